Context: an optimization exercise on an open-source flow, tuned for small area and a short achievable clock period. The choices shown serve that exercise and are no tape-out recipe.
Only simulation tests tie the RTL to the original design; equivalence was not proved.
Order is by start time. A run may have started before the one above it ended, and the first run may already hold edits.
Some runs may be left out. An edit can pass the tests and still lose a function that they never use.
No activity file was given, so power comes from the tool's default toggle rates.

<file path="config.mk">
export PLATFORM = sky130hd
export DESIGN_NAME = LEGv8_Processor
export DESIGN_NICKNAME = LEGv8_Processor
export VERILOG_FILES = /design/flow/design.v
export SDC_FILE = /design/flow/constraint.sdc
export NUM_CORES = 4
export LEC_CHECK = 0
export CAP_MARGIN = 30
export CORE_MARGIN = 2
export CORE_UTILIZATION = 40
export SLEW_MARGIN = 40
</file>
<file path="constraint.sdc">
create_clock -name core_clock -period 7.3 [get_ports {clk}]
set_input_delay 1.4600 -clock core_clock [delete_from_list [all_inputs] [get_ports {clk}]]
set_output_delay 1.4600 -clock core_clock [all_outputs]
set_load 0.01 [all_outputs]
</file>
<file path="design.v">
`timescale 1ns / 1ps
module LEGv8_ALC(
    input [10:0] op_code,
    input [1:0]  ALUOp,
    output reg [3:0] ALU_ctrl
    );
    always @(*)
        begin
            case(ALUOp)
            2'b00:
                ALU_ctrl <= 4'b0010;
            2'b01:
                ALU_ctrl <= 4'b0111;
            2'b10:
                if (op_code == 11'b10001011000)
                    ALU_ctrl <= 4'b0010;
                else if (op_code == 11'b11001011000)
                    ALU_ctrl <= 4'b0110;
                else if (op_code == 11'b10001010000)
                    ALU_ctrl <= 4'b0000;
                else if (op_code == 11'b10101010000)
                    ALU_ctrl <= 4'b0001;
                else
                    ALU_ctrl <= 4'b0010;
            default:
                ALU_ctrl <= 4'b0010;
            endcase
        end
endmodule
`timescale 1ns / 1ps
module LEGv8_ALU(
    input [3:0]  ALU_ctrl,
    input [63:0] src_1,
    input [63:0] src_2,
    output reg        zero,
    output reg [63:0] ALU_result
    );
    always @(*)
        case(ALU_ctrl)
            4'b0000: ALU_result <= src_1 & src_2;
            4'b0001:  ALU_result <= src_1 | src_2;
            4'b0010: ALU_result <= src_1 + src_2;
            4'b0110: ALU_result <= src_1 - src_2;
            4'b0111: ALU_result <= src_2;
            4'b1100: ALU_result <= !(src_1 | src_2);
            default: ALU_result <= 64'b0;
        endcase
    always @(ALU_result)
        if (ALU_result == 0)
            zero <= 1'b1;
        else
            zero <= 1'b0;
endmodule
`timescale 1ns / 1ps
module LEGv8_Ctrl(
    input        rst,
    input [10:0] Inst,
    output reg        UBranch,
    output reg        Branch,
    output reg        MemRead,
    output reg        MemtoReg,
    output reg [1:0]  ALUop,
    output reg        MemWrite,
    output reg        ALUSrc,
    output reg        RegWrite
    );
    always @(Inst or rst)
        begin
            if(Inst == 11'd1986)                 
                begin
                    UBranch     <= 1'b0;
                    Branch      <= 1'b0;
                    MemRead     <= 1'b1;
                    MemtoReg    <= 1'b1;
                    ALUop       <= 2'b00;
                    MemWrite    <= 1'b0;
                    ALUSrc      <= 1'b1;
                    RegWrite    <= 1'b1;
                end
            else if (Inst == 11'd1984)           
                begin
                    UBranch     <= 1'b0;
                    Branch      <= 1'b0;
                    MemRead     <= 1'b0;
                    MemtoReg    <= 1'b0;
                    ALUop       <= 2'b00;
                    MemWrite    <= 1'b1;
                    ALUSrc      <= 1'b1;
                    RegWrite    <= 1'b0;
                end
            else if (Inst[10:3] == 8'd180)       
                begin
                    UBranch     <= 1'b0;
                    Branch      <= 1'b1;
                    MemRead     <= 1'b0;
                    MemtoReg    <= 1'b0;
                    ALUop       <= 2'b01;
                    MemWrite    <= 1'b0;
                    ALUSrc      <= 1'b0;
                    RegWrite    <= 1'b0;
                end
            else if (Inst[10:5] == 6'd5)         
                begin
                    UBranch     <= 1'b1;
                    Branch      <= 1'b0;
                    MemRead     <= 1'b0;
                    MemtoReg    <= 1'b0;
                    ALUop       <= 2'b00;
                    MemWrite    <= 1'b0;
                    ALUSrc      <= 1'b0;
                    RegWrite    <= 1'b0;
                end
            else
                begin                            
                    UBranch     <= 1'b0;
                    Branch      <= 1'b0;
                    MemRead     <= 1'b0;
                    MemtoReg    <= 1'b0;
                    ALUop       <= 2'b10;
                    MemWrite    <= 1'b0;
                    ALUSrc      <= 1'b0;
                    RegWrite    <= 1'b1;
                end
        end
endmodule
`timescale 1ns / 1ps
module LEGv8_SE(
    input        rst,
    input [31:0] inst,
    output reg [63:0] extd
    );
    reg [63:0] temp;
    always @(inst or rst)
        case(inst[31:28])
        4'b1111:
            begin
                temp = inst[20:12];
                if (inst[20] == 1)
                    extd <= (64'hFFFFFFFFFFFFFE00) | temp;
                else
                    extd <= (64'h00000000000001FF) & temp;
            end
        4'b1011:
            begin
                temp = inst[23:5];
                if (inst[23] == 1)
                    extd <= (64'hFFFFFFFFFFFC0000) | temp;
                else
                    extd <= (64'h000000000003FFFF) & temp;
            end
        4'b0001:
            begin
                temp = inst[25:0];
                if (inst[25] == 1)
                    extd <= (64'hFFFFFFFFFC000000) | temp;
                else
                    extd <= (64'h0000000003FFFFFF) & temp;
            end
        default:
            begin
                temp = 64'b0;
                extd <= 64'b0;
            end
        endcase
endmodule
`timescale 1ns / 1ps
module LEGv8_RegFile(
    input        clk,
    input        rst,
    input        RegWrite,
    input [4:0]  RR1,
    input [4:0]  RR2,
    input [4:0]  WR,
    input [63:0] WD,
    output reg [63:0] RD1,
    output reg [63:0] RD2
    );
    reg [63:0] RegFile [31:0];
    always @(*)
        begin
            RD1 <= RegFile[RR1];
            RD2 <= RegFile[RR2];
        end
    always @(posedge clk)
        begin
            if(rst)
                RegFile[31] <= 64'h0000000000000000;
            else if(RegWrite == 1'b1)
                begin
                    RegFile[WR] <= WD;
                end
        end
endmodule
`timescale 1ns / 1ps
module LEGv8_MEM(
    input rst,
    input UBranch,
    input Branch,
    input is_zero,
    output reg PCSrc
    );
    reg CBZ;
    always @(Branch or is_zero)
        begin
            CBZ <= Branch & is_zero;
        end
    always @(UBranch or CBZ)
        begin
            PCSrc <= UBranch | CBZ;
        end
endmodule
`timescale 1ns / 1ps
module LEGv8_IF(
    input        clk,
    input        rst,
    input        PCSrc,
    input [63:0] Br_Tar,
    output reg [63:0] PC
    );
    always @(posedge clk)
        if (rst)
            PC <= 64'b0;
        else
        case (PCSrc)
        1'b0:
            begin
                PC <= PC + 4;
            end
        1'b1:
            begin
                PC <= Br_Tar;
            end
        endcase
endmodule
`timescale 1ns / 1ps
module LEGv8_ID(
    input        clk,
    input        rst,
    input [31:0] inst,
    input [4:0]  WR,
    input [63:0] WD,
    input        RegWrite,
    output wire [63:0] RD1,
    output wire [63:0] RD2,
    output wire [63:0] SE,
    output wire        UBranch,
    output wire        Branch,
    output wire        MemRead,
    output wire        MemtoReg,
    output wire [1:0]  ALUop,
    output wire        MemWrite,
    output wire        ALUSrc,
    output wire        RegWrite_c
    );
    reg Reg2Loc;
    reg [10:0] opcode;
    reg [4:0]  RR1;
    reg [4:0]  RR2;
    LEGv8_RegFile RF_mod(clk, rst, RegWrite, RR1, RR2, WR, WD, RD1, RD2);
    LEGv8_SE      SE_mod(rst, inst, SE);
    LEGv8_Ctrl    CT_mod(rst, opcode, UBranch, Branch, MemRead, MemtoReg,
                         ALUop, MemWrite, ALUSrc, RegWrite_c);
    always @(inst or rst)
        begin
            Reg2Loc = inst[28];
            opcode  <= inst[31:21];
            RR1     <= inst[9:5];
            case(Reg2Loc)
            1'b0:
                begin
                    RR2 <= inst[20:16];
                end
            1'b1:
                begin
                    RR2 <= inst[4:0];
                end
            endcase
        end
endmodule
`timescale 1ns / 1ps
module LEGv8_EX(
    input [63:0] RD1,
    input [63:0] RD2,
    input [63:0] PC,
    input [63:0] SE,
    input [10:0] op_code,
    input [1:0]  ALUop,
    input        ALUSrc,
    output reg  [63:0] Br_Tar,
    output wire        is_zero,
    output wire [63:0] ALU_result
    );
    reg  [63:0] src_2;
    reg  [63:0] shift;
    wire [3:0]  ALU_ctrl;
    LEGv8_ALC ALC_mod(op_code, ALUop, ALU_ctrl);
    LEGv8_ALU ALU_mod(ALU_ctrl, RD1, src_2, is_zero, ALU_result);
    always @(*)
        begin
            case(ALUSrc)
                1'b0: src_2 <= RD2;
                1'b1: src_2 <= SE;
            endcase
        end
    always @(SE)
        begin
            shift <= SE << 2;
        end
    always @(*)
        begin
            Br_Tar <= PC + shift;
        end
endmodule
`timescale 1ns / 1ps
module LEGv8_Processor(
    input        clk,
    input        rst,
    input [31:0] inst,
    input [63:0] RD_DM,
    output wire [63:0] PC,
    output reg [63:0] address_DM,
    output reg [63:0] WD_DM,
    output reg        MemRead_DM,
    output reg        MemWrite_DM
    );
    reg [63:0] IF_PC;
    reg [31:0] IF_inst;
    reg        IF_valid;
    reg [63:0] ID_RD1;
    reg [63:0] ID_RD2;
    reg [63:0] ID_PC;
    reg [63:0] ID_SE;
    reg        ID_UBranch;
    reg        ID_Branch;
    reg        ID_MemRead;
    reg        ID_MemtoReg;
    reg [1:0]  ID_ALUop;
    reg        ID_MemWrite;
    reg        ID_ALUSrc;
    reg        ID_RegWrite;
    reg [10:0] ID_op_code;
    reg [4:0]  ID_WR;
    reg [63:0] EX_Br_Tar;
    reg        EX_is_zero;
    reg [63:0] EX_ALU_result;
    reg        EX_UBranch;
    reg        EX_Branch;
    reg        EX_MemRead;
    reg        EX_MemtoReg;
    reg        EX_MemWrite;
    reg        EX_RegWrite;
    reg [63:0] EX_WD;
    reg [4:0]  EX_WR;
    reg [63:0] WB_RD_DM;
    reg [63:0] WB_ALU_result;
    reg [4:0]  WB_WR;
    reg        WB_MemtoReg;
    reg        WB_RegWrite;
    wire        PCSrc;
    wire [63:0] RD1;
    wire [63:0] RD2;
    wire [63:0] SE;
    wire        UBranch;
    wire        Branch;
    wire        MemRead;
    wire        MemtoReg;
    wire [1:0]  ALUop;
    wire        MemWrite;
    wire        ALUSrc;
    wire        RegWrite;
    wire [63:0] Br_Tar;
    wire        is_zero;
    wire [63:0] ALU_result;
    reg [63:0] WriteData;
    LEGv8_IF  M0(clk, rst, PCSrc, EX_Br_Tar, PC);
    LEGv8_ID  M1(clk, rst, IF_inst, WB_WR, WriteData,
                 WB_RegWrite, RD1, RD2, SE, UBranch, Branch,
                 MemRead, MemtoReg, ALUop, MemWrite,
                 ALUSrc, RegWrite);
    LEGv8_EX  M2(ID_RD1, ID_RD2, ID_PC, ID_SE, ID_op_code,
                 ID_ALUop, ID_ALUSrc, Br_Tar, is_zero,
                 ALU_result);
    LEGv8_MEM M3(rst, EX_UBranch, EX_Branch, EX_is_zero, PCSrc);
    always @(posedge clk)
        begin
            IF_PC <= PC;
            IF_inst <= inst;
            ID_RD1 <= RD1;
            ID_RD2 <= RD2;
            ID_PC <= IF_PC;
            ID_SE <= SE;
            ID_MemtoReg <= MemtoReg;
            ID_ALUop <= ALUop;
            ID_ALUSrc <= ALUSrc;
            ID_op_code <= IF_inst[31:21];
            ID_WR <= IF_inst[4:0];
            EX_Br_Tar <= Br_Tar;
            EX_is_zero <= is_zero;
            EX_ALU_result <= ALU_result;
            EX_WD <= ID_RD2;
            EX_WR <= ID_WR;
            EX_MemtoReg <= ID_MemtoReg;
            WB_RD_DM <= RD_DM;
            WB_ALU_result <= EX_ALU_result;
            WB_WR <= EX_WR;
            WB_MemtoReg <= EX_MemtoReg;
        end
    always @(posedge clk)
        begin
            if (rst)
                begin
                    IF_valid <= 1'b0;
                    ID_UBranch <= 1'b0;
                    ID_Branch <= 1'b0;
                    ID_MemRead <= 1'b0;
                    ID_MemWrite <= 1'b0;
                    ID_RegWrite <= 1'b0;
                    EX_UBranch <= 1'b0;
                    EX_Branch <= 1'b0;
                    EX_MemRead <= 1'b0;
                    EX_MemWrite <= 1'b0;
                    EX_RegWrite <= 1'b0;
                    WB_RegWrite <= 1'b0;
                end
            else
                begin
                    IF_valid <= 1'b1;
                    ID_UBranch <= UBranch & IF_valid;
                    ID_Branch <= Branch & IF_valid;
                    ID_MemRead <= MemRead & IF_valid;
                    ID_MemWrite <= MemWrite & IF_valid;
                    ID_RegWrite <= RegWrite & IF_valid;
                    EX_UBranch <= ID_UBranch;
                    EX_Branch <= ID_Branch;
                    EX_MemRead <= ID_MemRead;
                    EX_MemWrite <= ID_MemWrite;
                    EX_RegWrite <= ID_RegWrite;
                    WB_RegWrite <= EX_RegWrite;
                end
        end
    always @(*)
        begin
            address_DM <= EX_ALU_result;
            WD_DM <= EX_WD;
            MemRead_DM <= EX_MemRead;
            MemWrite_DM <= EX_MemWrite;
        end
    always @(*)
        begin
        case(WB_MemtoReg)
            1'b0: WriteData <= WB_ALU_result;
            1'b1: WriteData <= WB_RD_DM;
        endcase
        end
endmodule
</file>
<file path="run.sh">
#!/bin/bash
# synth_recipe.tcl (not shown) runs the flow's synth.tcl, then flattens the netlist and writes it again
# the make line also repeats each setting of config.mk as NAME=value (left out here)
make -C /OpenROAD-flow-scripts/flow DESIGN_CONFIG=/design/flow/config.mk WORK_HOME=/design/flow/orfs CLKGATE_MAP_FILE= SYNTH_SCRIPT=/design/flow/synth_recipe.tcl finish
</file>
==> notes.md, run 1 <==
Die Wd - 559 µm
Clock root cell - clkbuf_16
Worst EP required - 8.16 ns
Clock slew seen by the registers of the worst setup and hold paths - 0.06 ns
Max IR drop VDD - 203 µV
Vias per cell - 6.24
Initial DRT Pass Iterations - 6
Die area - 0.313 mm²
R2r endpoint - EX_is_zero$_DFF_P_
GRT Util Overall - 25.8%
Antenna-violating nets left - 0
Most frequent cells in the layout - 2048 x edfxtp_1, 1152 x mux4_2, 804 x nand2_1
Clock Path Buffers - 4
Number of global-route vias before repair - 77392
Cts bufs inserted - 306
YS warnings - 10
Fmax - 145 MHz
Hold path startpoint - IF_PC[62]$_DFF_P_
Syn Area/Cell - 16.0 µm²
R2R setup slack - 0.39 ns
Residual DRC - 0
Post-layout net count - 8310
Post-Layout Cell Count - 12469
Filler cells - 26104
Critical Path End Type - flip-flop
WL per Instance - 33.1 µm
Initial DRC Count - 9677
Period utilization - 94.7%
Unique masters post-synth - 77
R2R cell count - 26
Hold WC Path Type - flip-flop to flip-flop
Largest Register - M1.RF_mod.RegFile
Starting Density - 40.2%
Most common cell after layout, fill and taps aside - edfxtp_1
Asr flop ratio synth - 0%
Final clock skew - 0.0694 ns
Placed inst area - 0.133 mm²
Synth Cell Area - 0.123 mm²
Crit Path Category - flip-flop to flip-flop
Layout cells sized above 1 - 24.9%
Post-synth EDFFs - 2048
Die Height - 559 µm
Worst-Margin Slew - 0.955 ns
TritonCTS clock tree - yes
Routability cong. - 0.937
Most used flip-flop cell after synthesis - edfxtp_1
Hold Crit Depth - 0
Slew headroom - 34.5%
Final Hold Viols - 0
Post-route cell area - 0.143 mm²
Via Count - 77795
Max Cap Violations - 0
Hold Path Sink - ID_PC[62]$_DFF_P_
# clock sinks - 2791
Clock latency on the worst-skew pair - 0.94 ns
Syn Inst Count - 7697
Grt ovf - 0
Period minus WS final - 6.91 ns
DP Wirelength - 252 mm
CP max stage delay - 0.68 ns
IO buf count - 291
Initial antenna violation count - 32
Seq/Total Area, Yosys - 62.0%
Pwr/cell area - 264 mW/mm²
Placed insts - 11867
Total Neg Setup Slack - 0 ns
Launching point of the worst reg2reg path - ID_ALUSrc$_SDFF_PP1_
Overall power - 0.0378 W
Final setup viols - 0
Status - complete, no violations
First-pass GRT wire length - 582 mm
Drt total wl - 412 mm
H-tree depth - 5
Site Rows - 203
Leak - 44.5 nW
Area growth, synth to finish - 16.3%
Yosys reg bits - 2791
CP Max Fanout - 53
CP arrival - 7.77 ns
CP max-delay cell - or4b_2
CP most frequent cell - nor2_1
RSZ-0062 raised after global routing - false
Number of flip-flops under the largest register name - 2048
Core box area - 0.306 mm²
Largest net degree at the start of global routing - 118
Max-slew violation count - 0
I/O pin total - 292
Worst Setup Start Kind - flip-flop
## power by group
part	leakage (nW)	switching (W)	internal (W)	total, W
Sequential	21.8	0.000580	0.0173	0.0179
Combinational	17.7	0.00245	0.00172	0.00417
Clock	5.00	0.00665	0.00911	0.0158
Total	44.5	0.00969	0.0282	0.0378
## worst max-delay path, delay by kind of cell (launching register included)
family / cells / cell delay, ns
and+or+nand+nor: 14 / 3.95
AOI/OAI and AO/OA: 6 / 1.23
buffers and inverters: 3 / 0.63
DFF: 1 / 0.39
adders and majority gates: 1 / 0.34
xor gates and xnor gates: 2 / 0.32
## cell usage after synthesis, drive strengths merged, types with 26 or more instances
cell type / count / area [µm²]
and3: 27 / 169
mux2: 66 / 743
o21a: 28 / 210
a31oi: 32 / 200
nand3: 403 / 2020
inv: 52 / 195
nand4: 52 / 325
xnor2: 101 / 885
nor2b: 38 / 238
or3: 26 / 163
xor2: 120 / 1050
nor2: 309 / 1160
o21ai: 251 / 1260
a21oi: 219 / 1100
nand2: 808 / 3030
mux4: 1152 / 25900
clkbuf: 372 / 1400
buf: 136 / 521
nor3: 49 / 245
a21o: 77 / 578
mux2i: 101 / 1010
edfxtp: 2048 / 61500
a211oi: 61 / 458
o221ai: 28 / 245
ha: 130 / 1630
dfxtp: 743 / 14900
## through the flow
stage | worst slack, ns | util, % | hold WS (ns)
floorplan | 0.601 | - | 0.310
global route | 0.00171 | 46.8 | 0.315
detailed placement | -0.109 | 43.4 | 0.312
global placement | -0.247 | 43.2 | 0.310
CTS | 0.0738 | 46.7 | 0.301
finish | 0.386 | 46.8 | 0.296
## area by class of cell
class | instances | area, µm² | share of cell area (%)
sequential | 2791 | 76400 | 53.3
multi-input combinational | 4346 | 45300 | 31.6
clock buffer | 416 | 8520 | 5.94
timing repair buffer | 583 | 5960 | 4.15
tap | 4100 | 5130 | 3.58
clock inverter | 149 | 1770 | 1.23
inverter | 52 | 195 | 0.136
antenna | 32 | 80.1 | 0.0559
## logic make-up after synthesis
| family | share of synthesized area, % |
|---|---|
| AO/OA/AOI/OAI | 4.31 |
| XOR/XNOR | 1.57 |
| adder cells (fa/ha/maj) | 1.37 |
| buffers and inverters | 1.71 |
| flip-flops | 62.0 |
| multiplexers | 22.5 |
| AND/OR/NAND/NOR | 6.61 |
## how the worst max path moves through the flow
stage                    startpoint                 end  slack (ns)  depth (start not counted)
2_1_floorplan  ID_ALUSrc$_SDFF_PP1_  EX_is_zero$_DFF_P_        0.60                         31
3_3_place_gp   ID_ALUSrc$_SDFF_PP1_  EX_is_zero$_DFF_P_       -0.25                         23
3_5_place_dp   ID_ALUSrc$_SDFF_PP1_  EX_is_zero$_DFF_P_       -0.11                         23
4_1_cts        ID_ALUSrc$_SDFF_PP1_  EX_is_zero$_DFF_P_        0.07                         26
5_1_grt        ID_ALUSrc$_SDFF_PP1_  EX_is_zero$_DFF_P_       0.002                         26
6_report       ID_ALUSrc$_SDFF_PP1_  EX_is_zero$_DFF_P_        0.39                         26
## what timing repair did
action / CTS / global route
setup buffers: 0 / 1
setup endpoints to repair: 1 / 4
pin swaps: 0 / 1
gates resized for setup: 2 / 5
cloned: 0 / 0
hold buffers: 0 / 0
## per-layer routing
layer / GRT usage, % / share of wire (%) / vias to the layer above
met4: 11.9 / 5.1 / 16
met5: 0 / 0.023 / -
li1: - / - / 31528
met2: 40.3 / 46 / 4610
met3: 5.57 / 9.8 / 814
met1: 34.7 / 39 / 40827
==> inputs of run 2 (changes only) <==
==> design.v (replaced) <==
`timescale 1ns / 1ps
module LEGv8_Processor(
    input        clk,
    input        rst,
    input [31:0] inst,
    input [63:0] RD_DM,
    output wire [63:0] PC,
    output wire [63:0] address_DM,
    output wire [63:0] WD_DM,
    output wire        MemRead_DM,
    output wire        MemWrite_DM
    );
    reg  [63:2] pc_q;
    reg         ex_take;
    reg  [63:0] ex_res;
    assign PC = {pc_q, 2'b00};
    always @(posedge clk)
        if (rst)
            pc_q <= 62'd0;
        else if (ex_take)
            pc_q <= ex_res[63:2];
        else
            pc_q <= pc_q + 62'd1;
    wire [10:0] op = inst[31:21];
    wire f_ld  = (op == 11'b11111000010);
    wire f_st  = (op == 11'b11111000000);
    wire f_cbz = (op[10:3] == 8'b10110100);
    wire f_b   = (op[10:5] == 6'b000101);
    wire f_r   = ~(f_ld | f_st | f_cbz | f_b);
    reg [25:0] if_inst;
    reg [4:0]  if_rr2;
    reg [63:2] if_pc;
    reg        if_valid;
    reg        if_ld, if_st, if_cbz, if_b, if_br, if_r, if_sub, if_logic, if_orr;
    always @(posedge clk) begin
        if_inst  <= inst[25:0];
        if_rr2   <= inst[28] ? inst[4:0] : inst[20:16];
        if_pc    <= pc_q;
        if_valid <= ~rst;
        if_ld    <= f_ld;
        if_st    <= f_st;
        if_cbz   <= f_cbz;
        if_b     <= f_b;
        if_br    <= f_cbz | f_b;
        if_r     <= f_r;
        if_sub   <= (op == 11'b11001011000);
        if_logic <= (op == 11'b10001010000) | (op == 11'b10101010000);
        if_orr   <= (op == 11'b10101010000);
    end
    wire d_mem = if_ld | if_st;
    reg [27:0] d_imm;
    always @(*)
        if (d_mem)
            d_imm = {{19{if_inst[20]}}, if_inst[20:12]};
        else if (if_cbz)
            d_imm = {{7{if_inst[23]}}, if_inst[23:5], 2'b00};
        else
            d_imm = {if_inst[25:0], 2'b00};
    reg [63:0] rf [0:31];
    reg [63:0] wb_data;
    reg [4:0]  wb_wr;
    reg        wb_rw;
    wire [63:0] rd1 = rf[if_inst[9:5]];
    wire [63:0] rd2 = rf[if_rr2];
    always @(posedge clk)
        if (rst)
            rf[31] <= 64'd0;
        else if (wb_rw)
            rf[wb_wr] <= wb_data;
    reg [63:0] id_a;
    reg [63:0] id_b;
    reg [27:0] id_imm;
    reg        id_useimm, id_sub, id_logic, id_orr;
    reg [4:0]  id_wr;
    reg        id_ld, id_st, id_cbz, id_b_br, id_rw;
    always @(posedge clk) begin
        id_a      <= if_br ? {if_pc, 2'b00} : rd1;
        id_b      <= rd2;
        id_imm    <= d_imm;
        id_useimm <= ~if_r;
        id_sub    <= if_sub;
        id_logic  <= if_logic;
        id_orr    <= if_orr;
        id_wr     <= if_inst[4:0];
        if (rst) begin
            id_ld   <= 1'b0;
            id_st   <= 1'b0;
            id_cbz  <= 1'b0;
            id_b_br <= 1'b0;
            id_rw   <= 1'b0;
        end else begin
            id_ld   <= if_valid & if_ld;
            id_st   <= if_valid & if_st;
            id_cbz  <= if_valid & if_cbz;
            id_b_br <= if_valid & if_b;
            id_rw   <= if_valid & (if_r | if_ld);
        end
    end
    wire [63:0] op2 = id_useimm ? {{36{id_imm[27]}}, id_imm} : id_b;
    wire [63:0] op2x = id_sub ? ~op2 : op2;
    wire [64:0] sum1 = {id_a, 1'b1} + {op2x, id_sub};
    wire [63:0] sum = sum1[64:1];
    wire [63:0] lgc = id_orr ? (id_a | id_b) : (id_a & id_b);
    wire [63:0] res = id_logic ? lgc : sum;
    wire        take = id_b_br | (id_cbz & ~|id_b);
    reg [63:0] ex_wd;
    reg [4:0]  ex_wr;
    reg        ex_ld, ex_st, ex_rw;
    always @(posedge clk) begin
        ex_res <= res;
        ex_wd  <= id_b;
        ex_wr  <= id_wr;
        if (rst) begin
            ex_ld   <= 1'b0;
            ex_st   <= 1'b0;
            ex_rw   <= 1'b0;
            ex_take <= 1'b0;
        end else begin
            ex_ld   <= id_ld;
            ex_st   <= id_st;
            ex_rw   <= id_rw;
            ex_take <= take;
        end
    end
    assign address_DM  = ex_res;
    assign WD_DM       = ex_wd;
    assign MemRead_DM  = ex_ld;
    assign MemWrite_DM = ex_st;
    always @(posedge clk) begin
        wb_data <= ex_ld ? RD_DM : ex_res;
        wb_wr   <= ex_wr;
        wb_rw   <= ~rst & ex_rw;
    end
endmodule
==> notes.md, run 2 <==
Crit Path Category - flip-flop to flip-flop
GRT Util Overall - 25.4% (-0.42 points)
Period utilization - 67.1% (-28 points)
Die Wd - 540 µm (-3.4%)
R2r endpoint - ex_res[60]$_DFF_P_
R2R cell count - 14 (-46%)
Syn Area/Cell - 18.9 µm² (+18%)
Max IR drop VDD - 181 µV (-11%)
Most used flip-flop cell after synthesis - edfxtp_1
Antenna-violating nets left - 0 (unchanged)
DP Wirelength - 231 mm (-8.1%)
Largest net degree at the start of global routing - 109 (-7.6%)
Hold Path Sink - wb_wr[1]$_DFF_P_
Layout cells sized above 1 - 33.0% (+8.1 points)
Syn Inst Count - 6090 (-21%)
I/O pin total - 292 (unchanged)
Area growth, synth to finish - 16.0%
Slew headroom - 36.6% (+2.1 points)
Via Count - 65829 (-15%)
Number of flip-flops under the largest register name - 2048 (unchanged)
Most common cell after layout, fill and taps aside - edfxtp_1
Clock root cell - clkbuf_16
Worst-Margin Slew - 0.941 ns (-0.0143 ns)
Most frequent cells in the layout - 2048 x edfxtp_1, 1280 x mux4_2, 524 x dfxtp_1
Pwr/cell area - 264 mW/mm² (about the same)
Most instantiated library cell after synthesis - edfxtp_1
Status - complete, no violations
Total Neg Setup Slack - 0 ns (unchanged)
Die Height - 540 µm (-3.4%)
Final clock skew - 0.0518 ns (-0.0176 ns)
Clock Path Buffers - 4 (unchanged)
WL per Instance - 35.8 µm (+8.4%)
CP Max Fanout - 37 (-30%)
Initial DRT Pass Iterations - 5 (-1)
Critical Path End Type - flip-flop
Starting Density - 40.3% (about the same)
Residual DRC - 0 (unchanged)
Setup ws final - 2.40 ns (+2.01 ns)
Hold path startpoint - ex_wr[1]$_DFF_P_
Pre-CTS WS - 2.49 ns (+2.60 ns)
Routability cong. - 0.909 (-2.9%)
Vias per cell - 6.30 (+1.0%)
Unique masters post-synth - 78 (+1.3%)
YS warnings - 1 (-9)
R2R setup slack - 2.40 ns (+2.01 ns)
Fmax - 204 MHz (+41%)
Post-CTS Hold Fix Bufs - 0 (unchanged)
First-pass GRT wire length - 521 mm (-10%)
Cts repair resizes - 0 (-2)
Seq/Total Area, Yosys - 62.9% (+0.93 points)
Die area - 0.292 mm² (-6.6%)
Post-Layout Cell Count - 10445 (-16%)
Synth Cell Area - 0.115 mm² (-6.7%)
Initial antenna violation count - 20 (-38%)
TritonCTS clock tree - yes
Clock latency on the worst-skew pair - 0.87 ns (-0.07 ns)
Hold WC Path Type - flip-flop to flip-flop
Site Rows - 196 (-3.4%)
Post-layout net count - 6608 (-20%)
Clock slew seen by the registers of the worst setup and hold paths - 0.06 ns (about the same)
RSZ-0062 raised after global routing - false
Max Cap Violations - 0 (unchanged)
Synth area leaders - edfxtp_1 53%, mux4_2 25%, dfxtp_1 9.4%
Leading area contributor after synthesis - edfxtp_1
Worst Setup Start Kind - flip-flop
Setup bufs post-CTS - 0 (unchanged)
Core box area - 0.286 mm² (-6.7%)
Asr flop ratio synth - 0% (unchanged)
Yosys top cell area share - 53.5% (+3.6 points)
Grt ovf - 0 (unchanged)
Initial DRC Count - 8234 (-15%)
Yosys reg bits - 2590 (-7.2%)
Post-synth EDFFs - 2048 (unchanged)
Largest Register - rf
H-tree depth - 5 (unchanged)
Worst EP required - 8.03 ns (-0.13 ns)
Launching point of the worst reg2reg path - id_useimm$_DFF_P_
Leak - 43.3 nW (-2.6%)
# clock sinks - 2590 (-7.2%)
Number of global-route vias before repair - 66449 (-14%)
Placed insts - 9906 (-17%)
Cts bufs inserted - 290 (-5.2%)
Hold Crit Depth - 0 (unchanged)
Commonest cells in the netlist - 2048 x edfxtp_1, 1280 x mux4_2, 542 x dfxtp_1
Final Hold Viols - 0 (unchanged)
CP arrival - 5.63 ns (-2.14 ns)
Period minus WS final - 4.90 ns (-2.01 ns)
IO buf count - 289 (-0.69%)
Max-slew violation count - 0 (unchanged)
Drt total wl - 374 mm (-9.2%)
Final setup viols - 0 (unchanged)
[run 2: cell types whose count changed in the layout (fill, tap and decap cells not counted), moves of 61 or more]
cell	delta
ha_1	-61
and2_2	+61
mux4_2	+128
o21ai_0	-95
mux2_2	+73
buf_4	-112
nor2_1	-80
nand2_1	-603
dfxtp_1	-210
nand3_1	-361
xor2_1	-65
[run 2: critical path, cell delays in order, from the launching register on]
cell      delay (ns)
dfxtp_2         0.32
buf_4           0.44
clkinv_2        0.70
a21oi_1         0.38
xnor2_1         0.09
ha_1            0.40
a21o_1          0.21
o21bai_1        0.19
a221oi_1        0.43
o221ai_1        0.22
nor2_2          0.33
o21bai_2        0.22
a21o_1          0.25
a2111o_1        0.41
o211a_1         0.13
[run 2: logic make-up (layout without fill, tap and decap cells)]
logic type / count (synthesis) / count (layout) / synth area share, %
flip-flops: 2590 / 2590 / 62.9
multiplexers: 1536 / 1536 / 27.4
AND/OR/NAND/NOR: 718 / 718 / 3.06
AO/OA/AOI/OAI: 495 / 495 / 2.53
buffers and inverters: 447 / 1028 / 1.48
XOR/XNOR: 174 / 174 / 1.32
adder cells (fa/ha/maj): 129 / 129 / 1.27
other: 1 / 13 / 0.00326
[run 2: cell type report]
| type | instances | area [µm²] |
|---|---|---|
| antenna | 11 | 27.5 |
| clock buffer | 397 | 8250 |
| clock inverter | 126 | 1270 |
| fill | 23721 | 152000 |
| inverter | 28 | 106 |
| multi-input combinational | 3054 | 41400 |
| sequential | 2590 | 72400 |
| tap | 3762 | 4710 |
| timing repair buffer | 477 | 5320 |
[run 2: stage by stage]
step,cell area (µm²),hold slack (ns),utilization (%),total power (W)
2_1_floorplan,115000,0.310,-,0.0190
3_3_place_gp,123000,0.310,43.1,0.0209
3_5_place_dp,124000,0.312,43.3,0.0208
4_1_cts,133000,0.324,46.7,0.0355
5_1_grt,133000,0.323,46.7,0.0362
6_report,133000,0.320,46.7,0.0353
[run 2: layer usage]
layer,track usage [%],vias up,routed length [µm]
li1,-,26142,-
met1,33.7,35626,145000
met2,41.0,3373,180000
met3,4.93,682,31900
met4,10.9,6,18300
met5,0,-,40
[run 2: report_power, final]
| group | switching [W] | total (W) | leakage, nW | internal, W |
|---|---|---|---|---|
| clock network | 0.00609 | 0.0147 | 4.69 | 0.00861 |
| registers | 0.000793 | 0.0170 | 23.9 | 0.0162 |
| logic | 0.00184 | 0.00353 | 14.8 | 0.00169 |
[run 2: how the worst max path moves through the flow]
stage | depth (start not counted) | startpoint | end
after floorplan | 6 | rst | rf[24][0]$_DFFE_PP_
after global placement | 7 | rst | rf[9][25]$_DFFE_PP_
after detailed placement | 6 | rst | rf[24][41]$_DFFE_PP_
after CTS | 11 | id_sub$_DFF_P_ | ex_res[57]$_DFF_P_
after global routing | 14 | id_useimm$_DFF_P_ | ex_res[60]$_DFF_P_
final | 14 | id_useimm$_DFF_P_ | ex_res[60]$_DFF_P_
==> inputs of run 3 (changes only) <==
--- a/design.v
+++ b/design.v
@@ -29,5 +29,6 @@
     wire f_r   = ~(f_ld | f_st | f_cbz | f_b);
     reg [25:0] if_inst;
-    reg [4:0]  if_rr2;
+    reg [7:0]  if_s1, if_s2;
+    reg [3:0]  if_h1, if_h2;
     reg [63:2] if_pc;
     reg        if_valid;
@@ -35,5 +36,8 @@
     always @(posedge clk) begin
         if_inst  <= inst[25:0];
-        if_rr2   <= inst[28] ? inst[4:0] : inst[20:16];
+        if_s1    <= (f_cbz | f_b) ? 8'd0 : (8'd1 << inst[7:5]);
+        if_h1    <= 4'd1 << inst[9:8];
+        if_s2    <= 8'd1 << (inst[28] ? inst[2:0] : inst[18:16]);
+        if_h2    <= 4'd1 << (inst[28] ? inst[4:3] : inst[20:19]);
         if_pc    <= pc_q;
         if_valid <= ~rst;
@@ -59,27 +63,47 @@
     reg [63:0] rf [0:31];
     reg [63:0] wb_data;
-    reg [4:0]  wb_wr;
-    reg        wb_rw;
-    wire [63:0] rd1 = rf[if_inst[9:5]];
-    wire [63:0] rd2 = rf[if_rr2];
-    always @(posedge clk)
+    reg [31:0] wb_we;             
+    reg [63:0] q1 [0:3];
+    reg [63:0] q2 [0:3];
+    integer k, h;
+    always @(*)
+        for (h = 0; h < 4; h = h + 1) begin
+            q1[h] = 64'd0;
+            q2[h] = 64'd0;
+            for (k = 0; k < 8; k = k + 1) begin
+                q1[h] = q1[h] | ({64{if_s1[k]}} & rf[8*h + k]);
+                q2[h] = q2[h] | ({64{if_s2[k]}} & rf[8*h + k]);
+            end
+        end
+    wire [63:0] rd1 = ({64{if_h1[0]}} & q1[0]) | ({64{if_h1[1]}} & q1[1]) |
+                      ({64{if_h1[2]}} & q1[2]) | ({64{if_h1[3]}} & q1[3]) |
+                      (if_br ? {if_pc, 2'b00} : 64'd0);
+    wire [63:0] rd2 = ({64{if_h2[0]}} & q2[0]) | ({64{if_h2[1]}} & q2[1]) |
+                      ({64{if_h2[2]}} & q2[2]) | ({64{if_h2[3]}} & q2[3]);
+    integer w;
+    always @(posedge clk) begin
+        for (w = 0; w < 31; w = w + 1)
+            if (wb_we[w] & ~rst)
+                rf[w] <= wb_data;
         if (rst)
             rf[31] <= 64'd0;
-        else if (wb_rw)
-            rf[wb_wr] <= wb_data;
-    reg [63:0] id_a;
-    reg [63:0] id_b;
-    reg [27:0] id_imm;
-    reg        id_useimm, id_sub, id_logic, id_orr;
+        else if (wb_we[31])
+            rf[31] <= wb_data;
+    end
+    wire [63:0] opb = if_r ? (rd2 ^ {64{if_sub}}) : {{36{d_imm[27]}}, d_imm};
+    wire [63:0] p0  = rd1 ^ opb;
+    wire [63:0] g0  = rd1 & (opb & {64{~if_logic}});
+    wire [63:0] lg  = if_orr ? (rd1 | rd2) : (rd1 & rd2);
+    reg [63:0] id_p;
+    reg [63:1] id_g;
+    reg        id_g0;
+    reg [63:0] id_wd;
     reg [4:0]  id_wr;
     reg        id_ld, id_st, id_cbz, id_b_br, id_rw;
     always @(posedge clk) begin
-        id_a      <= if_br ? {if_pc, 2'b00} : rd1;
-        id_b      <= rd2;
-        id_imm    <= d_imm;
-        id_useimm <= ~if_r;
-        id_sub    <= if_sub;
-        id_logic  <= if_logic;
-        id_orr    <= if_orr;
+        id_p  <= if_logic ? lg : {p0[63:1], rd1[0] ^ (if_r ? rd2[0] : d_imm[0])};
+        id_g  <= g0[63:1];
+        id_g0 <= if_sub ? (rd1[0] | ~rd2[0]) : g0[0];
+        id_wd     <= rd2;
         id_wr     <= if_inst[4:0];
         if (rst) begin
@@ -97,11 +121,22 @@
         end
     end
-    wire [63:0] op2 = id_useimm ? {{36{id_imm[27]}}, id_imm} : id_b;
-    wire [63:0] op2x = id_sub ? ~op2 : op2;
-    wire [64:0] sum1 = {id_a, 1'b1} + {op2x, id_sub};
-    wire [63:0] sum = sum1[64:1];
-    wire [63:0] lgc = id_orr ? (id_a | id_b) : (id_a & id_b);
-    wire [63:0] res = id_logic ? lgc : sum;
-    wire        take = id_b_br | (id_cbz & ~|id_b);
+    reg [63:0] kg [0:6];
+    reg [63:0] kp [0:6];
+    integer l, j;
+    always @(*) begin
+        kg[0] = {id_g, id_g0};
+        kp[0] = id_p;
+        for (l = 0; l < 6; l = l + 1)
+            for (j = 0; j < 64; j = j + 1)
+                if (j >= (1 << l)) begin
+                    kg[l+1][j] = kg[l][j] | (kp[l][j] & kg[l][j - (1 << l)]);
+                    kp[l+1][j] = kp[l][j] & kp[l][j - (1 << l)];
+                end else begin
+                    kg[l+1][j] = kg[l][j];
+                    kp[l+1][j] = kp[l][j];
+                end
+    end
+    wire [63:0] res  = id_p ^ {kg[6][62:0], 1'b0};
+    wire        take = id_b_br | (id_cbz & ~|id_wd);
     reg [63:0] ex_wd;
     reg [4:0]  ex_wr;
@@ -109,5 +144,5 @@
     always @(posedge clk) begin
         ex_res <= res;
-        ex_wd  <= id_b;
+        ex_wd  <= id_wd;
         ex_wr  <= id_wr;
         if (rst) begin
@@ -129,6 +164,5 @@
     always @(posedge clk) begin
         wb_data <= ex_ld ? RD_DM : ex_res;
-        wb_wr   <= ex_wr;
-        wb_rw   <= ~rst & ex_rw;
+        wb_we   <= (~rst & ex_rw) ? (32'd1 << ex_wr) : 32'd0;
     end
 endmodule
--- a/config.mk
+++ b/config.mk
@@ -9,3 +9,5 @@
 export CORE_MARGIN = 2
 export CORE_UTILIZATION = 40
+export SETUP_SLACK_MARGIN = 4.5
 export SLEW_MARGIN = 40
+export TNS_END_PERCENT = 0
==> notes.md, run 3 <==
Status - complete, no violations
Cts bufs inserted - 274 (-5.5%)
Total Neg Setup Slack - 0 ns (unchanged)
Post-layout net count - 8417 (+27%)
Placed inst area - 0.116 mm² (-6.5%)
RSZ-0062 raised after global routing - true
Post-synthesis mux area share - 1.51% (-26 points)
CP Max Fanout - 7 (-81%)
Synth Cell Area - 0.108 mm² (-6.3%)
Yosys reg bits - 2666 (+2.9%)
YS warnings - 6 (+5)
Die Height - 523 µm (-3.2%)
Internal power - 0.0283 W (+6.7%)
Share of total power in sequential cells - 52.8% (+4.5 points)
Most used flip-flop cell after synthesis - edfxtp_1
Slew headroom - 31.8% (-4.8 points)
Leading area contributor after synthesis - edfxtp_1
TritonCTS clock tree - yes
Most frequent cells in the layout - 2128 x a22oi_1, 1984 x edfxtp_1, 535 x nand4_1
Synth Area in XOR/XNOR - 1.88% (+0.56 points)
Pwr/cell area - 308 mW/mm² (+17%)
Clock latency on the worst-skew pair - 0.89 ns (+0.02 ns)
CP max stage delay - 0.92 ns (+0.22 ns)
Fmax - 308 MHz (+51%)
Clock Path Buffers - 4 (unchanged)
Worst EP required - 7.99 ns (-0.04 ns)
R2R cell count - 11 (-3)
Max IR drop VDD - 175 µV (-3.5%)
Worst Setup Start Kind - flip-flop
Hold WC Path Type - flip-flop to flip-flop
Period minus WS final - 3.25 ns (-1.65 ns)
WL per Instance - 39.0 µm (+8.7%)
Most common cell after layout, fill and taps aside - a22oi_1
Simple-Gate Fraction of Synth Area - 6.45% (+3.4 points)
Crit Path Category - flip-flop to flip-flop
Syn Inst Count - 7984 (+31%)
Max-slew violation count - 0 (unchanged)
Grt ovf - 0 (unchanged)
Routability cong. - 0.918 (+0.97%)
Filler cells - 22683 (-4.4%)
Largest net degree at the start of global routing - 100 (-8.3%)
Asr flop ratio synth - 0% (unchanged)
Synth Area in Adders - 0.617% (-0.66 points)
CP most frequent cell - inv_1
I/O pin total - 292 (unchanged)
Initial DRT Pass Iterations - 13 (+8)
Synth Area in Compound Gates - 18.9% (+16 points)
Starting Density - 40.2% (-0.051 points)
Syn Area/Cell - 13.5 µm² (-28%)
Layout cells sized above 1 - 14.7% (-18 points)
Max Cap Violations - 0 (unchanged)
Unique masters post-synth - 79 (+1.3%)
Residual DRC - 0 (unchanged)
Leak - 42.1 nW (-2.8%)
H-tree depth - 5 (unchanged)
Initial DRC Count - 19629 (+140%)
Number of flip-flops under the largest register name - 2048 (unchanged)
CP arrival - 3.94 ns (-1.69 ns)
Largest family of logic cells by synthesized area - compound AO/OA/AOI/OAI gates
Yosys top cell area share - 55.2% (+1.8 points)
Critical Path End Type - flip-flop
NetSw - 0.0114 W (+31%)
Clock power share - 35.5% (-6.2 points)
Final Hold Viols - 0 (unchanged)
Largest Register - rf
Worst-Margin Slew - 1.02 ns (+0.0826 ns)
Number of global-route vias before repair - 79073 (+19%)
Final setup viols - 0 (unchanged)
IO buf count - 289 (unchanged)
Drt total wl - 472 mm (+26%)
Area growth, synth to finish - 19.6%
Vias per cell - 7.12 (+13%)
Die Wd - 523 µm (-3.2%)
Post-route cell area - 0.129 mm² (-3.3%)
Antenna-violating nets left - 0 (unchanged)
Clock slew seen by the registers of the worst setup and hold paths - 0.06 ns (about the same)
CP cell instances - buf_12 > buf_16 > a22oi_1 > nand4_1 > a222oi_1 > inv_1 > a221oi_2 > inv_1 > maj3_1 > nand2_1 > o21ai_0
Most instantiated library cell after synthesis - a22oi_1
DP Wirelength - 252 mm (+8.7%)
Post-CTS Hold Fix Bufs - 0 (unchanged)
# clock sinks - 2666 (+2.9%)
Period utilization - 44.5% (-23 points)
Final clock skew - 0.0790 ns (+0.0272 ns)
Switching part of the total - 28.7% (+4.0 points)
Hold Crit Depth - 0 (unchanged)
Core box area - 0.268 mm² (-6.1%)
Die area - 0.274 mm² (-6.2%)
GRT Util Overall - 31.6% (+6.2 points)
Placed insts - 11404 (+15%)
Post-Layout Cell Count - 12100 (+16%)
Site Rows - 190 (-3.1%)
Via Count - 86182 (+31%)
Post-synth EDFFs - 1984 (-3.1%)
Initial antenna violation count - 30 (+50%)
CP max-delay cell - a222oi_1
Clock root cell - clkbuf_16
Seq/Total Area, Yosys - 67.9% (+5.0 points)
Commonest cells in the netlist - 2183 x a22oi_1, 1984 x edfxtp_1, 682 x dfxtp_1
First-pass GRT wire length - 616 mm (+18%)
Logic pwr share - 11.8% (+1.8 points)
Synth area leaders - edfxtp_1 55%, a22oi_1 15%, dfxtp_1 13%
==> run 3: routing by layer <==
metal  global-route usage, %  vias up  share of wire, %
met5                       0        -              0.11
met4                    14.0       38               5.4
li1                        -    33191                 -
met3                    14.2     1644                19
met1                    41.4    42298                35
met2                    44.8     9011                41
==> run 3: path summary, 6_finish.rpt <==
check | start | end | slack (ns)
hold reg to reg | id_wr[4]$_DFF_P_ | ex_wr[4]$_DFF_P_ | 0.33
setup reg to reg | if_s1[1]$_SDFF_PP0_ | id_p[31]$_DFF_P_ | 4.05
setup / recovery | if_s1[1]$_SDFF_PP0_ | id_p[31]$_DFF_P_ | 4.05
hold / removal | id_wr[4]$_DFF_P_ | ex_wr[4]$_DFF_P_ | 0.33
==> run 3: cell type report <==
| class | instances | area, µm² | area share, % |
|---|---|---|---|
| Multi-Input combinational cell | 4534 | 33000 | 25.6 |
| Tap cell | 3552 | 4440 | 3.45 |
| Clock inverter | 123 | 1150 | 0.892 |
| Sequential cell | 2666 | 73600 | 57.0 |
| Inverter | 150 | 563 | 0.436 |
| Antenna cell | 17 | 42.5 | 0.0330 |
| Clock buffer | 367 | 7660 | 5.94 |
| Timing Repair Buffer | 691 | 8560 | 6.64 |
==> run 3: cells by family after synthesis <==
family,count (synthesis)
XOR/XNOR,232
flip-flops,2666
other,1
AND/OR/NAND/NOR,1306
AO/OA/AOI/OAI,2773
adder cells (fa/ha/maj),66
multiplexers,155
buffers and inverters,785
==> run 3: power groups by stage <==
stage                     logic (W)  clock network [W]  registers (W)
after floorplan             0.00194                  0         0.0202
after global placement      0.00411                  0         0.0211
after detailed placement    0.00414                  0         0.0212
after CTS                   0.00415             0.0141         0.0208
after global routing        0.00477             0.0147         0.0211
final                       0.00467             0.0141         0.0210
==> run 3: critical path: cells and delay by family, from the launching register on <==
family                     cells  cell delay [ns]
and+or+nand+nor                2             0.20
adders and majority gates      1             0.35
AOI/OAI and AO/OA              4             1.44
buffers and inverters          4             0.63
DFF                            1             0.44
==> run 3: repair_timing <==
item,in CTS,in global routing
buffers inserted,42,91
pin swaps,29,95
endpoints found under the setup margin,809,737
gates cloned,13,40
gates resized for setup,434,236
==> run 3: through the flow <==
step,utilization [%],hold WS (ns),setup slack (ns),total power (W)
after detailed placement,43.2,0.313,3.15,0.0253
after global placement,42.9,0.318,2.03,0.0252
after global routing,48.1,0.336,4.08,0.0405
after floorplan,-,0.310,4.12,0.0221
final,48.1,0.330,4.05,0.0397
after CTS,47.0,0.331,4.20,0.0390
==> inputs of run 4 (changes only) <==
--- a/config.mk
+++ b/config.mk
@@ -9,4 +9,6 @@
 export CORE_MARGIN = 2
 export CORE_UTILIZATION = 40
+export CTS_CLUSTER_DIAMETER = 100
+export CTS_CLUSTER_SIZE = 24
 export SETUP_SLACK_MARGIN = 4.5
 export SLEW_MARGIN = 40
==> notes.md, run 4 <==
Yosys top cell area share - 55.2% (unchanged)
# clock sinks - 2666 (unchanged)
Layout cells sized above 1 - 12.7% (-2.0 points)
Crit Path Category - flip-flop to flip-flop
Most frequent cells in the layout - 2114 x a22oi_1, 1984 x edfxtp_1, 535 x nand4_1
DP Wirelength - 252 mm (unchanged)
Total Neg Setup Slack - 0 ns (unchanged)
Die Height - 523 µm (unchanged)
Largest net degree at the start of global routing - 100 (unchanged)
Commonest cells in the netlist - 2183 x a22oi_1, 1984 x edfxtp_1, 682 x dfxtp_1
Synth Cell Area - 0.108 mm² (unchanged)
CP arrival - 4.03 ns (+0.09 ns)
Final clock skew - 0.0493 ns (-0.0297 ns)
Unique masters post-synth - 79 (unchanged)
Pwr/cell area - 272 mW/mm² (-12%)
Largest Register - rf
Syn Area/Cell - 13.5 µm² (unchanged)
Final Hold Viols - 0 (unchanged)
Number of global-route vias before repair - 77992 (-1.4%)
H-tree depth - 3 (-2)
Worst-Margin Slew - 1.03 ns (+0.00893 ns)
Leak - 39.7 nW (-5.8%)
Post-layout net count - 8283 (-1.6%)
Clock root cell - clkbuf_16
Post-synthesis mux area share - 1.51% (unchanged)
Via Count - 84601 (-1.8%)
Synth Area in Adders - 0.617% (unchanged)
Asr flop ratio synth - 0% (unchanged)
GRT Util Overall - 31.3% (-0.28 points)
R2r endpoint - id_g[49]$_DFF_P_
Antenna-violating nets left - 0 (unchanged)
Site Rows - 190 (unchanged)
Initial antenna violation count - 24 (-20%)
Cts bufs inserted - 121 (-56%)
Post-synth EDFFs - 1984 (unchanged)
Fmax - 306 MHz (-0.43%)
R2R setup slack - 4.04 ns (about the same)
Drt total wl - 470 mm (-0.30%)
IO buf count - 289 (unchanged)
Seq/Total Area, Yosys - 67.9% (unchanged)
Hold Path Sink - ex_wr[1]$_DFF_P_
Clock slew seen by the registers of the worst setup and hold paths - 0.10 ns (+0.04 ns)
WL per Instance - 39.6 µm (+1.7%)
RSZ-0062 raised after global routing - true
Clock Path Buffers - 3 (-1)
Final setup viols - 0 (unchanged)
Residual DRC - 0 (unchanged)
Area growth, synth to finish - 15.2%
Synth Area in XOR/XNOR - 1.88% (unchanged)
First-pass GRT wire length - 610 mm (-0.92%)
Yosys reg bits - 2666 (unchanged)
Critical Path End Type - flip-flop
Die Wd - 523 µm (unchanged)
Slew headroom - 31.2% (-0.60 points)
Filler cells - 23171 (+2.2%)
Post-route cell area - 0.124 mm² (-3.7%)
Number of flip-flops under the largest register name - 2048 (unchanged)
Largest family of logic cells by synthesized area - compound AO/OA/AOI/OAI gates
YS warnings - 6 (unchanged)
Launching point of the worst reg2reg path - if_s2[6]$_SDFF_PN0_
Period minus WS final - 3.26 ns (+0.0141 ns)
Grt ovf - 0 (unchanged)
Most instantiated library cell after synthesis - a22oi_1
Die area - 0.274 mm² (unchanged)
Leading area contributor after synthesis - edfxtp_1
Clock latency on the worst-skew pair - 0.86 ns (-0.03 ns)
Max IR drop VDD - 241 µV (+38%)
Max-slew violation count - 0 (unchanged)
Worst EP required - 8.07 ns (+0.08 ns)
Worst Setup Start Kind - flip-flop
Syn Inst Count - 7984 (unchanged)
Synth area leaders - edfxtp_1 55%, a22oi_1 15%, dfxtp_1 13%
Max Cap Violations - 0 (unchanged)
CP Max Fanout - 94 (+87)
Post-CTS Hold Fix Bufs - 0 (unchanged)
Most common cell after layout, fill and taps aside - a22oi_1
Most used flip-flop cell after synthesis - edfxtp_1
Status - complete, no violations
Hold WC Path Type - flip-flop to flip-flop
Period utilization - 44.7% (+0.19 points)
Initial DRT Pass Iterations - 13 (unchanged)
Hold Crit Depth - 0 (unchanged)
Routability cong. - 0.918 (unchanged)
Initial DRC Count - 18507 (-5.7%)
R2R cell count - 9 (-2)
I/O pin total - 292 (unchanged)
Starting Density - 40.2% (unchanged)
Simple-Gate Fraction of Synth Area - 6.45% (unchanged)
Vias per cell - 7.13 (+0.14%)
Hold path startpoint - id_wr[1]$_DFF_P_
Synth Area in Compound Gates - 18.9% (unchanged)
Placed inst area - 0.116 mm² (unchanged)
Core box area - 0.268 mm² (unchanged)
TritonCTS clock tree - yes
run 4: where the power goes:
part | switching [W] | total, W | internal (W) | leakage, nW
Combinational | 0.00310 | 0.00468 | 0.00158 | 14.4
Sequential | 0.00230 | 0.0210 | 0.0187 | 23.6
Clock | 0.00485 | 0.00814 | 0.00329 | 1.70
Total | 0.0102 | 0.0338 | 0.0235 | 39.7
run 4: stage by stage:
step | total power [W] | hold slack, ns | instances | util (%) | setup WS, ns
final | 0.0338 | 0.336 | 11861 | 46.3 | 4.04
after CTS | 0.0330 | 0.337 | 11697 | 45.1 | 4.20
after global routing | 0.0344 | 0.352 | 11839 | 46.3 | 4.18
after detailed placement | 0.0253 | 0.313 | 11404 | 43.2 | 3.15
after global placement | 0.0252 | 0.318 | 11376 | 42.9 | 2.03
after floorplan | 0.0221 | 0.310 | 7985 | - | 4.12
run 4: critical path: stages, from the launching register on:
cell	delay [ns]
dfxtp_4	0.42
buf_16	0.20
a22oi_1	0.44
nand4_1	0.16
a22oi_1	0.20
nand2_1	0.43
xnor2_1	0.26
a21oi_1	0.24
nor3b_1	0.26
buf_4	0.22
run 4: kinds of logic after synthesis:
kind of cell	Yosys count
AOI/OAI and AO/OA	2773
xor gates and xnor gates	232
DFF	2666
other	1
buffers and inverters	785
adders and majority gates	66
and+or+nand+nor	1306
muxes	155
run 4: area by class of cell:
cell class | count | area, µm² | share of cell area [%]
Sequential cell | 2666 | 73600 | 59.3
Timing Repair Buffer | 710 | 8900 | 7.17
Clock inverter | 3 | 36.3 | 0.0292
Inverter | 150 | 563 | 0.453
Tap cell | 3552 | 4440 | 3.58
Clock buffer | 223 | 3540 | 2.85
Antenna cell | 23 | 57.6 | 0.0463
Multi-Input combinational cell | 4534 | 33100 | 26.6
run 4: worst max-delay path by stage:
stage	from	to
final	if_s2[6]$_SDFF_PN0_	id_g[49]$_DFF_P_
after global placement	pc_q[2]$_SDFF_PP0_	pc_q[54]$_SDFF_PP0_
after CTS	if_s1[7]$_SDFF_PP0_	id_p[2]$_DFF_P_
after global routing	if_s2[6]$_SDFF_PN0_	id_g[49]$_DFF_P_
after floorplan	rst	rf[10][0]$_DFFE_PP_
after detailed placement	rst	id_ld$_SDFF_PP0_
run 4: repair_timing:
action / CTS / global route
buffers inserted: 54 / 85
gates cloned: 13 / 51
setup endpoints to repair: 814 / 740
pin swaps: 30 / 83
resized for setup: 472 / 264
run 4: metal layers:
metal / part of all wire (%) / GRT usage (%)
met2: 41 / 44.6
met1: 35 / 41.2
met5: 0.033 / 0
met3: 18 / 13.3
met4: 5.2 / 14.2
==> inputs of run 5 (changes only) <==
--- a/config.mk
+++ b/config.mk
@@ -6,10 +6,10 @@
 export NUM_CORES = 4
 export LEC_CHECK = 0
-export CAP_MARGIN = 30
+export CAP_MARGIN = 20
 export CORE_MARGIN = 2
-export CORE_UTILIZATION = 40
+export CORE_UTILIZATION = 35
 export CTS_CLUSTER_DIAMETER = 100
 export CTS_CLUSTER_SIZE = 24
 export SETUP_SLACK_MARGIN = 4.5
-export SLEW_MARGIN = 40
+export SLEW_MARGIN = 20
 export TNS_END_PERCENT = 0
==> notes.md, run 5 <==
Status - complete, no violations
R2R setup slack - 3.89 ns (-0.15 ns)
Routability cong. - 0.921 (+0.35%)
Site Rows - 203 (+6.8%)
Synth area leaders - edfxtp_1 55%, a22oi_1 15%, dfxtp_1 13%
Post-synth EDFFs - 1984 (unchanged)
Hold Crit Depth - 0 (unchanged)
H-tree depth - 3 (unchanged)
Worst EP required - 7.99 ns (-0.08 ns)
Cts bufs inserted - 121 (unchanged)
Grt ovf - 0 (unchanged)
Die Height - 559 µm (+6.9%)
Number of global-route vias before repair - 79794 (+2.3%)
Clock Path Buffers - 3 (unchanged)
Period minus WS final - 3.41 ns (+0.150 ns)
IO buf count - 289 (unchanged)
Fmax - 293 MHz (-4.4%)
Vias per cell - 6.86 (-3.8%)
Clock power share - 23.9% (-0.2 points)
Antenna-violating nets left - 0 (unchanged)
Total Neg Setup Slack - 0 ns (unchanged)
GRT Util Overall - 28.2% (-3.1 points)
Most instantiated library cell after synthesis - a22oi_1
Final hold slack - 0.339 ns (+0.00247 ns)
YS warnings - 6 (unchanged)
Post-Layout Cell Count - 12350 (+4.1%)
Initial antenna violation count - 38 (+58%)
Internal power - 0.0234 W (-0.53%)
R2R cell count - 12 (+3)
Placed inst area - 0.116 mm² (about the same)
Launching point of the worst reg2reg path - if_s1[5]$_SDFF_PP0_
CP cell instances - buf_4 > buf_16 > buf_16 > a22oi_1 > nand4_1 > a222oi_1 > inv_1 > a221oi_4 > inv_2 > maj3_1 > nand2_1 > o21ai_0
DP Wirelength - 255 mm (+1.4%)
Final setup viols - 0 (unchanged)
Slew headroom - 11.4% (-20 points)
Post-CTS Hold Fix Bufs - 0 (unchanged)
Overall power - 0.0336 W (-0.67%)
Commonest cells in the netlist - 2183 x a22oi_1, 1984 x edfxtp_1, 682 x dfxtp_1
Number of flip-flops under the largest register name - 2048 (unchanged)
CP most frequent cell - buf_16
CP arrival - 4.10 ns (+0.07 ns)
Post-route cell area - 0.123 mm² (-0.70%)
CP max stage delay - 0.84 ns (+0.40 ns)
Clock slew seen by the registers of the worst setup and hold paths - 0.10 ns (about the same)
Most frequent cells in the layout - 2152 x a22oi_1, 1984 x edfxtp_1, 535 x nand4_1
Largest net degree at the start of global routing - 108 (+8.0%)
I/O pin total - 292 (unchanged)
Die area - 0.313 mm² (+14%)
Final Hold Viols - 0 (unchanged)
Hold WC Path Type - flip-flop to flip-flop
Unique masters post-synth - 79 (unchanged)
# clock sinks - 2666 (unchanged)
First-pass GRT wire length - 634 mm (+3.9%)
Worst Setup Start Kind - flip-flop
Pwr/cell area - 272 mW/mm² (about the same)
Leak - 39.2 nW (-1.3%)
Crit Path Category - flip-flop to flip-flop
Logic pwr share - 13.5% (-0.4 points)
Area growth, synth to finish - 14.4%
R2r endpoint - id_p[53]$_DFF_P_
Period utilization - 46.7% (+2.1 points)
Max-slew violation count - 0 (unchanged)
Largest Register - rf
Final clock skew - 0.0544 ns (+0.00515 ns)
Leading area contributor after synthesis - edfxtp_1
Syn Inst Count - 7984 (unchanged)
Initial DRT Pass Iterations - 10 (-3)
Layout cells sized above 1 - 10.9% (-1.8 points)
Via Count - 84764 (+0.19%)
Clock latency on the worst-skew pair - 0.85 ns (about the same)
Yosys reg bits - 2666 (unchanged)
Synth Cell Area - 0.108 mm² (unchanged)
Asr flop ratio synth - 0% (unchanged)
Yosys top cell area share - 55.2% (unchanged)
TritonCTS clock tree - yes
WL per Instance - 37.8 µm (-4.6%)
Most used flip-flop cell after synthesis - edfxtp_1
Max IR drop VDD - 243 µV (+0.95%)
Placed insts - 11930 (+4.6%)
Starting Density - 35.2% (-5.0 points)
RSZ-0062 raised after global routing - true
NetSw - 0.0101 W (-0.98%)
CP max-delay cell - a222oi_1
Worst-Margin Slew - 1.31 ns (+0.282 ns)
Filler cells - 27983 (+21%)
Die Wd - 559 µm (+6.9%)
Core box area - 0.306 mm² (+14%)
Seq/Total Area, Yosys - 67.9% (unchanged)
Most common cell after layout, fill and taps aside - a22oi_1
Post-layout net count - 8236 (-0.57%)
Initial DRC Count - 18288 (-1.2%)
Share of total power in sequential cells - 62.7% (+0.7 points)
Max Cap Violations - 0 (unchanged)
Syn Area/Cell - 13.5 µm² (unchanged)
Crit path to - id_p[53]$_DFF_P_
Critical Path End Type - flip-flop
Residual DRC - 0 (unchanged)
Crit. Startpoint - if_s1[5]$_SDFF_PP0_
Switching part of the total - 30.2% (-0.095 points)
Clock root cell - clkbuf_16
CP Max Fanout - 23 (-76%)
Drt total wl - 467 mm (-0.71%)
## run 5: timing repair
action	in CTS	in global routing
cloned	35	6
gates resized for setup	505	82
endpoints found under the setup margin	949	1063
setup buffers	105	37
endpoints found under the hold margin	0	0
pin swaps	39	38
## run 5: power by group through the flow
stage | combinational, W | clock (W) | sequential (W)
6_report | 0.00452 | 0.00800 | 0.0210
5_1_grt | 0.00463 | 0.00851 | 0.0211
4_1_cts | 0.00423 | 0.00800 | 0.0209
3_5_place_dp | 0.00409 | 0 | 0.0212
3_3_place_gp | 0.00407 | 0 | 0.0212
2_1_floorplan | 0.00194 | 0 | 0.0202
## run 5: metal layers
metal  global-route usage, %  share of wire [%]  vias up
li1                        -                  -    32701
met1                    36.2                 35    41669
met2                    41.2                 42     8644
met3                    10.7                 17     1710
met4                    14.4                6.1       40
met5                       0              0.055        -
## run 5: worst max-delay path: cells and delay by family, from the launching register on
kind / cells / cell delay (ns)
AOI/OAI and AO/OA: 4 / 1.39
buffers and inverters: 5 / 0.84
DFF: 1 / 0.39
adders and majority gates: 1 / 0.35
and+or+nand+nor: 2 / 0.18
## run 5: cells by family after synthesis
logic type                 count (synthesis)  share of synthesized area (%)
adders and majority gates                 66                          0.617
buffers and inverters                    785                           2.77
and+or+nand+nor                         1306                           6.45
other                                      1                        0.00348
AOI/OAI and AO/OA                       2773                           18.9
xor gates and xnor gates                 232                           1.88
DFF                                     2666                           67.9
muxes                                    155                           1.51
## run 5: worst min path at each step
| stage | from | endpoint | slack, ns |
|---|---|---|---|
| 2_1_floorplan | id_p[0]$_DFF_P_ | ex_res[0]$_DFF_P_ | 0.31 |
| 3_3_place_gp | id_wr[0]$_DFF_P_ | ex_wr[0]$_DFF_P_ | 0.32 |
| 3_5_place_dp | id_wr[2]$_DFF_P_ | ex_wr[2]$_DFF_P_ | 0.31 |
| 4_1_cts | id_p[0]$_DFF_P_ | ex_res[0]$_DFF_P_ | 0.34 |
| 5_1_grt | id_p[0]$_DFF_P_ | ex_res[0]$_DFF_P_ | 0.35 |
| 6_report | id_p[0]$_DFF_P_ | ex_res[0]$_DFF_P_ | 0.34 |
## run 5: layout make-up
class                      count  area (µm²)  area share [%]
multi-input combinational   4535       32800            26.6
sequential                  2666       73600            59.6
timing repair buffer         662        7790            6.31
clock inverter                 8        98.8          0.0801
clock buffer                 217        3410            2.76
antenna                       12        30.0          0.0243
tap                         4100        5130            4.16
inverter                     150         563           0.456
## run 5: through the flow
stage	worst slack, ns	util [%]
3_5_place_dp	3.24	37.8
4_1_cts	4.19	40.0
3_3_place_gp	3.28	37.8
5_1_grt	3.95	40.3
6_report	3.89	40.3
2_1_floorplan	4.12	-
==> inputs of run 6 (changes only) <==
--- a/config.mk
+++ b/config.mk
@@ -8,5 +8,5 @@
 export CAP_MARGIN = 20
 export CORE_MARGIN = 2
-export CORE_UTILIZATION = 35
+export CORE_UTILIZATION = 45
 export CTS_CLUSTER_DIAMETER = 100
 export CTS_CLUSTER_SIZE = 24
==> notes.md, run 6 <==
Simple-Gate Fraction of Synth Area - 6.45% (unchanged)
Placed inst area - 0.115 mm² (-0.77%)
Synth Cell Area - 0.108 mm² (unchanged)
Core box area - 0.238 mm² (-22%)
Total Neg Setup Slack - 0 ns (unchanged)
Die area - 0.244 mm² (-22%)
Hold path startpoint - id_p[0]$_DFF_P_
# clock sinks - 2666 (unchanged)
WL per Instance - 41.7 µm (+10%)
Fmax - 283 MHz (-3.4%)
Switching part of the total - 30.5% (+0.25 points)
Clock latency on the worst-skew pair - 0.88 ns (+0.03 ns)
CP max stage delay - 0.52 ns (-0.32 ns)
Max IR drop VDD - 231 µV (-5.1%)
Synth Area in Compound Gates - 18.9% (unchanged)
Post-route cell area - 0.123 mm² (-0.63%)
Max-slew violation count - 0 (unchanged)
Syn Area/Cell - 13.5 µm² (unchanged)
R2R setup slack - 3.77 ns (-0.12 ns)
Synth area leaders - edfxtp_1 55%, a22oi_1 15%, dfxtp_1 13%
Area growth, synth to finish - 13.7%
CP cell instances - buf_4 > buf_16 > a22oi_1 > nand4_1 > a22oi_1 > nand2_1 > xor2_1 > a21oi_1 > nor3_1
Period utilization - 48.4% (+1.6 points)
Share of total power in sequential cells - 62.4% (-0.3 points)
Commonest cells in the netlist - 2183 x a22oi_1, 1984 x edfxtp_1, 682 x dfxtp_1
Crit Path Category - flip-flop to flip-flop
First-pass GRT wire length - 640 mm (+0.95%)
Clock power share - 23.8% (about the same)
Vias per cell - 7.45 (+8.6%)
YS warnings - 6 (unchanged)
Worst EP required - 7.99 ns (about the same)
Asr flop ratio synth - 0% (unchanged)
Routability cong. - 0.942 (+2.2%)
Post-synthesis mux area share - 1.51% (unchanged)
R2R cell count - 9 (-3)
Drt total wl - 478 mm (+2.5%)
Slew headroom - 16.8% (+5.4 points)
Unique masters post-synth - 79 (unchanged)
Final Hold Viols - 0 (unchanged)
Seq/Total Area, Yosys - 67.9% (unchanged)
Syn Inst Count - 7984 (unchanged)
Cts bufs inserted - 121 (unchanged)
Largest family of logic cells by synthesized area - compound AO/OA/AOI/OAI gates
Crit. Startpoint - if_s2[2]$_SDFF_PP0_
Overall power - 0.0337 W (+0.55%)
Period minus WS final - 3.53 ns (+0.120 ns)
Layout cells sized above 1 - 11.3% (+0.34 points)
Post-synth EDFFs - 1984 (unchanged)
Die Wd - 494 µm (-12%)
CP Max Fanout - 72 (+210%)
Residual DRC - 0 (unchanged)
Logic pwr share - 13.9% (+0.4 points)
CP max-delay cell - buf_4
Launching point of the worst reg2reg path - if_s2[2]$_SDFF_PP0_
Pwr/cell area - 275 mW/mm² (+1.2%)
GRT Util Overall - 37.4% (+9.3 points)
Clock root cell - clkbuf_16
Hold WC Path Type - flip-flop to flip-flop
Die Height - 494 µm (-12%)
RSZ-0062 raised after global routing - true
Most common cell after layout, fill and taps aside - a22oi_1
Initial DRC Count - 18752 (+2.5%)
Internal power - 0.0235 W (+0.20%)
Largest net degree at the start of global routing - 153 (+42%)
Filler cells - 19721 (-30%)
Yosys top cell area share - 55.2% (unchanged)
Status - complete, no violations
Most instantiated library cell after synthesis - a22oi_1
Worst-Margin Slew - 1.23 ns (-0.0804 ns)
Hold Crit Depth - 0 (unchanged)
Yosys reg bits - 2666 (unchanged)
CP arrival - 4.22 ns (+0.12 ns)
Most used flip-flop cell after synthesis - edfxtp_1
DP Wirelength - 261 mm (+2.4%)
Most frequent cells in the layout - 2148 x a22oi_1, 1984 x edfxtp_1, 535 x nand4_1
Clock slew seen by the registers of the worst setup and hold paths - 0.10 ns (about the same)
Antenna-violating nets left - 0 (unchanged)
CP most frequent cell - a22oi_1
Largest Register - rf
H-tree depth - 3 (unchanged)
Number of global-route vias before repair - 78616 (-1.5%)
Synth Area in XOR/XNOR - 1.88% (unchanged)
Clock Path Buffers - 3 (unchanged)
Post-layout net count - 8254 (+0.22%)
Leading area contributor after synthesis - edfxtp_1
Initial DRT Pass Iterations - 19 (+9)
TritonCTS clock tree - yes
R2r endpoint - id_g[5]$_DFF_P_
Number of flip-flops under the largest register name - 2048 (unchanged)
Via Count - 85427 (+0.78%)
Critical Path End Type - flip-flop
Initial antenna violation count - 33 (-13%)
IO buf count - 289 (unchanged)
Max Cap Violations - 0 (unchanged)
Synth Area in Adders - 0.617% (unchanged)
Final setup viols - 0 (unchanged)
Final clock skew - 0.0474 ns (-0.00705 ns)
Grt ovf - 0 (unchanged)
Leak - 39.1 nW (-0.21%)
Crit path to - id_g[5]$_DFF_P_
Starting Density - 45.3% (+10 points)
I/O pin total - 292 (unchanged)
NetSw - 0.0103 W (+1.4%)
Worst Setup Start Kind - flip-flop
Site Rows - 179 (-12%)
[run 6: changes by cell type in the layout (fill, tap and decap cells not counted), moves of 12 or more]
| cell | delta |
|---|---|
| buf_12 | +29 |
| buf_6 | +12 |
| clkdlybuf4s50_1 | +62 |
| buf_4 | -12 |
| buf_16 | -14 |
| dlygate4sd2_1 | -54 |
| diode_2 | +30 |
[run 6: metrics by stage]
stage	instances	setup slack [ns]	hold WS, ns	utilization, %
floorplan	7985	4.12	0.310	-
global placement	11004	2.76	0.318	48.2
detailed placement	11007	2.88	0.318	48.2
finish	11465	3.77	0.332	51.5
CTS	11357	4.06	0.334	50.9
global route	11427	3.92	0.345	51.4
[run 6: worst min path at each step]
stage,to,slack (ns)
final,ex_res[0]$_DFF_P_,0.33
after CTS,ex_res[0]$_DFF_P_,0.33
after detailed placement,ex_res[0]$_DFF_P_,0.32
after global placement,ex_wr[4]$_DFF_P_,0.32
after global routing,ex_wr[0]$_DFF_P_,0.34
after floorplan,ex_res[0]$_DFF_P_,0.31
[run 6: logic make-up (layout without fill, tap and decap cells)]
kind of cell | Yosys count | count (layout)
DFF | 2666 | 2666
other | 1 | 44
buffers and inverters | 785 | 1055
xor gates and xnor gates | 232 | 232
adders and majority gates | 66 | 66
and+or+nand+nor | 1306 | 1307
muxes | 155 | 155
AOI/OAI and AO/OA | 2773 | 2773
[run 6: timing repair]
item                       in CTS  in global routing
gates cloned                   31                  7
resized for setup             410                132
hold buffers                    0                  0
pin swaps                      38                 48
setup buffers                  94                 57
setup endpoints to repair     732                746
[run 6: cell type report]
type	instances	area [µm²]	area share, %
diodes	42	105	0.0857
clock buffers	217	3400	2.77
clock inverters	8	96.3	0.0786
inverters	150	567	0.462
multi-input cells	4535	32700	26.7
flip-flops and latches	2666	73600	60.0
well taps	3167	3960	3.23
repair buffers	680	8140	6.64
[run 6: routing by layer]
metal	track usage, %	vias up	wire length [µm]
met5	0	-	232
met4	21.2	34	32500
met3	16.6	1818	86400
met2	52.8	9100	196000
met1	47.7	41718	163000
li1	-	32757	-
[run 6: power by group through the flow]
stage | registers (W) | clock network [W] | logic [W]
after global placement | 0.0212 | 0 | 0.00414
after CTS | 0.0209 | 0.00798 | 0.00430
after detailed placement | 0.0212 | 0 | 0.00415
final | 0.0210 | 0.00802 | 0.00468
after global routing | 0.0211 | 0.00850 | 0.00476
after floorplan | 0.0202 | 0 | 0.00194
[run 6: critical path: cells and delay by family, from the launching register on]
| family | cells | cell delay [ns] |
|---|---|---|
| AO/OA/AOI/OAI | 3 | 0.43 |
| XOR/XNOR | 1 | 0.19 |
| buffers and inverters | 2 | 0.98 |
| flip-flops | 1 | 0.49 |
| AND/OR/NAND/NOR | 3 | 1.16 |
==> inputs of run 7 (changes only) <==
--- a/config.mk
+++ b/config.mk
@@ -8,5 +8,5 @@
 export CAP_MARGIN = 20
 export CORE_MARGIN = 2
-export CORE_UTILIZATION = 45
+export CORE_UTILIZATION = 40
 export CTS_CLUSTER_DIAMETER = 100
 export CTS_CLUSTER_SIZE = 24
==> notes.md, run 7 <==
Post-CTS Hold Fix Bufs - 0 (unchanged)
Status - complete, no violations
Grt ovf - 0 (unchanged)
R2R cell count - 10 (+1)
Synth Cell Area - 0.108 mm² (unchanged)
Post-layout net count - 8294 (+0.48%)
Layout cells sized above 1 - 12.2% (+0.98 points)
Worst-Margin Slew - 1.30 ns (+0.0667 ns)
Period utilization - 47.2% (-1.2 points)
Clock Path Buffers - 3 (unchanged)
Routability cong. - 0.918 (-2.5%)
H-tree depth - 3 (unchanged)
Initial antenna violation count - 37 (+12%)
Worst Setup Start Kind - flip-flop
First-pass GRT wire length - 630 mm (-1.6%)
Asr flop ratio synth - 0% (unchanged)
CP arrival - 4.14 ns (-0.08 ns)
Final Hold Viols - 0 (unchanged)
Hold WC Path Type - flip-flop to flip-flop
Pwr/cell area - 272 mW/mm² (-1.0%)
# clock sinks - 2666 (unchanged)
Residual DRC - 0 (unchanged)
Via Count - 85030 (-0.46%)
CP cell instances - buf_16 > a22oi_2 > nand4_1 > a222oi_1 > inv_1 > a221oi_2 > inv_1 > maj3_2 > nand2_1 > o21ai_1
Most frequent cells in the layout - 2121 x a22oi_1, 1984 x edfxtp_1, 535 x nand4_1, 535 x dfxtp_1, 267 x nor2_1
Clock root cell - clkbuf_16
Final setup viols - 0 (unchanged)
Worst EP required - 7.99 ns (about the same)
Number of flip-flops under the largest register name - 2048 (unchanged)
Hold Crit Depth - 0 (unchanged)
Syn Area/Cell - 13.5 µm² (unchanged)
Die Wd - 523 µm (+6.0%)
Number of global-route vias before repair - 78821 (+0.26%)
CP Depth - 10 (+1)
Overall power - 0.0338 W (about the same)
Initial DRC Count - 18481 (-1.4%)
IO buf count - 289 (unchanged)
Slew headroom - 12.4% (-4.5 points)
Synth area leaders - edfxtp_1 55%, a22oi_1 15%, dfxtp_1 13%
CP bufs+invs - 3 (+1)
Max Cap Violations - 0 (unchanged)
Largest net degree at the start of global routing - 100 (-35%)
Total Neg Setup Slack - 0 ns (unchanged)
RSZ-0062 raised after global routing - true
Cts bufs inserted - 121 (unchanged)
Most common cell after layout, fill and taps aside - a22oi_1
Critical Path End Type - flip-flop
CP max stage delay - 1.17 ns (+0.65 ns)
Delay-heaviest family, CP - compound AO/OA/AOI/OAI gates
Yosys reg bits - 2666 (unchanged)
Core box area - 0.268 mm² (+13%)
CP Max Fanout - 13 (-82%)
Initial DRT Pass Iterations - 17 (-2)
Largest Register - rf
Commonest cells in the netlist - 2183 x a22oi_1, 1984 x edfxtp_1, 682 x dfxtp_1
Max IR drop VDD - 226 µV (-2.1%)
Max-slew violation count - 0 (unchanged)
Fmax - 290 MHz (+2.6%)
Antenna-violating nets left - 0 (unchanged)
DP Wirelength - 250 mm (-4.4%)
Syn Inst Count - 7984 (unchanged)
GRT Util Overall - 32.6% (-4.9 points)
Unique masters post-synth - 79 (unchanged)
Seq/Total Area, Yosys - 67.9% (unchanged)
Drt total wl - 467 mm (-2.4%)
TritonCTS clock tree - yes
Crit Path Category - flip-flop to flip-flop
Clock slew seen by the registers of the worst setup and hold paths - 0.11 ns (about the same)
CP max-delay cell - a222oi_1
Post-synth EDFFs - 1984 (unchanged)
Filler cells - 23225 (+18%)
WL per Instance - 39.3 µm (-5.7%)
Starting Density - 40.2% (-5.1 points)
Site Rows - 190 (+6.1%)
Leak - 39.7 nW (+1.6%)
Placed insts - 11384 (+3.4%)
Period minus WS final - 3.44 ns (-0.0885 ns)
Clock latency on the worst-skew pair - 0.86 ns (-0.02 ns)
Most used flip-flop cell after synthesis - edfxtp_1
Most instantiated library cell after synthesis - a22oi_1
YS warnings - 6 (unchanged)
CP most frequent cell - inv_1
Final clock skew - 0.0511 ns (+0.00374 ns)
Die area - 0.274 mm² (+12%)
Leading area contributor after synthesis - edfxtp_1
Area growth, synth to finish - 14.9%
Die Height - 523 µm (+6.0%)
Yosys top cell area share - 55.2% (unchanged)
Vias per cell - 7.17 (-3.8%)
I/O pin total - 292 (unchanged)
Post-Layout Cell Count - 11865 (+3.5%)
[run 7: cell counts after synthesis]
Identical to the previous run, type by type.
[run 7: through the flow]
stage	hold WS, ns	util (%)	cell area, µm²	setup slack (ns)
2_1_floorplan	0.310	-	108000	4.12
3_3_place_gp	0.318	42.9	115000	2.03
3_5_place_dp	0.313	43.0	115000	2.97
4_1_cts	0.338	46.0	123000	4.22
5_1_grt	0.351	46.2	124000	3.95
6_report	0.338	46.2	124000	3.86
[run 7: worst paths after layout]
kind	startpoint	to	slack, ns
worst min-delay path	id_wr[1]$_DFF_P_	ex_wr[1]$_DFF_P_	0.34
worst max-delay path	if_s1[6]$_SDFF_PP0_	id_p[39]$_DFF_P_	3.86
worst min register to register	id_wr[1]$_DFF_P_	ex_wr[1]$_DFF_P_	0.34
worst max register to register	if_s1[6]$_SDFF_PP0_	id_p[39]$_DFF_P_	3.86
[run 7: report_power, final]
part | switching (W) | internal (W)
Sequential | 0.00227 | 0.0187
Combinational | 0.00311 | 0.00161
Clock | 0.00483 | 0.00330
Total | 0.0102 | 0.0236
[run 7: cell type report]
| type | count | area (µm²) | share of cell area (%) |
|---|---|---|---|
| clock inverter | 5 | 37.5 | 0.0303 |
| tap | 3552 | 4440 | 3.59 |
| clock buffer | 221 | 3540 | 2.86 |
| antenna | 16 | 40.0 | 0.0323 |
| inverter | 150 | 563 | 0.454 |
| timing repair buffer | 721 | 8750 | 7.06 |
| multi-input combinational | 4534 | 33000 | 26.6 |
| sequential | 2666 | 73600 | 59.3 |
[run 7: cell families after synthesis]
family                   Yosys count  share of synthesized area [%]
AND/OR/NAND/NOR                 1306                           6.45
buffers and inverters            785                           2.77
multiplexers                     155                           1.51
adder cells (fa/ha/maj)           66                          0.617
XOR/XNOR                         232                           1.88
other                              1                        0.00348
flip-flops                      2666                           67.9
AO/OA/AOI/OAI                   2773                           18.9
[run 7: what timing repair did]
action                      CTS  global route
setup endpoints to repair  1008           939
setup buffers               165            17
resized for setup           635            56
gates cloned                 48             3
pin swaps                    71            40
[run 7: layer usage]
layer  vias to the layer above  global-route usage, %  part of all wire (%)
li1                      32828                      -                     -
met1                     41936                   42.2                    35
met2                      8636                   46.4                    41
met3                      1590                   14.7                    18
met4                        40                   15.1                   5.5
met5                         -                      0                 0.051
==> inputs of run 8 (changes only) <==
--- a/config.mk
+++ b/config.mk
@@ -11,4 +11,5 @@
 export CTS_CLUSTER_DIAMETER = 100
 export CTS_CLUSTER_SIZE = 24
+export PLACE_DENSITY = 0.7
 export SETUP_SLACK_MARGIN = 4.5
 export SLEW_MARGIN = 20
==> notes.md, run 8 <==
Max-slew violation count - 0 (unchanged)
First-pass GRT wire length - 593 mm (-5.9%)
Synth area leaders - edfxtp_1 55%, a22oi_1 15%, dfxtp_1 13%
Max Cap Violations - 0 (unchanged)
Worst Setup Start Kind - flip-flop
Clock latency on the worst-skew pair - 0.86 ns (about the same)
WL per Instance - 36.8 µm (-6.4%)
Filler cells - 23019 (-0.89%)
Core box area - 0.268 mm² (unchanged)
Unique masters post-synth - 79 (unchanged)
CP bufs+invs - 5 (+2)
Hold WC Path Type - flip-flop to flip-flop
Residual DRC - 0 (unchanged)
CP arrival - 4.19 ns (+0.05 ns)
Largest net degree at the start of global routing - 104 (+4.0%)
Total Neg Setup Slack - 0 ns (unchanged)
Leak - 38.8 nW (-2.4%)
Post-layout net count - 8175 (-1.4%)
Drt total wl - 432 mm (-7.4%)
DP Wirelength - 229 mm (-8.4%)
Final setup viols - 0 (unchanged)
Largest Register - rf
Yosys reg bits - 2666 (unchanged)
CP max stage delay - 1.19 ns (+0.02 ns)
Area growth, synth to finish - 13.0%
Placed inst area - 0.115 mm² (-0.46%)
Leading area contributor after synthesis - edfxtp_1
Initial antenna violation count - 25 (-32%)
CP max-delay cell - a222oi_1
Seq/Total Area, Yosys - 67.9% (unchanged)
Period minus WS final - 3.51 ns (+0.0622 ns)
Crit Path Category - flip-flop to flip-flop
Die Wd - 523 µm (unchanged)
Most used flip-flop cell after synthesis - edfxtp_1
Number of global-route vias before repair - 79777 (+1.2%)
YS warnings - 6 (unchanged)
GRT Util Overall - 30.0% (-2.5 points)
Routability cong. - 0.969 (+5.5%)
Layout cells sized above 1 - 10.2% (-2.1 points)
Starting Density - 40.2% (unchanged)
Commonest cells in the netlist - 2183 x a22oi_1, 1984 x edfxtp_1, 682 x dfxtp_1
Worst-Margin Slew - 1.40 ns (+0.0945 ns)
Synth Cell Area - 0.108 mm² (unchanged)
Max IR drop VDD - 257 µV (+14%)
Final Hold Viols - 0 (unchanged)
Site Rows - 190 (unchanged)
# clock sinks - 2666 (unchanged)
Fmax - 285 MHz (-1.8%)
Most frequent cells in the layout - 2162 x a22oi_1, 1984 x edfxtp_1, 537 x dfxtp_1
Die area - 0.274 mm² (unchanged)
Layout Utilization - 45.5% (-0.77 points)
Worst EP required - 7.99 ns (about the same)
Post-route cell area - 0.122 mm² (-1.7%)
Final hold slack - 0.349 ns (+0.0106 ns)
Number of flip-flops under the largest register name - 2048 (unchanged)
Delay-heaviest family, CP - compound AO/OA/AOI/OAI gates
Yosys top cell area share - 55.2% (unchanged)
CP Max Fanout - 5 (-8)
Antenna-violating nets left - 0 (unchanged)
Vias per cell - 7.20 (+0.43%)
Period utilization - 48.0% (+0.85 points)
Most instantiated library cell after synthesis - a22oi_1
Via Count - 84517 (-0.60%)
Initial DRC Count - 20046 (+8.5%)
Clock root cell - clkbuf_16
CP cell instances - buf_12 > buf_12 > buf_16 > a22oi_2 > nand4_1 > a222oi_1 > inv_1 > a221oi_4 > inv_1 > maj3_1 > nand2_1 > o21ai_1
Clock slew seen by the registers of the worst setup and hold paths - 0.10 ns (about the same)
Critical Path End Type - flip-flop
Asr flop ratio synth - 0% (unchanged)
RSZ-0062 raised after global routing - true
Clock Path Buffers - 3 (unchanged)
Cts bufs inserted - 121 (unchanged)
TritonCTS clock tree - yes
IO buf count - 289 (unchanged)
Multi-input logic area - 0.0326 mm² (-1.2%)
Syn Area/Cell - 13.5 µm² (unchanged)
Post-synth EDFFs - 1984 (unchanged)
Status - complete, no violations
Post-CTS Hold Fix Bufs - 0 (unchanged)
Storage cell area - 0.0736 mm² (about the same)
Die Height - 523 µm (unchanged)
Most common cell after layout, fill and taps aside - a22oi_1
Pwr/cell area - 273 mW/mm² (+0.12%)
Initial DRT Pass Iterations - 22 (+5)
Grt ovf - 0 (unchanged)
H-tree depth - 3 (unchanged)
Final clock skew - 0.0539 ns (+0.00280 ns)
I/O pin total - 292 (unchanged)
Syn Inst Count - 7984 (unchanged)
Slew headroom - 6.97% (-5.4 points)
[run 8: cell counts after synthesis]
No cell type changed its count.
[run 8: layout make-up]
type	instances	area share (%)
multi-input combinational	4535	26.8
clock buffer	219	2.86
clock inverter	4	0.0370
sequential	2666	60.4
antenna	16	0.0328
inverter	150	0.462
tap	3552	3.65
timing repair buffer	601	5.85
[run 8: routing by layer]
metal  vias to the layer above  routed length, µm  part of all wire (%)  GRT usage (%)
met5                         -                400                 0.093          0.381
met4                        32              29800                   6.9           17.1
met3                      2025              83100                    19           14.3
met2                      9256             179000                    41           43.4
met1                     40639             140000                    32           36.6
li1                      32565                  -                     -              -
[run 8: repair_timing]
| action | in CTS | in global routing |
|---|---|---|
| gates resized for setup | 584 | 6 |
| setup endpoints to repair | 1037 | 987 |
| pin swaps | 53 | 8 |
| gates cloned | 36 | 0 |
| endpoints found under the hold margin | 0 | 0 |
| buffers inserted | 112 | 6 |
[run 8: kinds of logic (layout without fill, tap and decap cells)]
logic type               after synthesis  in the layout  synth area share [%]
flip-flops                          2666           2666                  67.9
AO/OA/AOI/OAI                       2773           2773                  18.9
adder cells (fa/ha/maj)               66             66                 0.617
XOR/XNOR                             232            232                  1.88
buffers and inverters                785            974                  2.77
other                                  1             18               0.00348
AND/OR/NAND/NOR                     1306           1307                  6.45
multiplexers                         155            155                  1.51
[run 8: final timing paths]
check	startpoint	end	slack [ns]	cells past startpoint
worst max-delay path	if_s1[0]$_SDFF_PP0_	id_p[19]$_DFF_P_	3.79	12
worst min-delay path	id_wr[1]$_DFF_P_	ex_wr[1]$_DFF_P_	0.35	0
worst max register to register	if_s1[0]$_SDFF_PP0_	id_p[19]$_DFF_P_	3.79	12
worst min register to register	id_wr[1]$_DFF_P_	ex_wr[1]$_DFF_P_	0.35	0
[run 8: per-stage QoR]
stage / worst slack [ns] / instances / power (W)
detailed placement: 3.06 / 11348 / 0.0250
global route: 3.93 / 11732 / 0.0339
CTS: 4.23 / 11719 / 0.0327
global placement: 2.44 / 11345 / 0.0249
finish: 3.79 / 11743 / 0.0333
floorplan: 4.12 / 7985 / 0.0221
[run 8: power breakdown]
part	internal, W	switching [W]	leakage [nW]
combinational	0.00150	0.00279	13.5
sequential	0.0187	0.00232	23.6
clock	0.00325	0.00472	1.67
==> inputs of run 9 (changes only) <==
--- a/config.mk
+++ b/config.mk
@@ -6,11 +6,10 @@
 export NUM_CORES = 4
 export LEC_CHECK = 0
-export CAP_MARGIN = 20
+export CAP_MARGIN = 30
 export CORE_MARGIN = 2
 export CORE_UTILIZATION = 40
 export CTS_CLUSTER_DIAMETER = 100
 export CTS_CLUSTER_SIZE = 24
-export PLACE_DENSITY = 0.7
-export SETUP_SLACK_MARGIN = 4.5
-export SLEW_MARGIN = 20
+export SETUP_SLACK_MARGIN = 4.8
+export SLEW_MARGIN = 40
 export TNS_END_PERCENT = 0
==> notes.md, run 9 <==
Seq/Total Area, Yosys - 67.9% (unchanged)
H-tree depth - 3 (unchanged)
Post-synth EDFFs - 1984 (unchanged)
NetSw - 0.0103 W (+4.9%)
Number of flip-flops under the largest register name - 2048 (unchanged)
Final Hold Viols - 0 (unchanged)
Syn Area/Cell - 13.5 µm² (unchanged)
Crit Path Category - flip-flop to flip-flop
Cts bufs inserted - 121 (unchanged)
Layout cells sized above 1 - 15.4% (+5.2 points)
TritonCTS clock tree - yes
Share of total power in sequential cells - 61.7% (-1.4 points)
Die Height - 523 µm (unchanged)
Max-slew violation count - 0 (unchanged)
Hold WC Path Type - flip-flop to flip-flop
Status - complete, no violations
Synth area leaders - edfxtp_1 55%, a22oi_1 15%, dfxtp_1 13%
Storage cell area - 0.0737 mm² (+0.23%)
Yosys reg bits - 2666 (unchanged)
Most common cell after layout, fill and taps aside - a22oi_1
Asr flop ratio synth - 0% (unchanged)
Site Rows - 190 (unchanged)
Commonest cells in the netlist - 2183 x a22oi_1, 1984 x edfxtp_1, 682 x dfxtp_1
Clock slew seen by the registers of the worst setup and hold paths - 0.11 ns (about the same)
Post-route cell area - 0.126 mm² (+3.2%)
Clock root cell - clkbuf_16
CP arrival - 4.00 ns (-0.19 ns)
Area growth, synth to finish - 16.6%
Via Count - 85680 (+1.4%)
Max Cap Violations - 0 (unchanged)
Initial antenna violation count - 27 (+8.0%)
Antenna-violating nets left - 0 (unchanged)
Clock latency on the worst-skew pair - 0.85 ns (about the same)
Switching part of the total - 30.3% (+0.74 points)
Vias per cell - 7.16 (-0.48%)
Multi-input logic area - 0.0332 mm² (+1.9%)
Slew headroom - 34.4% (+27 points)
Period utilization - 45.0% (-3.0 points)
Number of global-route vias before repair - 79325 (-0.57%)
Post-CTS Hold Fix Bufs - 0 (unchanged)
CP Max Fanout - 53 (+48)
Post-layout net count - 8380 (+2.5%)
Placed inst area - 0.116 mm² (+0.87%)
Drt total wl - 477 mm (+10%)
Pwr/cell area - 270 mW/mm² (-0.87%)
Initial DRC Count - 18988 (-5.3%)
Initial DRT Pass Iterations - 12 (-45%)
DP Wirelength - 252 mm (+10%)
GRT Util Overall - 32.8% (+2.8 points)
Clock Path Buffers - 3 (unchanged)
Logic pwr share - 14.5% (+1.6 points)
Filler cells - 22942 (-0.33%)
Grt ovf - 0 (unchanged)
Synth Cell Area - 0.108 mm² (unchanged)
Critical Path End Type - flip-flop
Starting Density - 40.2% (unchanged)
Worst Setup Start Kind - flip-flop
Syn Inst Count - 7984 (unchanged)
Largest Register - rf
IO buf count - 289 (unchanged)
Internal power - 0.0237 W (+1.2%)
YS warnings - 6 (unchanged)
Max IR drop VDD - 239 µV (-7.0%)
Worst EP required - 8.02 ns (+0.03 ns)
Die area - 0.274 mm² (unchanged)
Final setup viols - 0 (unchanged)
Unique masters post-synth - 79 (unchanged)
Leak - 40.1 nW (+3.3%)
# clock sinks - 2666 (unchanged)
Routability cong. - 0.918 (-5.2%)
First-pass GRT wire length - 635 mm (+7.1%)
WL per Instance - 39.9 µm (+8.3%)
Period minus WS final - 3.28 ns (-0.221 ns)
Core box area - 0.268 mm² (unchanged)
Leading area contributor after synthesis - edfxtp_1
RSZ-0062 raised after global routing - true
Worst-Margin Slew - 0.985 ns (-0.411 ns)
Most frequent cells in the layout - 2103 x a22oi_1, 1984 x edfxtp_1, 535 x nand4_1
Clock power share - 23.9% (about the same)
I/O pin total - 292 (unchanged)
Most used flip-flop cell after synthesis - edfxtp_1
Final clock skew - 0.0449 ns (-0.00905 ns)
Yosys top cell area share - 55.2% (unchanged)
Largest net degree at the start of global routing - 95 (-8.7%)
Fmax - 304 MHz (+6.7%)
Die Wd - 523 µm (unchanged)
Residual DRC - 0 (unchanged)
Most instantiated library cell after synthesis - a22oi_1
Total Neg Setup Slack - 0 ns (unchanged)
-- run 9: layer usage --
metal / up-vias / global-route usage, % / part of all wire, %
li1: 33015 / - / -
met1: 42202 / 42.8 / 35
met2: 8804 / 46.6 / 41
met3: 1627 / 14.0 / 18
met4: 32 / 16.2 / 5.7
met5: - / 0 / 0.063
-- run 9: repair_timing --
item                        CTS  global route
cloned                       48            20
setup endpoints to repair  1266          1155
pin swaps                    69            76
hold endpoints to repair      0             0
resized for setup           968           120
buffers inserted            177            56
-- run 9: path summary, 6_finish.rpt --
path	start	cells past startpoint	end	slack, ns
max reg2reg	if_s1[2]$_SDFF_PP0_	10	id_p[2]$_DFF_P_	4.02
min	id_wr[1]$_DFF_P_	0	ex_wr[1]$_DFF_P_	0.34
min reg2reg	id_wr[1]$_DFF_P_	0	ex_wr[1]$_DFF_P_	0.34
max	if_s1[2]$_SDFF_PP0_	10	id_p[2]$_DFF_P_	4.02
-- run 9: critical path, cell delays in order, from the launching register on --
cell	delay, ns
dfxtp_4	0.42
buf_12	0.20
a22oi_2	0.25
nand4_1	0.55
a222oi_1	0.62
inv_1	0.22
a221oi_4	0.24
inv_1	0.08
maj3_2	0.31
nand2_1	0.07
o21ai_1	0.07
-- run 9: cell type report --
class / instances / share of cell area, %
Inverter: 150 / 0.448
Sequential cell: 2666 / 58.6
Clock inverter: 3 / 0.0288
Multi-Input combinational cell: 4534 / 26.4
Tap cell: 3552 / 3.53
Antenna cell: 27 / 0.0537
Timing Repair Buffer: 807 / 8.09
Clock buffer: 223 / 2.81
-- run 9: metrics by stage --
stage / setup slack [ns] / hold slack (ns) / instances / power (W) / utilization [%]
after CTS: 4.34 / 0.337 / 11855 / 0.0334 / 46.3
after floorplan: 4.12 / 0.310 / 7985 / 0.0221 / -
after global placement: 2.03 / 0.318 / 11376 / 0.0252 / 42.9
final: 4.02 / 0.337 / 11962 / 0.0340 / 46.9
after global routing: 4.19 / 0.352 / 11937 / 0.0347 / 46.9
after detailed placement: 3.15 / 0.313 / 11404 / 0.0253 / 43.2
-- run 9: power by group through the flow --
stage	registers, W	clock network [W]	logic (W)
6_report	0.0210	0.00812	0.00492
5_1_grt	0.0211	0.00859	0.00502
4_1_cts	0.0208	0.00809	0.00451
3_5_place_dp	0.0212	0	0.00414
3_3_place_gp	0.0211	0	0.00411
2_1_floorplan	0.0202	0	0.00194
-- run 9: logic make-up after synthesis --
logic type | after synthesis | synth area share [%]
AOI/OAI and AO/OA | 2773 | 18.9
DFF | 2666 | 67.9
and+or+nand+nor | 1306 | 6.45
buffers and inverters | 785 | 2.77
xor gates and xnor gates | 232 | 1.88
muxes | 155 | 1.51
adders and majority gates | 66 | 0.617
other | 1 | 0.00348
==> inputs of run 10 (changes only) <==
==> config.mk (replaced) <==
export PLATFORM = sky130hd
export DESIGN_NAME = LEGv8_Processor
export DESIGN_NICKNAME = LEGv8_Processor
export VERILOG_FILES = /design/flow/design.v
export SDC_FILE = /design/flow/constraint.sdc
export NUM_CORES = 4
export LEC_CHECK = 0
export CAP_MARGIN = 20
export CORE_MARGIN = 2
export CORE_UTILIZATION = 38
export CTS_CLUSTER_DIAMETER = 100
export CTS_CLUSTER_SIZE = 22
export SETUP_SLACK_MARGIN = 4.5
export SLEW_MARGIN = 30
export TNS_END_PERCENT = 0
==> notes.md, run 10 <==
Number of flip-flops under the largest register name - 2048 (unchanged)
Commonest cells in the netlist - 2183 x a22oi_1, 1984 x edfxtp_1, 682 x dfxtp_1
Max IR drop VDD - 234 µV (-2.0%)
Synth area leaders - edfxtp_1 55%, a22oi_1 15%, dfxtp_1 13%
Layout cells sized above 1 - 11.2% (-4.2 points)
Final Hold Viols - 0 (unchanged)
Status - complete, no violations
Setup ws final - 3.75 ns (-0.266 ns)
Delay-heaviest family, CP - simple AND/OR/NAND/NOR gates
Most used flip-flop cell after synthesis - edfxtp_1
Period utilization - 48.6% (+3.6 points)
Routability cong. - 0.953 (+3.8%)
RSZ-0062 raised after global routing - true
Max Cap Violations - 0 (unchanged)
H-tree depth - 4 (+1)
CP most frequent cell - a22oi_1
Syn Area/Cell - 13.5 µm² (unchanged)
Critical Path End Type - flip-flop
Core box area - 0.282 mm² (+5.3%)
Final setup viols - 0 (unchanged)
CP cell instances - buf_16 > a22oi_1 > nand4_1 > a22oi_1 > nand2_1 > xnor2_1 > a21oi_1 > nor3b_1
Clock latency on the worst-skew pair - 0.87 ns (+0.02 ns)
Fmax - 282 MHz (-7.5%)
Max-slew violation count - 0 (unchanged)
Asr flop ratio synth - 0% (unchanged)
TritonCTS clock tree - yes
Clock root cell - clkbuf_16
Drt total wl - 447 mm (-6.3%)
Leak - 39.6 nW (-1.2%)
R2R setup slack - 3.75 ns (-0.27 ns)
Most common cell after layout, fill and taps aside - a22oi_1
Largest Register - rf
Hold WC Path Type - flip-flop to flip-flop
Placed insts - 11584 (+1.6%)
Yosys top cell area share - 55.2% (unchanged)
Cts bufs inserted - 147 (+21%)
CP Max Fanout - 98 (+85%)
Initial DRT Pass Iterations - 10 (-2)
Synth Cell Area - 0.108 mm² (unchanged)
Post-synth EDFFs - 1984 (unchanged)
CP bufs+invs - 1 (-2)
Hold Crit Depth - 0 (unchanged)
CP arrival - 4.23 ns (+0.23 ns)
Clock slew seen by the registers of the worst setup and hold paths - 0.10 ns (about the same)
Seq/Total Area, Yosys - 67.9% (unchanged)
CP max stage delay - 0.56 ns (-0.06 ns)
Initial DRC Count - 16720 (-12%)
Pwr/cell area - 278 mW/mm² (+2.9%)
Worst-Margin Slew - 1.10 ns (+0.115 ns)
Total Neg Setup Slack - 0 ns (unchanged)
Unique masters post-synth - 79 (unchanged)
GRT Util Overall - 29.6% (-3.2 points)
Number of global-route vias before repair - 76907 (-3.0%)
Post-CTS Hold Fix Bufs - 0 (unchanged)
Crit Path Category - flip-flop to flip-flop
First-pass GRT wire length - 611 mm (-3.7%)
Antenna-violating nets left - 0 (unchanged)
I/O pin total - 292 (unchanged)
# clock sinks - 2666 (unchanged)
Final clock skew - 0.0470 ns (+0.00209 ns)
IO buf count - 289 (unchanged)
Residual DRC - 0 (unchanged)
Initial antenna violation count - 22 (-19%)
Worst EP required - 7.98 ns (-0.04 ns)
Site Rows - 195 (+2.6%)
Post-Layout Cell Count - 12023 (+0.51%)
Overall power - 0.0344 W (+1.2%)
Most instantiated library cell after synthesis - a22oi_1
Hold path startpoint - id_wd[26]$_DFF_P_
Syn Inst Count - 7984 (unchanged)
Period minus WS final - 3.55 ns (+0.266 ns)
Worst Setup Start Kind - flip-flop
Die Wd - 537 µm (+2.6%)
YS warnings - 6 (unchanged)
Vias per cell - 6.94 (-3.1%)
CP Depth - 8 (-2)
Starting Density - 38.2% (-2.0 points)
Post-layout net count - 8280 (-1.2%)
Grt ovf - 0 (unchanged)
Crit. Startpoint - if_s2[1]$_SDFF_PP0_
Slew headroom - 25.9% (-8.5 points)
Clock Path Buffers - 4 (+1)
Largest net degree at the start of global routing - 116 (+22%)
Most frequent cells in the layout - 2141 x a22oi_1, 1984 x edfxtp_1, 540 x dfxtp_1
Filler cells - 24867 (+8.4%)
Die area - 0.288 mm² (+5.2%)
Pre-CTS WS - 2.95 ns (-0.201 ns)
Via Count - 83427 (-2.6%)
DP Wirelength - 252 mm (+0.33%)
Area growth, synth to finish - 14.8%
Yosys reg bits - 2666 (unchanged)
CP max-delay cell - nor3b_1
R2R cell count - 8 (-2)
WL per Instance - 37.2 µm (-6.8%)
Leading area contributor after synthesis - edfxtp_1
Die Height - 537 µm (+2.6%)
Launching point of the worst reg2reg path - if_s2[1]$_SDFF_PP0_
run 10: cell count changes in the layout (fill, tap and decap cells not counted), sizes merged:
cell	previous run	this run
diode	27	11
inv	152	155
buf	499	363
clkdlybuf4s15	115	2
bufbuf	24	30
clkdlybuf4s50	96	118
clkbuf	244	233
dlygate4sd2	52	168
clkinv	1	0
run 10: layout make-up:
type	instances	area, µm²	area share, %
Antenna cell	11	27.5	0.0222
Clock buffer	233	4040	3.27
Clock inverter	5	48.8	0.0394
Inverter	150	563	0.455
Multi-Input combinational cell	4534	32700	26.4
Sequential cell	2666	73500	59.4
Tap cell	3743	4680	3.78
Timing Repair Buffer	681	8110	6.56
run 10: stage by stage:
| step | hold WS, ns | cell area, µm² | util [%] |
|---|---|---|---|
| 2_1_floorplan | 0.310 | 108000 | - |
| 3_3_place_gp | 0.317 | 115000 | 40.8 |
| 3_5_place_dp | 0.313 | 116000 | 41.0 |
| 4_1_cts | 0.345 | 123000 | 43.7 |
| 5_1_grt | 0.353 | 124000 | 43.8 |
| 6_report | 0.345 | 124000 | 43.8 |
run 10: what timing repair did:
item                       4_1_cts  5_1_grt
setup endpoints to repair      974      994
cloned                          36        0
pin swaps                       76       24
resized for setup              506       17
buffers inserted               137       10
run 10: final timing paths:
kind | to
min reg2reg | ex_wd[26]$_DFF_P_
max reg2reg | id_g[51]$_DFF_P_
max | id_g[51]$_DFF_P_
min | ex_wd[26]$_DFF_P_
run 10: power breakdown:
part / leakage, nW / internal, W / total [W] / switching, W
clock network: 1.96 / 0.00385 / 0.00880 / 0.00494
registers: 23.6 / 0.0186 / 0.0206 / 0.00196
logic: 14.1 / 0.00162 / 0.00504 / 0.00342
run 10: cell families after synthesis:
| logic type | synth area share, % |
|---|---|
| mux | 1.51 |
| other cells | 0.00348 |
| buf+inv | 2.77 |
| flops | 67.9 |
| xor+xnor | 1.88 |
| compound gates | 18.9 |
| simple gates | 6.45 |
| fa+ha+maj | 0.617 |
run 10: metal layers:
layer  share of wire [%]  wire length [µm]  vias to the layer above  global-route usage [%]
met4                 4.5             20200                       14                    11.0
met2                  41            185000                     8024                    42.5
li1                    -                 -                    32764                       -
met3                  18             79500                     1301                    12.3
met1                  36            162000                    41324                    39.9
met5               0.018                80                        -                       0

[port drivers added, routing unchanged]
The results above use ideal ports. As a check the final layouts listed here were re-extracted and re-timed, cells and wires unchanged. Step 1: set_driving_cell puts a clkbuf_16 on clk and a buf_2 on each other input, an assumption about the parent block. Step 2 also shifts input and output timing later by t, the mid clock arrival at the registers, as if the neighbouring blocks saw the same clock. a / b / c = ideal ports / drivers / drivers and shift; a / b = the first two.
| run | shift t [ns] | slack for setup (ns) | cell pins on the clock port's net |
|---|---|---|---|
| run 1 | 1.011 | 0.386 / 0.386 / 0.386 | 1 |
| run 2 | 0.946 | 2.400 / 2.400 / 2.400 | 1 |
| run 3 | 0.960 | 4.051 / 4.051 / 3.178 | 1 |
| run 4 | 0.925 | 4.037 / 4.037 / 3.190 | 1 |
| run 5 | 0.921 | 3.888 / 3.888 / 3.178 | 1 |
| run 6 | 0.964 | 3.768 / 3.768 / 3.088 | 1 |
| run 7 | 0.930 | 3.856 / 3.856 / 3.205 | 1 |
| run 8 | 0.935 | 3.794 / 3.794 / 3.225 | 1 |
| run 9 | 0.924 | 4.015 / 4.015 / 3.213 | 1 |
| run 10 | 0.945 | 3.749 / 3.749 / 3.067 | 1 |
After both steps setup and hold are still met in every run listed. For run 3, which loses most, drivers alone change the setup slack by 0.000 ns; drivers and shift together by -0.873 ns.
